From an optimization exercise on the open Yosys and OpenROAD flow, aimed at small area and a short achievable clock period; shortcuts taken in it are not production practice.
Only simulation tests tie the RTL to the original design; equivalence was not proved.
Order is by start time. A run may have started before the one above it ended, and the first run may already hold edits.
Not every run is shown, and edits may drop behaviour that the tests do not exercise.

==> flow/design.v <==
module pipeline_processor(
    input clk,
    input reset,
    input [31:0] instr,
    output [31:0] result
);
    reg [31:0] reg_file [0:31];
    reg [31:0] IF_instr, ID_instr, EX_instr, WB_instr;
    reg [31:0] IF_PC, ID_PC, EX_PC, WB_PC;
    reg [31:0] ALU_result, WB_data;
    always @(posedge clk or posedge reset) begin
        if (reset) begin
            IF_PC <= 0;
            IF_instr <= 32'b0;
        end else begin
            IF_instr <= instr;
            IF_PC <= IF_PC + 1;
        end
    end
    always @(posedge clk or posedge reset) begin
        if (reset) begin
            ID_instr <= 32'b0;
            ID_PC <= 0;
        end else begin
            ID_instr <= IF_instr;
            ID_PC <= IF_PC;
        end
    end
    always @(posedge clk or posedge reset) begin
        if (reset) begin
            EX_instr <= 32'b0;
            EX_PC <= 0;
            ALU_result <= 0;
        end else begin
            EX_instr <= ID_instr;
            EX_PC <= ID_PC;
            case (EX_instr[31:26])  
                6'b000000:  
                    case (EX_instr[5:0])
                        6'b100000: ALU_result <= reg_file[EX_instr[25:21]] + reg_file[EX_instr[20:16]];  
                        6'b100010: ALU_result <= reg_file[EX_instr[25:21]] - reg_file[EX_instr[20:16]];  
                        default: ALU_result <= 0;
                    endcase
                6'b100011:  
                    ALU_result <= reg_file[EX_instr[25:21]] + EX_instr[15:0];  
                default: ALU_result <= 0;
            endcase
        end
    end
    always @(posedge clk or posedge reset) begin
        if (reset) begin
            WB_instr <= 32'b0;
            WB_PC <= 0;
            WB_data <= 0;
        end else begin
            WB_instr <= EX_instr;
            WB_PC <= EX_PC;
            case (WB_instr[31:26])
                6'b000000: reg_file[WB_instr[15:11]] <= ALU_result;  
                6'b100011: reg_file[WB_instr[20:16]] <= ALU_result;  
                default: ;
            endcase
            WB_data <= ALU_result;
        end
    end
    assign result = WB_data;
endmodule
==> flow/run.sh <==
#!/bin/bash
# synth_recipe.tcl (not shown) runs the flow's synth.tcl, then flattens the netlist and writes it again
# the make line also repeats each setting of config.mk as NAME=value (left out here)
make -C /OpenROAD-flow-scripts/flow DESIGN_CONFIG=/design/flow/config.mk WORK_HOME=/design/flow/orfs CLKGATE_MAP_FILE= SYNTH_SCRIPT=/design/flow/synth_recipe.tcl finish
==> flow/config.mk <==
export PLATFORM = sky130hd
export DESIGN_NAME = pipeline_processor
export DESIGN_NICKNAME = pipeline_processor
export VERILOG_FILES = /design/flow/design.v
export SDC_FILE = /design/flow/constraint.sdc
export NUM_CORES = 4
export LEC_CHECK = 0
export CAP_MARGIN = 20
export CORE_MARGIN = 2
export CORE_UTILIZATION = 40
export SLEW_MARGIN = 20
==> flow/constraint.sdc <==
create_clock -name core_clock -period 8.0 [get_ports {clk}]
set_input_delay 1.6000 -clock core_clock [delete_from_list [all_inputs] [get_ports {clk}]]
set_output_delay 1.6000 -clock core_clock [all_outputs]
set_load 0.01 [all_outputs]
==> insert_results.sql, run 1 <==
INSERT INTO impl_metrics (metric_group, metric, value, unit) VALUES
('yosys', 'synth.ff_latch_count', '1200', ''),
('clock_network', 'cts.path.max_buffers', '3', ''),
('clock_network', 'cts-buffers-inserted', '131', ''),
('yosys', 'ys.warnings.count', '2', ''),
('yosys', 'synth_top_cell_by_area', 'sky130_fd_sc_hd__edfxtp_1', ''),
('worst_setup_path', 'crit_fanout', '19', ''),
('clock_network', 'cts_setup_buffers', '0', ''),
('route', 'postRouteAntennaNets', '0', ''),
('worst_setup_path', 'arrival_time_of_data_at_the_critical_path_endpoint', '8.01', 'ns'),
('yosys', 'synth.lib_cells_used.distinct', '81', ''),
('yosys', 'synthesis.area_per_instance', '12.9', 'um2'),
('worst_setup_path', 'critPathKind', 'reg -> reg', ''),
('yosys', 'ys_top_cells_by_area', 'sky130_fd_sc_hd__edfxtp_1 57%, sky130_fd_sc_hd__dfrtp_1 8.2%, sky130_fd_sc_hd__a22oi_1 6.8%, sky130_fd_sc_hd__and3_1 4.3%, sky130_fd_sc_hd__nand3_1 2.5%', ''),
('clock_network', 'cts-hold-fix-buffers', '0', ''),
('global_routing', 'combined_global_route_utilization_of_all_metal_layers', '0.396', ''),
('timing', 'fin_worst_skew', '0.0368', 'ns'),
('yosys', 'netlist_area', '0.0540', 'mm2'),
('global_routing', 'global_route_wire_length_before_repair', '370', 'mm'),
('route', 'via_count', '47602', ''),
('route', 'drt-total-wl', '279', 'mm'),
('layout', 'drive_gt1_frac', '0.135', ''),
('worst_setup_path', 'setup.worst_path.start_class', 'flip-flop', ''),
('global_routing', 'grt_antenna_before_repair', '19', ''),
('yosys', 'synthesized_netlist_net_count', '4285', ''),
('timing', 'final-setup-viol-count', '0', ''),
('placed_design', 'placement.io_buffers', '65', ''),
('route', 'drt-initial-drc-count', '12375', ''),
('timing', 'final_worst_path_period_share', '0.922', ''),
('yosys', 'synth.top_cell.area_share', '0.569', ''),
('global_routing', 'first_global_vias', '43561', ''),
('floorplan', 'rows', '134', ''),
('timing', 'worst_pin_slew', '1.36', 'ns'),
('floorplan', 'horiz_die_dim', '371', 'um'),
('clock_network', 'ctsHtreeMaxLevel', '4', ''),
('clock_network', 'number_of_gates_given_a_new_drive_strength_after_cts', '0', ''),
('yosys', 'synth_sequential_area_ratio', '0.651', ''),
('route', 'wl_per_cell', '44.8', 'um'),
('clock_network', 'clkTransAtPathRegs', '0.06', 'ns'),
('floorplan', 'die_y', '371', 'um'),
('floorplan', 'die_area', '0.138', 'mm2'),
('clock_network', 'clock-sinks', '1200', ''),
('layout', 'fin_nets', '4417', ''),
('yosys', 'synth.most_common_cell', 'sky130_fd_sc_hd__edfxtp_1', ''),
('yosys', 'ys_dominant_reg_cell', 'sky130_fd_sc_hd__edfxtp_1', ''),
('timing', 'max_freq', '136', 'MHz'),
('timing', 'timing.max_slew.rel_slack', '0.0881', ''),
('run_status', 'outcome', 'complete, no violations', ''),
('layout', 'syn2layout_area_growth', '15.4', '%'),
('clock_network', 'cts_tree', 'yes', ''),
('route', 'drcViolationCount', '0', ''),
('floorplan', 'initial_utilization', '0.404', ''),
('clock_network', 'root_buffer_cell', 'sky130_fd_sc_hd__clkbuf_16', ''),
('global_routing', 'grt_max_degree', '76', ''),
('flow_run', 'drv.max_cap_violation_count', '0', ''),
('floorplan', 'top_level_i_o_count', '66', ''),
('placed_design', 'gpl.final_weighted_congestion', '1.03', ''),
('yosys', 'number_of_synthesized_flops_with_an_enable_pin', '1024', ''),
('worst_setup_path', 'cp_data_required_time', '8.63', 'ns'),
('timing', 'final_period_minus_worst_setup_slack', '7.38', 'ns'),
('timing', 'setup_repair_after_global_routing_missed_its_margin', 'no', ''),
('yosys', 'ys_async_sr_fraction', '0.147', ''),
('route', 'via_per_inst', '7.64', ''),
('placed_design', 'dp_hpwl', '164', 'mm'),
('min_path', 'hold_path_class', 'reg -> reg', ''),
('yosys', 'synth_cells', '4201', ''),
('clock_network', 'insertion_delay', '0.82', 'ns'),
('timing', 'slew_viol_final', '0', ''),
('yosys', 'netlist_top_cells_count', '1024 x sky130_fd_sc_hd__edfxtp_1, 489 x sky130_fd_sc_hd__a22oi_1, 375 x sky130_fd_sc_hd__and3_1, 268 x sky130_fd_sc_hd__nand3_1, 242 x sky130_fd_sc_hd__clkbuf_1', ''),
('timing', 'total_count_of_hold_check_failures_in_the_final_report', '0', ''),
('floorplan', 'core_area', '0.134', 'mm2'),
('timing', 'timing.setup.tns', '0', 'ns'),
('global_routing', 'gr-total-overflow', '0', ''),
('worst_setup_path', 'worst_r2r_path_depth', '22', ''),
('worst_setup_path', 'type_of_destination_of_the_critical_path', 'flip-flop', ''),
('min_path', 'min_delay_path_depth', '0', ''),
('route', 'number_of_iterations_in_the_first_detailed_routing_pass', '9', '');
[worst paths after layout]
path	from	end	slack [ns]
setup / recovery	EX_instr[20]$_DFF_PP0_	ALU_result[30]$_DFF_PP0_	0.62
hold / removal	ID_instr[9]$_DFF_PP0_	EX_instr[9]$_DFF_PP0_	0.34
setup reg to reg	EX_instr[20]$_DFF_PP0_	ALU_result[30]$_DFF_PP0_	0.62
hold reg to reg	ID_instr[9]$_DFF_PP0_	EX_instr[9]$_DFF_PP0_	0.34
max in group asynchronous	reset	EX_instr[25]$_DFF_PP0_	5.15
min in group asynchronous	reset	IF_instr[12]$_DFF_PP0_	1.42
[cells in the final DEF (no fill, tap or decap), types with 36 or more instances in the layout]
| master | instances |
|---|---|
| sky130_fd_sc_hd__dfrtp_1 | 162 |
| sky130_fd_sc_hd__ha_1 | 48 |
| sky130_fd_sc_hd__nand3_1 | 268 |
| sky130_fd_sc_hd__a21oi_1 | 137 |
| sky130_fd_sc_hd__and3_1 | 374 |
| sky130_fd_sc_hd__o21ai_0 | 47 |
| sky130_fd_sc_hd__a2111oi_0 | 98 |
| sky130_fd_sc_hd__a221oi_1 | 38 |
| sky130_fd_sc_hd__nand2_1 | 206 |
| sky130_fd_sc_hd__nand4_1 | 123 |
| sky130_fd_sc_hd__xor2_1 | 45 |
| sky130_fd_sc_hd__edfxtp_1 | 1024 |
| sky130_fd_sc_hd__a22oi_1 | 489 |
| sky130_fd_sc_hd__clkdlybuf4s50_1 | 65 |
| sky130_fd_sc_hd__nor4_1 | 46 |
| sky130_fd_sc_hd__buf_4 | 235 |
| sky130_fd_sc_hd__clkbuf_16 | 135 |
| sky130_fd_sc_hd__nor2_1 | 101 |
| sky130_fd_sc_hd__xnor2_1 | 36 |
| sky130_fd_sc_hd__nor3_1 | 46 |
[registers in the layout (all words and copies together) (netlist names)]
signal	cells
ALU_result	32
reg_file	1024
IF_instr	32
ID_instr	32
WB_instr	16
WB_data	32
EX_instr	32
[worst max-delay path: stages (launching register included)]
cell and delay, ns:
sky130_fd_sc_hd__dfrtp_1 0.79, sky130_fd_sc_hd__nand2b_1 0.50, sky130_fd_sc_hd__nor2_2 1.12, sky130_fd_sc_hd__a22oi_1 0.14, sky130_fd_sc_hd__and4_1 0.25, sky130_fd_sc_hd__a41oi_1 0.64
sky130_fd_sc_hd__inv_1 0.11, sky130_fd_sc_hd__ha_1 0.26, sky130_fd_sc_hd__nor3b_1 0.18, sky130_fd_sc_hd__nand2_1 0.16, sky130_fd_sc_hd__o31ai_1 0.08, sky130_fd_sc_hd__xor2_1 0.19
sky130_fd_sc_hd__ha_1 0.38, sky130_fd_sc_hd__nand2_1 0.06, sky130_fd_sc_hd__o21ai_0 0.46, sky130_fd_sc_hd__a31oi_1 0.12, sky130_fd_sc_hd__o31ai_1 0.59, sky130_fd_sc_hd__a211o_1 0.27
sky130_fd_sc_hd__a41o_1 0.25, sky130_fd_sc_hd__nand3_1 0.13, sky130_fd_sc_hd__and4_1 0.21, sky130_fd_sc_hd__nor3_1 0.19, sky130_fd_sc_hd__o22ai_1 0.11
[metrics by stage]
step	area (um2)	util	worst slack, ns	hold WS, ns	std cells
2_1_floorplan	54000	-	1.24	0.331	4201
3_3_place_gp	58000	0.434	0.950	0.333	5966
3_5_place_dp	58000	0.434	0.875	0.335	5967
4_1_cts	62200	0.465	0.837	0.345	6208
5_1_grt	62300	0.466	0.363	0.353	6209
6_report	62400	0.466	0.621	0.343	6234
[logic make-up (layout without fill, tap and decap cells)]
| kind of cell | count (synthesis) | count (layout) | synth area share |
|---|---|---|---|
| fa+ha+maj | 50 | 50 | 0.0119 |
| mux | 14 | 14 | 0.00273 |
| flops | 1200 | 1200 | 0.651 |
| compound gates | 1072 | 1072 | 0.149 |
| other cells | 0 | 25 | 0 |
| buf+inv | 332 | 572 | 0.0251 |
| xor+xnor | 81 | 81 | 0.0131 |
| simple gates | 1452 | 1452 | 0.148 |
[area by class of cell]
cell class                 count  area, um2
antenna                       25       62.6
clock buffer                 174       3620
clock inverter                67        589
fill                       11905      71400
inverter                      27        105
multi-input combinational   2669      18100
sequential                  1200      35200
tap                         1768       2210
timing repair buffer         304       2480
[metal layers]
layer	vias to the layer above	wire length (um)	global-route usage
li1	17298	-	-
met1	23012	93700	0.502
met2	5759	109000	0.539
met3	1511	50700	0.175
met4	22	25200	0.271
met5	-	142	0
Power of run 1 is not shown: the default activity estimate is doubtful for this run.
==> run 2: changes to the inputs <==
==> flow/design.v (replaced) <==
module pipeline_processor(
    input clk,
    input reset,
    input [31:0] instr,
    output [31:0] result
);
    reg [31:0] reg_file [0:31];
    reg [31:0] s0_instr;
    reg        s0_valid;
    always @(posedge clk)
        s0_instr <= instr;
    always @(posedge clk or posedge reset)
        if (reset) s0_valid <= 1'b0;
        else       s0_valid <= 1'b1;
    wire [5:0] op    = s0_instr[31:26];
    wire [5:0] funct = s0_instr[5:0];
    wire is_r    = (op == 6'h00);
    wire is_load = (op == 6'h23);
    wire is_add  = is_r & (funct == 6'h20);
    wire is_sub  = is_r & (funct == 6'h22);
    reg [4:0]  s1_rs, s1_rt, s2_rs, s2_rt;
    reg [15:0] s1_imm, s2_imm;
    reg        s1_use_a, s1_use_b, s1_load, s1_sub, s1_wen;
    reg [4:0]  s1_wd;
    reg        s2_use_a, s2_use_b, s2_load, s2_sub, s2_wen;
    reg [4:0]  s2_wd;
    always @(posedge clk) begin
        s1_rs  <= s0_instr[25:21];
        s1_rt  <= s0_instr[20:16];
        s1_imm <= s0_instr[15:0];
        s2_rs  <= s1_rs;
        s2_rt  <= s1_rt;
        s2_imm <= s1_imm;
    end
    always @(posedge clk or posedge reset) begin
        if (reset) begin
            s1_use_a <= 1'b0; s1_use_b <= 1'b0; s1_load <= 1'b0; s1_sub <= 1'b0;
            s1_wen <= 1'b1; s1_wd <= 5'd0;
            s2_use_a <= 1'b0; s2_use_b <= 1'b0; s2_load <= 1'b0; s2_sub <= 1'b0;
            s2_wen <= 1'b1; s2_wd <= 5'd0;
        end else begin
            s1_use_a <= s0_valid & (is_add | is_sub | is_load);
            s1_use_b <= s0_valid & (is_add | is_sub);
            s1_load  <= s0_valid & is_load;
            s1_sub   <= s0_valid & is_sub;
            s1_wen   <= ~s0_valid | is_r | is_load;
            s1_wd    <= ~s0_valid ? 5'd0 : is_r ? s0_instr[15:11] : s0_instr[20:16];
            s2_use_a <= s1_use_a; s2_use_b <= s1_use_b; s2_load <= s1_load;
            s2_sub <= s1_sub; s2_wen <= s1_wen; s2_wd <= s1_wd;
        end
    end
    wire [31:0] sel_a = {31'd0, s2_use_a} << s2_rs;
    wire [31:0] sel_b = {31'd0, s2_use_b} << s2_rt;
    reg  [31:0] rd_a, rd_b;
    integer k;
    always @* begin
        rd_a = 32'd0;
        rd_b = {16'd0, s2_imm & {16{s2_load}}};
        for (k = 0; k < 32; k = k + 1) begin
            rd_a = rd_a | (reg_file[k] & {32{sel_a[k]}});
            rd_b = rd_b | (reg_file[k] & {32{sel_b[k]}});
        end
    end
    reg [31:0] s3_a, s3_b;
    reg        s3_sub, s3_wen;
    reg [4:0]  s3_wd;
    always @(posedge clk or posedge reset) begin
        if (reset) begin
            s3_a <= 32'd0; s3_b <= 32'd0; s3_sub <= 1'b0;
            s3_wen <= 1'b1; s3_wd <= 5'd0;
        end else begin
            s3_a <= rd_a; s3_b <= rd_b; s3_sub <= s2_sub;
            s3_wen <= s2_wen; s3_wd <= s2_wd;
        end
    end
    wire [31:0] sum = s3_a + (s3_b ^ {32{s3_sub}}) + {31'd0, s3_sub};
    reg [31:0] res;
    always @(posedge clk or posedge reset)
        if (reset) res <= 32'd0;
        else       res <= sum;
    always @(posedge clk)
        if (s3_wen) reg_file[s3_wd] <= sum;
    assign result = res;
endmodule
==> insert_results.sql, run 2 <==
INSERT INTO impl_metrics (metric_group, metric, value, unit) VALUES
('yosys', 'netlist_area', '0.0489', 'mm2'),
('layout', 'drive_gt1_frac', '0.143', ''),
('yosys', 'ys_async_sr_fraction', '0.101', ''),
('yosys', 'ys_top_cells_by_area', 'sky130_fd_sc_hd__edfxtp_1 63%, sky130_fd_sc_hd__a22oi_1 9.7%, sky130_fd_sc_hd__dfrtp_1 6.2%, sky130_fd_sc_hd__dfxtp_1 3.4%, sky130_fd_sc_hd__a221oi_1 3.2%', ''),
('yosys', 'synthesized_netlist_net_count', '3245', ''),
('timing', 'fin_worst_skew', '0.0352', 'ns'),
('worst_setup_path', 'critical_path.slowest_cell', 'sky130_fd_sc_hd__dfrtp_2', ''),
('clock_network', 'clkTransAtPathRegs', '0.06', 'ns'),
('layout', 'design_area', '0.0574', 'mm2'),
('yosys', 'synth_top_cell_by_area', 'sky130_fd_sc_hd__edfxtp_1', ''),
('layout', 'n_fill_cell', '10262', ''),
('timing', 'timing.setup.tns', '0', 'ns'),
('clock_network', 'insertion_delay', '0.77', 'ns'),
('clock_network', 'cts.path.max_buffers', '3', ''),
('timing', 'worst_pin_slew', '1.27', 'ns'),
('global_routing', 'grt_antenna_before_repair', '11', ''),
('worst_setup_path', 'cp_data_required_time', '8.44', 'ns'),
('floorplan', 'top_level_i_o_count', '66', ''),
('worst_setup_path', 'critical-path-top-delay-family', 'compound AO/OA/AOI/OAI gates', ''),
('worst_setup_path', 'reg2reg_setup_slack', '2.97', 'ns'),
('floorplan', 'rows', '128', ''),
('run_status', 'outcome', 'complete, no violations', ''),
('clock_network', 'cts-buffers-inserted', '130', ''),
('yosys', 'synth.lib_cells_used.distinct', '57', ''),
('placed_design', 'dp_hpwl', '105', 'mm'),
('timing', 'final-setup-viol-count', '0', ''),
('route', 'drcViolationCount', '0', ''),
('route', 'number_of_iterations_in_the_first_detailed_routing_pass', '14', ''),
('route', 'drt-initial-drc-count', '10499', ''),
('worst_setup_path', 'cp_cell_sequence', 'xor2_1 -> ha_1 -> nand2_1 -> or4_1 -> o31ai_1 -> a41o_1 -> a21bo_2 -> a211oi_1 -> o21bai_1 -> xor2_4', ''),
('route', 'via_count', '38748', ''),
('yosys', 'netlist_top_cells_count', '1024 x sky130_fd_sc_hd__edfxtp_1, 633 x sky130_fd_sc_hd__a22oi_1, 180 x sky130_fd_sc_hd__a221oi_1, 175 x sky130_fd_sc_hd__a22o_1, 173 x sky130_fd_sc_hd__clkbuf_1', ''),
('timing', 'setup_repair_after_global_routing_missed_its_margin', 'no', ''),
('clock_network', 'number_of_gates_given_a_new_drive_strength_after_cts', '0', ''),
('clock_network', 'root_buffer_cell', 'sky130_fd_sc_hd__clkbuf_16', ''),
('floorplan', 'horiz_die_dim', '353', 'um'),
('global_routing', 'combined_global_route_utilization_of_all_metal_layers', '0.350', ''),
('clock_network', 'cts_tree', 'yes', ''),
('layout', 'syn2layout_area_growth', '17.4', '%'),
('worst_setup_path', 'slowest_stage_delay_cp', '1.04', 'ns'),
('floorplan', 'die_area', '0.125', 'mm2'),
('worst_setup_path', 'setup.worst_path.start_class', 'flip-flop', ''),
('layout', 'largest_reg_flops', '1024', ''),
('route', 'wl_per_cell', '44.6', 'um'),
('floorplan', 'die_y', '353', 'um'),
('clock_network', 'cts_setup_buffers', '0', ''),
('yosys', 'number_of_synthesized_flops_with_an_enable_pin', '1024', ''),
('route', 'postRouteAntennaNets', '0', ''),
('placed_design', 'placed_cells', '4794', ''),
('yosys', 'synthesis.area_per_instance', '15.4', 'um2'),
('yosys', 'synth_sequential_area_ratio', '0.727', ''),
('route', 'via_per_inst', '7.68', ''),
('global_routing', 'first_global_vias', '36112', ''),
('yosys', 'ys.warnings.count', '1', ''),
('global_routing', 'gr-total-overflow', '0', ''),
('min_path', 'hold_path_class', 'reg -> reg', ''),
('yosys', 'synth.ff_latch_count', '1232', ''),
('yosys', 'synth.most_common_cell', 'sky130_fd_sc_hd__edfxtp_1', ''),
('layout', 'leading_cell_type_in_the_layout_fill_and_taps_excluded', 'sky130_fd_sc_hd__edfxtp_1', ''),
('placed_design', 'gpl.final_weighted_congestion', '0.914', ''),
('worst_setup_path', 'crit_fanout', '33', ''),
('route', 'drt-total-wl', '225', 'mm'),
('floorplan', 'initial_utilization', '0.402', ''),
('clock_network', 'cts-hold-fix-buffers', '0', ''),
('worst_setup_path', 'arrival_time_of_data_at_the_critical_path_endpoint', '5.47', 'ns'),
('clock_network', 'ctsHtreeMaxLevel', '4', ''),
('global_routing', 'grt_max_degree', '67', ''),
('timing', 'timing.max_slew.rel_slack', '0.153', ''),
('timing', 'max_freq', '199', 'MHz'),
('layout', 'mostFrequentLayoutCells', '1024 x sky130_fd_sc_hd__edfxtp_1, 633 x sky130_fd_sc_hd__a22oi_1, 180 x sky130_fd_sc_hd__a221oi_1', ''),
('global_routing', 'global_route_wire_length_before_repair', '299', 'mm'),
('placed_design', 'placement.io_buffers', '65', ''),
('timing', 'final_worst_path_period_share', '0.629', ''),
('layout', 'fin_nets', '3366', ''),
('yosys', 'synth.top_cell.area_share', '0.629', ''),
('worst_setup_path', 'critPathKind', 'reg -> reg', ''),
('timing', 'slew_viol_final', '0', ''),
('layout', 'final-instance-count-excl-fill', '5045', ''),
('clock_network', 'clock-sinks', '1232', ''),
('yosys', 'synth_cells', '3180', ''),
('worst_setup_path', 'critPathBufInv', '0', ''),
('timing', 'final_period_minus_worst_setup_slack', '5.03', 'ns'),
('worst_setup_path', 'type_of_destination_of_the_critical_path', 'flip-flop', ''),
('floorplan', 'core_area', '0.122', 'mm2'),
('placed_design', 'post_dp_cell_area', '0.0527', 'mm2'),
('yosys', 'ys_dominant_reg_cell', 'sky130_fd_sc_hd__edfxtp_1', ''),
('timing', 'total_count_of_hold_check_failures_in_the_final_report', '0', ''),
('flow_run', 'drv.max_cap_violation_count', '0', '');
run 2: cell count changes after synthesis, sizes merged, moves of 41 or more:
cell,change
dfxtp,+84
a22o,+141
nand2,-156
a221oi,+142
a21oi,-113
nor2,-62
a22oi,+144
nor4,-41
clkbuf,-68
dfrtp,-55
and3,-371
a2111oi,-99
nand3,-173
run 2: final timing paths:
| check | startpoint | to | depth (start not counted) |
|---|---|---|---|
| worst max-delay path | s3_sub$_DFF_PP0_ | reg_file[9][30]$_DFFE_PP_ | 10 |
| worst min-delay path | s0_instr[24]$_DFF_P_ | s1_rs[3]$_DFF_P_ | 0 |
| worst max register to register | s3_sub$_DFF_PP0_ | reg_file[9][30]$_DFFE_PP_ | 10 |
| worst min register to register | s0_instr[24]$_DFF_P_ | s1_rs[3]$_DFF_P_ | 0 |
| max in group asynchronous | reset | s3_sub$_DFF_PP0_ | 3 |
| min in group asynchronous | reset | res[0]$_DFF_PP0_ | 2 |
run 2: cell families (layout without fill, tap and decap cells):
kind of cell	count (synthesis)	count (layout)	synth area share
xor+xnor	63	63	0.0113
fa+ha+maj	31	31	0.00809
compound gates	1100	1100	0.178
simple gates	530	530	0.0569
flops	1232	1232	0.727
mux	7	7	0.00146
buf+inv	216	443	0.0169
other cells	1	14	0.0000768
run 2: metrics by stage:
step	util	worst slack, ns	hold slack [ns]
after global placement	0.433	2.98	0.311
after CTS	0.471	2.84	0.323
after floorplan	-	3.11	0.310
after global routing	0.472	2.87	0.332
final	0.472	2.97	0.325
after detailed placement	0.434	2.85	0.312
run 2: area by class of cell:
| cell class | instances | area (um2) | area share |
|---|---|---|---|
| Clock buffer | 171 | 3630 | 0.0633 |
| Clock inverter | 67 | 946 | 0.0165 |
| Timing Repair Buffer | 196 | 1630 | 0.0285 |
| Antenna cell | 13 | 32.5 | 0.000567 |
| Inverter | 9 | 41.3 | 0.000720 |
| Sequential cell | 1232 | 35500 | 0.619 |
| Tap cell | 1625 | 2030 | 0.0354 |
| Multi-Input combinational cell | 1732 | 13500 | 0.236 |
run 2: layer usage:
metal	part of all wire	wire length, um	up-vias	global-route usage
li1	-	-	13739	-
met1	0.33	73200	18568	0.439
met2	0.39	88600	5070	0.476
met3	0.20	44700	1355	0.185
met4	0.081	18200	16	0.206
met5	0.00085	192	-	0.00566
Power of run 2 is not shown: the default activity estimate is doubtful for this run.
==> run 3: changes to the inputs <==
--- a/flow/design.v
+++ b/flow/design.v
@@ -69,11 +69,12 @@
             s3_a <= 32'd0; s3_b <= 32'd0; s3_sub <= 1'b0;
             s3_wen <= 1'b1; s3_wd <= 5'd0;
         end else begin
-            s3_a <= rd_a; s3_b <= rd_b; s3_sub <= s2_sub;
+            s3_a <= rd_a; s3_b <= rd_b ^ {32{s2_sub}}; s3_sub <= s2_sub;
             s3_wen <= s2_wen; s3_wd <= s2_wd;
         end
     end
-    wire [31:0] sum = s3_a + (s3_b ^ {32{s3_sub}}) + {31'd0, s3_sub};
+    wire [32:0] sum_x = {s3_a, 1'b1} + {s3_b, s3_sub};
+    wire [31:0] sum = sum_x[32:1];
     reg [31:0] res;
     always @(posedge clk or posedge reset)
         if (reset) res <= 32'd0;
--- a/flow/config.mk
+++ b/flow/config.mk
@@ -8,4 +8,5 @@
 export CAP_MARGIN = 20
 export CORE_MARGIN = 2
 export CORE_UTILIZATION = 40
+export SETUP_SLACK_MARGIN = 4.5
 export SLEW_MARGIN = 20
==> insert_results.sql, run 3 <==
INSERT INTO impl_metrics (metric_group, metric, value, unit) VALUES
('worst_setup_path', 'reg2reg_setup_slack', '4.51', 'ns'),
('placed_design', 'placement.io_buffers', '65', ''),
('worst_setup_path', 'crit_fanout', '17', ''),
('min_path', 'hold_path_class', 'reg -> reg', ''),
('worst_setup_path', 'cp_data_required_time', '8.66', 'ns'),
('global_routing', 'combined_global_route_utilization_of_all_metal_layers', '0.354', ''),
('floorplan', 'horiz_die_dim', '356', 'um'),
('worst_setup_path', 'cp_cell_sequence', 'nand2b_1 -> nor2_4 -> buf_4 -> a22oi_1 -> nand2_1 -> nor4_1 -> nand3_1 -> xor2_1', ''),
('min_path', 'worstHoldEndpoint', 's2_imm[4]$_DFF_P_', ''),
('yosys', 'synthesized_netlist_net_count', '3354', ''),
('placed_design', 'gpl.final_weighted_congestion', '0.903', ''),
('clock_network', 'cts_tree', 'yes', ''),
('timing', 'worst_pin_slew', '1.24', 'ns'),
('timing', 'total_count_of_hold_check_failures_in_the_final_report', '0', ''),
('route', 'drcViolationCount', '0', ''),
('clock_network', 'insertion_delay', '0.77', 'ns'),
('timing', 'max_freq', '287', 'MHz'),
('layout', 'largest_reg_flops', '1024', ''),
('worst_setup_path', 'critPathKind', 'reg -> reg', ''),
('yosys', 'ys_top_cells_by_area', 'sky130_fd_sc_hd__edfxtp_1 62%, sky130_fd_sc_hd__a22oi_1 14%, sky130_fd_sc_hd__dfrtp_1 6.1%, sky130_fd_sc_hd__dfxtp_1 3.4%, sky130_fd_sc_hd__nand4_1 2.4%', ''),
('global_routing', 'grt_antenna_before_repair', '7', ''),
('yosys', 'synth_sequential_area_ratio', '0.719', ''),
('timing', 'slew_viol_final', '0', ''),
('worst_setup_path', 'critPathBufInv', '1', ''),
('clock_network', 'ctsHtreeMaxLevel', '4', ''),
('floorplan', 'initial_utilization', '0.405', ''),
('yosys', 'netlist_area', '0.0494', 'mm2'),
('yosys', 'ys.warnings.count', '1', ''),
('floorplan', 'core_area', '0.122', 'mm2'),
('layout', 'fin_nets', '3455', ''),
('clock_network', 'clkTransAtPathRegs', '0.06', 'ns'),
('global_routing', 'grt_max_degree', '125', ''),
('timing', 'final_worst_path_period_share', '0.436', ''),
('yosys', 'synth_cells', '3288', ''),
('yosys', 'synthesis.area_per_instance', '15.0', 'um2'),
('floorplan', 'rows', '128', ''),
('timing', 'fin_worst_skew', '0.0404', 'ns'),
('floorplan', 'top_level_i_o_count', '66', ''),
('global_routing', 'global_route_wire_length_before_repair', '306', 'mm'),
('layout', 'final-instance-count-excl-fill', '5127', ''),
('yosys', 'synth_top_cell_by_area', 'sky130_fd_sc_hd__edfxtp_1', ''),
('worst_setup_path', 'slowest_stage_delay_cp', '0.92', 'ns'),
('global_routing', 'first_global_vias', '36772', ''),
('worst_setup_path', 'critical_path.slowest_cell', 'sky130_fd_sc_hd__nor2_4', ''),
('route', 'drt-initial-drc-count', '10830', ''),
('yosys', 'ys_dominant_reg_cell', 'sky130_fd_sc_hd__edfxtp_1', ''),
('route', 'via_per_inst', '7.78', ''),
('min_path', 'hold_path.startpoint', 's1_imm[4]$_DFF_P_', ''),
('run_status', 'outcome', 'complete, no violations', ''),
('timing', 'final-setup-viol-count', '0', ''),
('route', 'number_of_iterations_in_the_first_detailed_routing_pass', '10', ''),
('yosys', 'netlist_top_cells_count', '1024 x sky130_fd_sc_hd__edfxtp_1, 927 x sky130_fd_sc_hd__a22oi_1, 192 x sky130_fd_sc_hd__nand4_1, 166 x sky130_fd_sc_hd__clkbuf_1, 121 x sky130_fd_sc_hd__dfrtp_1', ''),
('yosys', 'synth.lib_cells_used.distinct', '76', ''),
('yosys', 'synth.ff_latch_count', '1232', ''),
('timing', 'setup_repair_after_global_routing_missed_its_margin', 'yes', ''),
('floorplan', 'die_area', '0.126', 'mm2'),
('placed_design', 'dp_hpwl', '106', 'mm'),
('worst_setup_path', 'worstReg2RegStart', 's2_rt[4]$_DFF_P_', ''),
('worst_setup_path', 'arrival_time_of_data_at_the_critical_path_endpoint', '4.15', 'ns'),
('flow_run', 'drv.max_cap_violation_count', '0', ''),
('clock_network', 'root_buffer_cell', 'sky130_fd_sc_hd__clkbuf_16', ''),
('timing', 'setup_ws', '4.51', 'ns'),
('timing', 'timing.setup.tns', '0', 'ns'),
('layout', 'mostFrequentLayoutCells', '1024 x sky130_fd_sc_hd__edfxtp_1, 927 x sky130_fd_sc_hd__a22oi_1, 192 x sky130_fd_sc_hd__nand4_1', ''),
('yosys', 'ys_async_sr_fraction', '0.101', ''),
('yosys', 'synth.most_common_cell', 'sky130_fd_sc_hd__edfxtp_1', ''),
('yosys', 'number_of_synthesized_flops_with_an_enable_pin', '1024', ''),
('layout', 'drive_gt1_frac', '0.142', ''),
('worst_setup_path', 'worst_r2r_path_depth', '8', ''),
('clock_network', 'clock-sinks', '1232', ''),
('timing', 'timing.max_slew.rel_slack', '0.174', ''),
('route', 'via_count', '39908', ''),
('worst_setup_path', 'setup.worst_path.start_class', 'flip-flop', ''),
('worst_setup_path', 'worstReg2RegEnd', 's3_b[6]$_DFF_PP0_', ''),
('yosys', 'synth.top_cell.area_share', '0.622', ''),
('route', 'wl_per_cell', '44.9', 'um'),
('worst_setup_path', 'type_of_destination_of_the_critical_path', 'flip-flop', ''),
('placed_design', 'preCtsSetupSlack', '4.04', 'ns'),
('layout', 'syn2layout_area_growth', '16.6', '%'),
('global_routing', 'gr-total-overflow', '0', ''),
('clock_network', 'cts-hold-fix-buffers', '0', ''),
('route', 'drt-total-wl', '230', 'mm'),
('timing', 'final_period_minus_worst_setup_slack', '3.49', 'ns'),
('placed_design', 'placed_cells', '4872', ''),
('worst_setup_path', 'critical-path-top-delay-family', 'simple AND/OR/NAND/NOR gates', ''),
('layout', 'leading_cell_type_in_the_layout_fill_and_taps_excluded', 'sky130_fd_sc_hd__edfxtp_1', ''),
('floorplan', 'die_y', '356', 'um'),
('min_path', 'min_delay_path_depth', '0', ''),
('layout', 'n_fill_cell', '10358', ''),
('timing', 'holdWs', '0.313', 'ns'),
('route', 'postRouteAntennaNets', '0', ''),
('clock_network', 'cts.path.max_buffers', '3', ''),
('clock_network', 'cts-buffers-inserted', '130', '');
run 3: changes by cell type after synthesis, sizes merged, moves of 21 or more:
cell	before	now
xor2	43	21
a22o	175	40
or4	12	33
nor3	49	14
buf	33	67
a22oi	633	927
nand4	156	192
a221oi	180	42
run 3: worst max-delay path by stage:
stage | from | to | cells past startpoint | slack, ns
after detailed placement | s3_a[0]$_DFF_PP0_ | reg_file[26][21]$_DFFE_PP_ | 9 | 4.04
after CTS | s3_a[9]$_DFF_PP0_ | reg_file[4][30]$_DFFE_PP_ | 8 | 4.27
after global placement | s3_a[0]$_DFF_PP0_ | reg_file[4][21]$_DFFE_PP_ | 9 | 4.15
after global routing | s3_a[9]$_DFF_PP0_ | reg_file[12][28]$_DFFE_PP_ | 9 | 4.43
after floorplan | s3_a[19]$_DFF_PP0_ | reg_file[0][30]$_DFFE_PP_ | 8 | 4.09
final | s2_rt[4]$_DFF_P_ | s3_b[6]$_DFF_PP0_ | 8 | 4.51
run 3: final cells by class:
type / instances / area [um2] / area share
tap: 1625 / 2030 / 0.0353
sequential: 1232 / 35500 / 0.617
inverter: 10 / 41.3 / 0.000716
clock inverter: 57 / 704 / 0.0122
multi-input combinational: 1815 / 13800 / 0.240
antenna: 9 / 22.5 / 0.000391
clock buffer: 179 / 3720 / 0.0645
timing repair buffer: 200 / 1740 / 0.0302
run 3: metrics by stage:
step | area [um2] | utilization
floorplan | 49400 | -
global placement | 52900 | 0.433
detailed placement | 53000 | 0.433
CTS | 57400 | 0.470
global route | 57600 | 0.471
finish | 57600 | 0.472
run 3: cells by family (layout without fill, tap and decap cells):
group	Yosys count	in the layout	share of synthesized area
AO/OA/AOI/OAI	1138	1139	0.175
multiplexers	4	4	0.000835
buffers and inverters	243	446	0.0206
adder cells (fa/ha/maj)	32	32	0.00825
AND/OR/NAND/NOR	586	586	0.0671
flip-flops	1232	1232	0.719
other	1	10	0.0000759
XOR/XNOR	52	53	0.00921
run 3: worst register-to-register path, cell delays in order, from the launching register on:
cell	delay, ns
sky130_fd_sc_hd__dfxtp_1	0.70
sky130_fd_sc_hd__nand2b_1	0.34
sky130_fd_sc_hd__nor2_4	0.92
sky130_fd_sc_hd__buf_4	0.59
sky130_fd_sc_hd__a22oi_1	0.21
sky130_fd_sc_hd__nand2_1	0.10
sky130_fd_sc_hd__nor4_1	0.05
sky130_fd_sc_hd__nand3_1	0.28
sky130_fd_sc_hd__xor2_1	0.21
run 3: timing repair:
item                                    4_1_cts  5_1_grt
setup buffers                                 0        5
gates resized for setup                       8        7
endpoints found under the setup margin      294      220
gates cloned                                  0        2
pin swaps                                     1        2
run 3: metal layers:
metal | track usage | vias to the layer above | part of all wire | wire, um
li1 | - | 14001 | - | -
met1 | 0.445 | 19283 | 0.33 | 75100
met2 | 0.491 | 5109 | 0.40 | 91500
met3 | 0.155 | 1503 | 0.18 | 42200
met4 | 0.236 | 12 | 0.092 | 21100
met5 | 0.0143 | - | 0.0014 | 329
Power of run 3 is not shown: the default activity estimate is doubtful for this run.
==> run 4: changes to the inputs <==
--- a/flow/config.mk
+++ b/flow/config.mk
@@ -7,6 +7,6 @@
 export LEC_CHECK = 0
 export CAP_MARGIN = 20
 export CORE_MARGIN = 2
-export CORE_UTILIZATION = 40
+export CORE_UTILIZATION = 55
 export SETUP_SLACK_MARGIN = 4.5
 export SLEW_MARGIN = 20
==> insert_results.sql, run 4 <==
INSERT INTO impl_metrics (metric_group, metric, value, unit) VALUES
('floorplan', 'horiz_die_dim', '304', 'um'),
('yosys', 'synth.top_cell.area_share', '0.622', ''),
('yosys', 'ys_dominant_reg_cell', 'sky130_fd_sc_hd__edfxtp_1', ''),
('yosys', 'netlist_top_cells_count', '1024 x sky130_fd_sc_hd__edfxtp_1, 927 x sky130_fd_sc_hd__a22oi_1, 192 x sky130_fd_sc_hd__nand4_1, 166 x sky130_fd_sc_hd__clkbuf_1, 121 x sky130_fd_sc_hd__dfrtp_1', ''),
('timing', 'timing.setup.tns', '0', 'ns'),
('global_routing', 'combined_global_route_utilization_of_all_metal_layers', '0.505', ''),
('floorplan', 'core_area', '0.0888', 'mm2'),
('layout', 'design_area', '0.0571', 'mm2'),
('worst_setup_path', 'type_of_destination_of_the_critical_path', 'flip-flop', ''),
('yosys', 'synth.lib_cells_used.distinct', '76', ''),
('global_routing', 'grt_max_degree', '125', ''),
('flow_run', 'drv.max_cap_violation_count', '0', ''),
('clock_network', 'ctsHtreeMaxLevel', '3', ''),
('layout', 'largest_reg_flops', '1024', ''),
('clock_network', 'clkTransAtPathRegs', '0.07', 'ns'),
('timing', 'total_count_of_hold_check_failures_in_the_final_report', '0', ''),
('yosys', 'number_of_synthesized_flops_with_an_enable_pin', '1024', ''),
('clock_network', 'cts_tree', 'yes', ''),
('timing', 'max_freq', '266', 'MHz'),
('global_routing', 'first_global_vias', '37462', ''),
('route', 'drt-initial-drc-count', '10733', ''),
('global_routing', 'gr-total-overflow', '0', ''),
('run_status', 'outcome', 'complete, no violations', ''),
('worst_setup_path', 'setup.worst_path.start_class', 'flip-flop', ''),
('route', 'drcViolationCount', '0', ''),
('route', 'postRouteAntennaNets', '0', ''),
('layout', 'fin_util', '0.644', ''),
('timing', 'holdWs', '0.324', 'ns'),
('layout', 'drive_gt1_frac', '0.147', ''),
('clock_network', 'clock-sinks', '1232', ''),
('layout', 'leading_cell_type_in_the_layout_fill_and_taps_excluded', 'sky130_fd_sc_hd__edfxtp_1', ''),
('timing', 'worst_pin_slew', '1.32', 'ns'),
('placed_design', 'gpl.final_weighted_congestion', '0.969', ''),
('floorplan', 'initial_utilization', '0.557', ''),
('timing', 'timing.max_slew.rel_slack', '0.119', ''),
('clock_network', 'insertion_delay', '0.73', 'ns'),
('layout', 'syn2layout_area_growth', '15.6', '%'),
('route', 'number_of_iterations_in_the_first_detailed_routing_pass', '12', ''),
('yosys', 'synth.ff_latch_count', '1232', ''),
('floorplan', 'die_area', '0.0923', 'mm2'),
('min_path', 'hold_path_class', 'reg -> reg', ''),
('worst_setup_path', 'critPathKind', 'reg -> reg', ''),
('placed_design', 'placement.io_buffers', '65', ''),
('clock_network', 'cts-buffers-inserted', '120', ''),
('route', 'via_per_inst', '8.59', ''),
('layout', 'mostFrequentLayoutCells', '1024 x sky130_fd_sc_hd__edfxtp_1, 927 x sky130_fd_sc_hd__a22oi_1, 192 x sky130_fd_sc_hd__nand4_1', ''),
('yosys', 'synth.most_common_cell', 'sky130_fd_sc_hd__edfxtp_1', ''),
('yosys', 'synthesized_netlist_net_count', '3354', ''),
('worst_setup_path', 'critPathBufInv', '1', ''),
('yosys', 'synth_cells', '3288', ''),
('placed_design', 'dp_hpwl', '119', 'mm'),
('global_routing', 'global_route_wire_length_before_repair', '316', 'mm'),
('timing', 'fin_worst_skew', '0.0273', 'ns'),
('worst_setup_path', 'cp_cell_sequence', 'nand3_1 -> nor2_4 -> buf_4 -> a22oi_1 -> nand4_1 -> or4_1', ''),
('worst_setup_path', 'arrival_time_of_data_at_the_critical_path_endpoint', '4.38', 'ns'),
('clock_network', 'cts-hold-fix-buffers', '0', ''),
('floorplan', 'die_y', '304', 'um'),
('route', 'drt-total-wl', '237', 'mm'),
('yosys', 'synth_top_cell_by_area', 'sky130_fd_sc_hd__edfxtp_1', ''),
('yosys', 'synthesis.area_per_instance', '15.0', 'um2'),
('clock_network', 'root_buffer_cell', 'sky130_fd_sc_hd__clkbuf_16', ''),
('yosys', 'ys_async_sr_fraction', '0.101', ''),
('timing', 'final_period_minus_worst_setup_slack', '3.75', 'ns'),
('timing', 'final-setup-viol-count', '0', ''),
('clock_network', 'cts.path.max_buffers', '3', ''),
('worst_setup_path', 'crit_fanout', '20', ''),
('timing', 'final_worst_path_period_share', '0.469', ''),
('route', 'wl_per_cell', '50.7', 'um'),
('worst_setup_path', 'slowest_stage_delay_cp', '1.13', 'ns'),
('timing', 'setup_repair_after_global_routing_missed_its_margin', 'no', ''),
('yosys', 'ys_top_cells_by_area', 'sky130_fd_sc_hd__edfxtp_1 62%, sky130_fd_sc_hd__a22oi_1 14%, sky130_fd_sc_hd__dfrtp_1 6.1%, sky130_fd_sc_hd__dfxtp_1 3.4%, sky130_fd_sc_hd__nand4_1 2.4%', ''),
('placed_design', 'post_dp_cell_area', '0.0525', 'mm2'),
('route', 'via_count', '40215', ''),
('worst_setup_path', 'cp_data_required_time', '8.63', 'ns'),
('layout', 'fin_nets', '3461', ''),
('yosys', 'ys.warnings.count', '1', ''),
('yosys', 'netlist_area', '0.0494', 'mm2'),
('yosys', 'synth_sequential_area_ratio', '0.719', ''),
('floorplan', 'top_level_i_o_count', '66', ''),
('global_routing', 'grt_antenna_before_repair', '14', ''),
('timing', 'slew_viol_final', '0', ''),
('floorplan', 'rows', '109', ''),
('worst_setup_path', 'critical_path.slowest_cell', 'sky130_fd_sc_hd__nor2_4', ''),
('worst_setup_path', 'critical-path-top-delay-family', 'simple AND/OR/NAND/NOR gates', '');
[run 4: cell counts after synthesis]
Identical to the previous run, type by type.
[run 4: worst paths after layout]
| check | from | endpoint | slack, ns | depth (start not counted) |
|---|---|---|---|---|
| setup reg to reg | s2_use_a$_DFF_PP0_ | s3_a[18]$_DFF_PP0_ | 4.25 | 6 |
| hold / removal | s1_rs[0]$_DFF_P_ | s2_rs[0]$_DFF_P_ | 0.32 | 0 |
| min in group asynchronous | reset | res[6]$_DFF_PP0_ | 1.44 | 3 |
| hold reg to reg | s1_rs[0]$_DFF_P_ | s2_rs[0]$_DFF_P_ | 0.32 | 0 |
| setup / recovery | s2_use_a$_DFF_PP0_ | s3_a[18]$_DFF_PP0_ | 4.25 | 6 |
| max in group asynchronous | reset | res[31]$_DFF_PP0_ | 5.74 | 3 |
[run 4: what timing repair did]
item,4_1_cts,5_1_grt
gates resized for setup,9,8
hold endpoints to repair,0,0
cloned,0,2
pin swaps,2,7
buffers inserted,4,14
endpoints found under the setup margin,297,268
[run 4: logic make-up after synthesis]
family          Yosys count  share of synthesized area
compound gates         1138                      0.175
flops                  1232                      0.719
mux                       4                   0.000835
other cells               1                  0.0000759
fa+ha+maj                32                    0.00825
simple gates            586                     0.0671
xor+xnor                 52                    0.00921
buf+inv                 243                     0.0206
[run 4: through the flow]
stage | setup slack [ns] | instances
2_1_floorplan | 4.09 | 3288
3_3_place_gp | 4.21 | 4408
3_5_place_dp | 4.12 | 4414
4_1_cts | 4.28 | 4645
5_1_grt | 4.50 | 4666
6_report | 4.25 | 4681
[run 4: metal layers]
layer  vias to the layer above  GRT usage  routed length [um]
met1                     19327      0.636               76200
met5                         -     0.0382                 541
met4                        29      0.339               22100
met3                      1626      0.262               46900
li1                      14032          -                   -
met2                      5201      0.672               91400
[run 4: area by class of cell]
class	count	area (um2)
inverter	10	41.3
antenna	16	40.0
fill	6274	31600
clock inverter	71	915
clock buffer	156	3260
multi-input combinational	1815	13900
timing repair buffer	216	1990
tap	1165	1460
sequential	1232	35500
[run 4: worst register-to-register path, cell delays in order (launching register included)]
cell	delay [ns]
sky130_fd_sc_hd__dfrtp_1	0.65
sky130_fd_sc_hd__nand3_1	0.46
sky130_fd_sc_hd__nor2_4	1.14
sky130_fd_sc_hd__buf_4	0.77
sky130_fd_sc_hd__a22oi_1	0.25
sky130_fd_sc_hd__nand4_1	0.14
sky130_fd_sc_hd__or4_1	0.25
Power of run 4 is not shown: the default activity estimate is doubtful for this run.
==> run 5: changes to the inputs <==
==> flow/design.v (replaced) <==
module pipeline_processor(
    input clk,
    input reset,
    input [31:0] instr,
    output [31:0] result
);
    reg [31:0] reg_file [0:31];
    reg [31:0] s0_instr;
    reg        s0_valid;
    always @(posedge clk)
        s0_instr <= instr;
    always @(posedge clk or posedge reset)
        if (reset) s0_valid <= 1'b0;
        else       s0_valid <= 1'b1;
    wire [5:0] op    = s0_instr[31:26];
    wire [5:0] funct = s0_instr[5:0];
    wire is_r    = (op == 6'h00);
    wire is_load = (op == 6'h23);
    wire is_add  = is_r & (funct == 6'h20);
    wire is_sub  = is_r & (funct == 6'h22);
    reg [4:0]  s1_rs, s1_rt;
    reg [15:0] s1_imm, s2_imm;
    reg        s1_use_a, s1_use_b, s1_load, s1_sub, s1_wen;
    reg [4:0]  s1_wd;
    reg        s2_load, s2_sub, s2_wen;
    reg [4:0]  s2_wd;
    reg        s3_sub, s3_wen;
    reg [4:0]  s3_wd;
    always @(posedge clk) begin
        s1_rs  <= s0_instr[25:21];
        s1_rt  <= s0_instr[20:16];
        s1_imm <= s0_instr[15:0];
        s2_imm <= s1_imm;
    end
    always @(posedge clk or posedge reset) begin
        if (reset) begin
            s1_use_a <= 1'b0; s1_use_b <= 1'b0; s1_load <= 1'b0; s1_sub <= 1'b0;
            s1_wen <= 1'b1; s1_wd <= 5'd0;
            s2_load <= 1'b0; s2_sub <= 1'b0; s2_wen <= 1'b1; s2_wd <= 5'd0;
        end else begin
            s1_use_a <= s0_valid & (is_add | is_sub | is_load);
            s1_use_b <= s0_valid & (is_add | is_sub);
            s1_load  <= s0_valid & is_load;
            s1_sub   <= s0_valid & is_sub;
            s1_wen   <= ~s0_valid | is_r | is_load;
            s1_wd    <= ~s0_valid ? 5'd0 : is_r ? s0_instr[15:11] : s0_instr[20:16];
            s2_load <= s1_load; s2_sub <= s1_sub; s2_wen <= s1_wen; s2_wd <= s1_wd;
        end
    end
    wire byp_a = s1_use_a & s3_wen & (s1_rs == s3_wd);
    wire byp_b = s1_use_b & s3_wen & (s1_rt == s3_wd);
    wire rf_a  = s1_use_a & ~byp_a;
    wire rf_b  = s1_use_b & ~byp_b;
    reg [3:0] s2_lo_a, s2_lo_b;
    reg [7:0] s2_hi_a, s2_hi_b;
    reg       s2_byp_a, s2_byp_b;
    always @(posedge clk) begin
        s2_lo_a <= 4'd1 << s1_rs[1:0];
        s2_lo_b <= 4'd1 << s1_rt[1:0];
    end
    always @(posedge clk or posedge reset) begin
        if (reset) begin
            s2_hi_a <= 8'd0; s2_hi_b <= 8'd0; s2_byp_a <= 1'b0; s2_byp_b <= 1'b0;
        end else begin
            s2_hi_a <= {7'd0, rf_a} << s1_rs[4:2];
            s2_hi_b <= {7'd0, rf_b} << s1_rt[4:2];
            s2_byp_a <= byp_a;
            s2_byp_b <= byp_b;
        end
    end
    reg  [31:0] wb_data;
    reg  [31:0] rd_a, rd_b;
    integer k;
    always @* begin
        rd_a = wb_data & {32{s2_byp_a}};
        rd_b = (wb_data & {32{s2_byp_b}}) | {16'd0, s2_imm & {16{s2_load}}};
        for (k = 0; k < 32; k = k + 1) begin
            rd_a = rd_a | (reg_file[k] & {32{s2_hi_a[k / 4] & s2_lo_a[k % 4]}});
            rd_b = rd_b | (reg_file[k] & {32{s2_hi_b[k / 4] & s2_lo_b[k % 4]}});
        end
    end
    reg [31:0] s3_a, s3_b;
    always @(posedge clk or posedge reset) begin
        if (reset) begin
            s3_a <= 32'd0; s3_b <= 32'd0; s3_sub <= 1'b0;
            s3_wen <= 1'b1; s3_wd <= 5'd0;
        end else begin
            s3_a <= rd_a; s3_b <= rd_b ^ {32{s2_sub}}; s3_sub <= s2_sub;
            s3_wen <= s2_wen; s3_wd <= s2_wd;
        end
    end
    wire [32:0] sum_x = {s3_a, 1'b1} + {s3_b, s3_sub};
    wire [31:0] sum = sum_x[32:1];
    reg [31:0] res;
    always @(posedge clk or posedge reset)
        if (reset) res <= 32'd0;
        else       res <= sum;
    reg       wb_wen;
    reg [4:0] wb_wd;
    always @(posedge clk) begin
        wb_data <= sum;
        wb_wen  <= s3_wen;
        wb_wd   <= s3_wd;
    end
    always @(posedge clk)
        if (wb_wen) reg_file[wb_wd] <= wb_data;
    assign result = res;
endmodule
==> flow/flow/run.sh (new file) <==
#!/bin/bash
# The standard layout (standard.sh, all steps through finish), except
# that the input and output ports are buffered with buf_4 cells instead of the
# slow delay buffer the port buffering picks by default.
set -euo pipefail
bash "$(dirname "$0")/../standard.sh" "BUFFER_PORTS_ARGS=-buffer_cell sky130_fd_sc_hd__buf_4" finish > flow_make.log 2>&1
==> flow/standard.sh (new file) <==
#!/bin/bash
# synth_recipe.tcl (not shown) runs the flow's synth.tcl, then flattens the netlist and writes it again
# the make line also repeats each setting of config.mk as NAME=value (left out here)
make -C /OpenROAD-flow-scripts/flow DESIGN_CONFIG=/design/flow/config.mk WORK_HOME=/design/flow/orfs CLKGATE_MAP_FILE= SYNTH_SCRIPT=/design/flow/synth_recipe.tcl "${@:-finish}"
--- a/flow/config.mk
+++ b/flow/config.mk
@@ -7,6 +7,8 @@
 export LEC_CHECK = 0
 export CAP_MARGIN = 20
 export CORE_MARGIN = 2
-export CORE_UTILIZATION = 55
-export SETUP_SLACK_MARGIN = 4.5
+export CORE_UTILIZATION = 40
+export CTS_CLUSTER_DIAMETER = 100
+export CTS_CLUSTER_SIZE = 30
+export SETUP_SLACK_MARGIN = 5
 export SLEW_MARGIN = 20
removed: flow/run.sh
==> insert_results.sql, run 5 <==
INSERT INTO impl_metrics (metric_group, metric, value, unit) VALUES
('route', 'wl_met2', '94.1', 'mm'),
('worst_setup_path', 'setup.worst_path.start_class', 'flip-flop', ''),
('floorplan', 'die_y', '361', 'um'),
('yosys', 'synth.top_cell.area_share', '0.604', ''),
('placed_design', 'placement.io_buffers', '65', ''),
('global_routing', 'global_route_wire_length_before_repair', '313', 'mm'),
('layout', 'n_fill_cell', '11152', ''),
('yosys', 'synth_sequential_area_ratio', '0.721', ''),
('yosys', 'synth_top_cell_by_area', 'sky130_fd_sc_hd__edfxtp_1', ''),
('global_routing', 'combined_global_route_utilization_of_all_metal_layers', '0.351', ''),
('worst_setup_path', 'slowest_stage_delay_cp', '0.51', 'ns'),
('yosys', 'synthesized_netlist_net_count', '3420', ''),
('layout', 'syn2layout_area_growth', '8.77', '%'),
('floorplan', 'core_area', '0.126', 'mm2'),
('placed_design', 'dp_hpwl', '113', 'mm'),
('floorplan', 'top_level_i_o_count', '66', ''),
('worst_setup_path', 'crit_fanout', '1', ''),
('timing', 'timing.max_slew.rel_slack', '0.216', ''),
('route', 'postRouteAntennaNets', '0', ''),
('yosys', 'synth.lib_cells_used.distinct', '57', ''),
('route', 'drcViolationCount', '0', ''),
('timing', 'slew_viol_final', '0', ''),
('route', 'wirelength_met1', '77.4', 'mm'),
('floorplan', 'rows', '130', ''),
('run_status', 'outcome', 'complete, no violations', ''),
('layout', 'leading_cell_type_in_the_layout_fill_and_taps_excluded', 'sky130_fd_sc_hd__edfxtp_1', ''),
('timing', 'holdWs', '0.323', 'ns'),
('timing', 'setup_repair_after_global_routing_missed_its_margin', 'no', ''),
('yosys', 'ys.warnings.count', '1', ''),
('clock_network', 'insertion_delay', '0.73', 'ns'),
('timing', 'max_freq', '333', 'MHz'),
('floorplan', 'initial_utilization', '0.404', ''),
('layout', 'mostFrequentLayoutCells', '1024 x sky130_fd_sc_hd__edfxtp_1, 444 x sky130_fd_sc_hd__a22oi_1, 251 x sky130_fd_sc_hd__a22o_1', ''),
('timing', 'total_count_of_hold_check_failures_in_the_final_report', '0', ''),
('worst_setup_path', 'critical_path.slowest_cell', 'sky130_fd_sc_hd__dfrtp_2', ''),
('timing', 'fin_worst_skew', '0.0482', 'ns'),
('route', 'route.top_layer_used', 'met5', ''),
('layout', 'fin_nets', '3394', ''),
('global_routing', 'grt_max_degree', '141', ''),
('yosys', 'synth.most_common_cell', 'sky130_fd_sc_hd__edfxtp_1', ''),
('worst_setup_path', 'cp_data_required_time', '6.40', 'ns'),
('flow_run', 'drv.max_cap_violation_count', '0', ''),
('worst_setup_path', 'critPathKind', 'reg -> out', ''),
('worst_setup_path', 'cp_cell_sequence', 'buf_4', ''),
('yosys', 'netlist_area', '0.0509', 'mm2'),
('route', 'number_of_iterations_in_the_first_detailed_routing_pass', '12', ''),
('yosys', 'number_of_synthesized_flops_with_an_enable_pin', '1024', ''),
('floorplan', 'horiz_die_dim', '361', 'um'),
('timing', 'timing.setup.tns', '0', 'ns'),
('global_routing', 'first_global_vias', '36406', ''),
('clock_network', 'root_buffer_cell', 'sky130_fd_sc_hd__clkbuf_16', ''),
('global_routing', 'grt_antenna_before_repair', '8', ''),
('yosys', 'ys_top_cells_by_area', 'sky130_fd_sc_hd__edfxtp_1 60%, sky130_fd_sc_hd__dfrtp_1 6.7%, sky130_fd_sc_hd__a22oi_1 6.6%, sky130_fd_sc_hd__dfxtp_1 4.7%, sky130_fd_sc_hd__a22o_1 4.3%', ''),
('route', 'drt-total-wl', '235', 'mm'),
('yosys', 'ys_async_sr_fraction', '0.109', ''),
('floorplan', 'die_area', '0.130', 'mm2'),
('yosys', 'netlist_top_cells_count', '1024 x sky130_fd_sc_hd__edfxtp_1, 444 x sky130_fd_sc_hd__a22oi_1, 251 x sky130_fd_sc_hd__a22o_1, 250 x sky130_fd_sc_hd__a221oi_1, 235 x sky130_fd_sc_hd__clkbuf_1', ''),
('route', 'routed-wl-met3', '42.9', 'mm'),
('clock_network', 'ctsHtreeMaxLevel', '2', ''),
('yosys', 'synth_cells', '3354', ''),
('clock_network', 'cts_tree', 'yes', ''),
('yosys', 'synthesis.area_per_instance', '15.2', 'um2'),
('worst_setup_path', 'critPathBufInv', '1', ''),
('timing', 'worst_pin_slew', '1.18', 'ns'),
('worst_setup_path', 'critical-path-top-delay-family', 'flip-flops', ''),
('placed_design', 'gpl.final_weighted_congestion', '0.927', ''),
('worst_setup_path', 'type_of_destination_of_the_critical_path', 'output port', ''),
('yosys', 'synth.ff_latch_count', '1284', ''),
('min_path', 'hold_path_class', 'reg -> reg', ''),
('clock_network', 'cts.path.max_buffers', '3', ''),
('clock_network', 'clock-sinks', '1284', ''),
('route', 'wl_per_cell', '46.8', 'um'),
('timing', 'final_period_minus_worst_setup_slack', '3.00', 'ns'),
('yosys', 'ys_dominant_reg_cell', 'sky130_fd_sc_hd__edfxtp_1', ''),
('timing', 'final_worst_path_period_share', '0.375', ''),
('worst_setup_path', 'arrival_time_of_data_at_the_critical_path_endpoint', '1.40', 'ns'),
('clock_network', 'cts-buffers-inserted', '50', ''),
('clock_network', 'clkTransAtPathRegs', '0.12', 'ns'),
('route', 'via_count', '39505', ''),
('route', 'drt-initial-drc-count', '11566', ''),
('layout', 'drive_gt1_frac', '0.115', ''),
('timing', 'final-setup-viol-count', '0', ''),
('layout', 'largest_reg_flops', '1024', ''),
('global_routing', 'gr-total-overflow', '0', ''),
('route', 'via_per_inst', '7.86', '');
[run 5: cell count changes in the layout (fill, tap and decap cells not counted), sizes merged, moves of 36 or more]
cell and delta:
a22oi -483, a22o +211, a221oi +208, nand4 -102
clkbuf -71, a222oi +65, clkdlybuf4s50 -65, nand3 +65
and2 +51, buf +42, clkinv -39, nor2 -37
dfxtp +36
[run 5: area by class of cell]
class	count	area, um2	area share
Clock buffer	85	1410	0.0256
Inverter	13	52.6	0.000950
Antenna cell	10	25.0	0.000452
Clock inverter	8	101	0.00183
Timing Repair Buffer	193	1470	0.0265
Tap cell	1650	2060	0.0373
Multi-Input combinational cell	1786	13500	0.245
Sequential cell	1284	36700	0.663
[run 5: cells by family (layout without fill, tap and decap cells)]
group           Yosys count  count (layout)  synth area share
xor+xnor                 67              67            0.0115
flops                  1284            1284             0.721
compound gates         1117            1117             0.180
simple gates            568             568            0.0587
fa+ha+maj                32              32           0.00802
mux                       1               1          0.000197
buf+inv                 284             299            0.0211
other cells               1              11         0.0000737
[run 5: what timing repair did]
item                                    4_1_cts  5_1_grt
pin swaps                                     1        2
endpoints found under the setup margin       13       17
hold buffers                                  0        0
resized for setup                            12        8
setup buffers                                 0        1
[run 5: final timing paths]
path / start / end / slack, ns / depth (start not counted)
max: res[9]$_DFF_PP0_ / result[9] / 5.00 / 1
min in group asynchronous: reset / s2_hi_a[6]$_DFF_PP0_ / 1.11 / 3
max reg2reg: s2_lo_b[0]$_SDFF_PP0_ / s3_b[6]$_DFF_PP0_ / 5.06 / 6
min: s1_imm[1]$_DFF_P_ / s2_imm[1]$_DFF_P_ / 0.32 / 0
min reg2reg: s1_imm[1]$_DFF_P_ / s2_imm[1]$_DFF_P_ / 0.32 / 0
max in group asynchronous: reset / res[6]$_DFF_PP0_ / 6.11 / 3
[run 5: metal layers]
metal,global-route usage,up-vias
li1,-,13939
met1,0.439,19131
met2,0.490,4979
met3,0.163,1441
met4,0.217,15
met5,0.0115,-
[run 5: through the flow]
step                      cell area, um2  instances  setup slack [ns]  utilization
after floorplan                    50900       3354              4.65            -
after global placement             53700       4925              4.85        0.427
after detailed placement           53700       4925              4.90        0.427
after CTS                          55200       5018              5.00        0.439
after global routing               55300       5020              5.00        0.439
final                              55300       5029              5.00        0.439
Power of run 5 is not shown: the default activity estimate is doubtful for this run.
==> run 6: changes to the inputs <==
--- a/flow/config.mk
+++ b/flow/config.mk
@@ -8,7 +8,7 @@
 export CAP_MARGIN = 20
 export CORE_MARGIN = 2
 export CORE_UTILIZATION = 40
-export CTS_CLUSTER_DIAMETER = 100
-export CTS_CLUSTER_SIZE = 30
+export CTS_CLUSTER_DIAMETER = 80
+export CTS_CLUSTER_SIZE = 24
 export SETUP_SLACK_MARGIN = 5
 export SLEW_MARGIN = 20
==> insert_results.sql, run 6 <==
INSERT INTO impl_metrics (metric_group, metric, value, unit) VALUES
('run_status', 'outcome', 'complete, no violations', ''),
('clock_network', 'ctsHtreeMaxLevel', '3', ''),
('worst_setup_path', 'slowest_stage_delay_cp', '0.51', 'ns'),
('yosys', 'synth.ff_latch_count', '1284', ''),
('floorplan', 'initial_utilization', '0.404', ''),
('yosys', 'ys_top_cells_by_area', 'sky130_fd_sc_hd__edfxtp_1 60%, sky130_fd_sc_hd__dfrtp_1 6.7%, sky130_fd_sc_hd__a22oi_1 6.6%, sky130_fd_sc_hd__dfxtp_1 4.7%, sky130_fd_sc_hd__a22o_1 4.3%', ''),
('worst_setup_path', 'critical-path-top-delay-family', 'flip-flops', ''),
('global_routing', 'first_global_vias', '36633', ''),
('worst_setup_path', 'critical_path.slowest_cell', 'sky130_fd_sc_hd__dfrtp_1', ''),
('yosys', 'synth.top_cell.area_share', '0.604', ''),
('timing', 'slew_viol_final', '0', ''),
('clock_network', 'cts.path.max_buffers', '3', ''),
('layout', 'fin_nets', '3411', ''),
('placed_design', 'placed_cells', '4925', ''),
('yosys', 'netlist_area', '0.0509', 'mm2'),
('timing', 'timing.setup.tns', '0', 'ns'),
('worst_setup_path', 'setup.worst_path.start_class', 'flip-flop', ''),
('timing', 'timing.max_slew.rel_slack', '0.201', ''),
('worst_setup_path', 'critPathKind', 'reg -> out', ''),
('route', 'number_of_iterations_in_the_first_detailed_routing_pass', '14', ''),
('clock_network', 'cts_tree', 'yes', ''),
('timing', 'setup_repair_after_global_routing_missed_its_margin', 'no', ''),
('placed_design', 'preCtsSetupSlack', '4.90', 'ns'),
('placed_design', 'placement.io_buffers', '65', ''),
('yosys', 'synth.lib_cells_used.distinct', '57', ''),
('clock_network', 'insertion_delay', '0.69', 'ns'),
('timing', 'fin_worst_skew', '0.0503', 'ns'),
('route', 'wl_per_cell', '46.7', 'um'),
('global_routing', 'grt_max_degree', '141', ''),
('yosys', 'synth_top_cell_by_area', 'sky130_fd_sc_hd__edfxtp_1', ''),
('min_path', 'min_delay_path_depth', '0', ''),
('worst_setup_path', 'cp_cell_sequence', 'buf_4', ''),
('global_routing', 'global_route_wire_length_before_repair', '313', 'mm'),
('worst_setup_path', 'cp_data_required_time', '6.40', 'ns'),
('timing', 'total_count_of_hold_check_failures_in_the_final_report', '0', ''),
('timing', 'setup_ws', '5.00', 'ns'),
('yosys', 'ys.warnings.count', '1', ''),
('timing', 'final_worst_path_period_share', '0.375', ''),
('global_routing', 'gr-usage-met2', '0.490', ''),
('route', 'drcViolationCount', '0', ''),
('min_path', 'hold_path_class', 'reg -> reg', ''),
('timing', 'final_period_minus_worst_setup_slack', '3.00', 'ns'),
('layout', 'mostFrequentLayoutCells', '1024 x sky130_fd_sc_hd__edfxtp_1, 444 x sky130_fd_sc_hd__a22oi_1, 251 x sky130_fd_sc_hd__a22o_1', ''),
('clock_network', 'root_buffer_cell', 'sky130_fd_sc_hd__clkbuf_16', ''),
('layout', 'largest_reg_flops', '1024', ''),
('layout', 'final-instance-count-excl-fill', '5050', ''),
('global_routing', 'gr-total-overflow', '0', ''),
('yosys', 'synth.most_common_cell', 'sky130_fd_sc_hd__edfxtp_1', ''),
('floorplan', 'core_area', '0.126', 'mm2'),
('worst_setup_path', 'worst-path-stages', '1', ''),
('route', 'via_per_inst', '7.76', ''),
('layout', 'syn2layout_area_growth', '9.94', '%'),
('clock_network', 'clkTransAtPathRegs', '0.09', 'ns'),
('global_routing', 'grt_util_met1', '0.437', ''),
('yosys', 'netlist_top_cells_count', '1024 x sky130_fd_sc_hd__edfxtp_1, 444 x sky130_fd_sc_hd__a22oi_1, 251 x sky130_fd_sc_hd__a22o_1, 250 x sky130_fd_sc_hd__a221oi_1, 235 x sky130_fd_sc_hd__clkbuf_1', ''),
('floorplan', 'die_area', '0.130', 'mm2'),
('placed_design', 'gpl.final_weighted_congestion', '0.927', ''),
('global_routing', 'combined_global_route_utilization_of_all_metal_layers', '0.352', ''),
('route', 'via_count', '39208', ''),
('yosys', 'synth_cells', '3354', ''),
('yosys', 'ys_dominant_reg_cell', 'sky130_fd_sc_hd__edfxtp_1', ''),
('placed_design', 'dp_hpwl', '113', 'mm'),
('global_routing', 'use_met3', '0.169', ''),
('floorplan', 'rows', '130', ''),
('worst_setup_path', 'type_of_destination_of_the_critical_path', 'output port', ''),
('clock_network', 'cts-hold-fix-buffers', '0', ''),
('route', 'postRouteAntennaNets', '0', ''),
('floorplan', 'die_y', '361', 'um'),
('route', 'drt-total-wl', '236', 'mm'),
('floorplan', 'top_level_i_o_count', '66', ''),
('worst_setup_path', 'worst_r2r_path_depth', '6', ''),
('timing', 'worst_pin_slew', '1.20', 'ns'),
('clock_network', 'cts-buffers-inserted', '67', ''),
('yosys', 'synthesized_netlist_net_count', '3420', ''),
('global_routing', 'grt_antenna_before_repair', '5', ''),
('global_routing', 'gr-max-usage-layer', 'met2', ''),
('layout', 'n_fill_cell', '11074', ''),
('flow_run', 'drv.max_cap_violation_count', '0', ''),
('worst_setup_path', 'critPathBufInv', '1', ''),
('layout', 'leading_cell_type_in_the_layout_fill_and_taps_excluded', 'sky130_fd_sc_hd__edfxtp_1', ''),
('worst_setup_path', 'arrival_time_of_data_at_the_critical_path_endpoint', '1.40', 'ns'),
('worst_setup_path', 'crit_fanout', '1', ''),
('route', 'drt-initial-drc-count', '11775', ''),
('yosys', 'synthesis.area_per_instance', '15.2', 'um2'),
('layout', 'fin_util', '0.444', ''),
('yosys', 'synth_sequential_area_ratio', '0.721', ''),
('yosys', 'number_of_synthesized_flops_with_an_enable_pin', '1024', ''),
('yosys', 'ys_async_sr_fraction', '0.109', ''),
('timing', 'final-setup-viol-count', '0', ''),
('floorplan', 'horiz_die_dim', '361', 'um'),
('layout', 'drive_gt1_frac', '0.121', ''),
('timing', 'max_freq', '334', 'MHz'),
('clock_network', 'clock-sinks', '1284', '');
## run 6: final timing paths
path                                        from              endpoint  slack (ns)
max                            res[11]$_DFF_PP0_            result[11]        5.00
min                            s1_imm[4]$_DFF_P_     s2_imm[4]$_DFF_P_        0.32
max reg2reg                s2_lo_b[0]$_SDFF_PP0_     s3_b[6]$_DFF_PP0_        5.01
min reg2reg                    s1_imm[4]$_DFF_P_     s2_imm[4]$_DFF_P_        0.32
max in group asynchronous                  reset      res[9]$_DFF_PP0_        6.12
min in group asynchronous                  reset  s2_hi_a[2]$_DFF_PP0_        1.16
## run 6: through the flow
step	instance area, um2	hold WS, ns
after floorplan	50900	0.310
after detailed placement	53700	0.312
after global placement	53700	0.311
after CTS	55900	0.329
final	55900	0.320
after global routing	55900	0.330
## run 6: layout make-up
type | count | area [um2] | area share
Antenna cell | 2 | 5.00 | 0.0000895
Clock buffer | 108 | 1950 | 0.0348
Clock inverter | 14 | 186 | 0.00333
Inverter | 13 | 52.6 | 0.000940
Multi-Input combinational cell | 1786 | 13500 | 0.242
Sequential cell | 1284 | 36700 | 0.656
Tap cell | 1650 | 2060 | 0.0369
Timing Repair Buffer | 193 | 1460 | 0.0261
## run 6: kinds of logic after synthesis
logic type                 Yosys count  share of synthesized area
AOI/OAI and AO/OA                 1117                      0.180
xor gates and xnor gates            67                     0.0115
adders and majority gates           32                    0.00802
buffers and inverters              284                     0.0211
DFF                               1284                      0.721
muxes                                1                   0.000197
other                                1                  0.0000737
and+or+nand+nor                    568                     0.0587
## run 6: timing repair
action / 4_1_cts / 5_1_grt
endpoints found under the setup margin: 10 / 17
setup buffers: 0 / 1
resized for setup: 8 / 11
pin swaps: 1 / 2
## run 6: worst register-to-register path: stages, from the launching register on
cell	delay, ns
sky130_fd_sc_hd__dfxtp_1	0.48
sky130_fd_sc_hd__and2_2	0.93
sky130_fd_sc_hd__buf_4	0.60
sky130_fd_sc_hd__a22oi_1	0.16
sky130_fd_sc_hd__nand3_1	0.19
sky130_fd_sc_hd__nor3_1	0.10
sky130_fd_sc_hd__xnor2_1	0.38
## run 6: layer usage
layer	vias up	wire (um)
met5	-	217
met4	12	21200
met3	1448	43300
met2	4821	93500
met1	18952	77700
li1	13975	-
Power of run 6 is not shown: the default activity estimate is doubtful for this run.
==> run 7: changes to the inputs <==
==> flow/flow/run.sh (replaced) <==
#!/bin/bash
set -euo pipefail
bash "$(dirname "$0")/../standard.sh" \
  "BUFFER_PORTS_ARGS=-buffer_cell sky130_fd_sc_hd__buf_4" \
  SETUP_SLACK_MARGIN=5.3 \
  finish > flow_make.log 2>&1
--- a/flow/config.mk
+++ b/flow/config.mk
@@ -7,8 +7,9 @@
 export LEC_CHECK = 0
 export CAP_MARGIN = 20
 export CORE_MARGIN = 2
-export CORE_UTILIZATION = 40
+export CORE_UTILIZATION = 55
 export CTS_CLUSTER_DIAMETER = 80
 export CTS_CLUSTER_SIZE = 24
+export PLACE_DENSITY = 0.65
 export SETUP_SLACK_MARGIN = 5
 export SLEW_MARGIN = 20
==> insert_results.sql, run 7 <==
INSERT INTO impl_metrics (metric_group, metric, value, unit) VALUES
('run_status', 'outcome', 'complete, no violations', ''),
('global_routing', 'combined_global_route_utilization_of_all_metal_layers', '0.481', ''),
('yosys', 'netlist_area', '0.0509', 'mm2'),
('worst_setup_path', 'slowest_stage_delay_cp', '0.54', 'ns'),
('clock_network', 'ctsHtreeMaxLevel', '2', ''),
('clock_network', 'root_buffer_cell', 'sky130_fd_sc_hd__clkbuf_16', ''),
('global_routing', 'grt_max_degree', '74', ''),
('global_routing', 'first_global_vias', '37019', ''),
('timing', 'timing.max_slew.rel_slack', '0.194', ''),
('timing', 'fin_worst_skew', '0.0333', 'ns'),
('worst_setup_path', 'critPathBufInv', '1', ''),
('floorplan', 'core_area', '0.0917', 'mm2'),
('layout', 'largest_reg_flops', '1024', ''),
('global_routing', 'grt_antenna_before_repair', '7', ''),
('floorplan', 'die_y', '308', 'um'),
('floorplan', 'die_area', '0.0949', 'mm2'),
('route', 'drcViolationCount', '0', ''),
('route', 'wl_per_cell', '50.5', 'um'),
('route', 'drt-initial-drc-count', '12148', ''),
('worst_setup_path', 'critical_path.slowest_cell', 'sky130_fd_sc_hd__dfrtp_2', ''),
('timing', 'total_count_of_hold_check_failures_in_the_final_report', '0', ''),
('worst_setup_path', 'reg2reg_setup_slack', '5.11', 'ns'),
('yosys', 'synth.top_cell.area_share', '0.604', ''),
('yosys', 'ys_dominant_reg_cell', 'sky130_fd_sc_hd__edfxtp_1', ''),
('layout', 'syn2layout_area_growth', '9.34', '%'),
('yosys', 'synth.most_common_cell', 'sky130_fd_sc_hd__edfxtp_1', ''),
('layout', 'n_fill_cell', '6839', ''),
('yosys', 'ys_top_cells_by_area', 'sky130_fd_sc_hd__edfxtp_1 60%, sky130_fd_sc_hd__dfrtp_1 6.7%, sky130_fd_sc_hd__a22oi_1 6.6%, sky130_fd_sc_hd__dfxtp_1 4.7%, sky130_fd_sc_hd__a22o_1 4.3%', ''),
('timing', 'worst_pin_slew', '1.21', 'ns'),
('timing', 'final_worst_path_period_share', '0.380', ''),
('timing', 'slew_viol_final', '0', ''),
('layout', 'multi_input_area', '0.0139', 'mm2'),
('yosys', 'number_of_synthesized_flops_with_an_enable_pin', '1024', ''),
('yosys', 'synthesized_netlist_net_count', '3420', ''),
('yosys', 'synth_sequential_area_ratio', '0.721', ''),
('route', 'drt-total-wl', '232', 'mm'),
('placed_design', 'placement.io_buffers', '65', ''),
('worst_setup_path', 'setup.worst_path.start_class', 'flip-flop', ''),
('floorplan', 'initial_utilization', '0.555', ''),
('yosys', 'synth.lib_cells_used.distinct', '57', ''),
('layout', 'mostFrequentLayoutCells', '1024 x sky130_fd_sc_hd__edfxtp_1, 444 x sky130_fd_sc_hd__a22oi_1, 251 x sky130_fd_sc_hd__a22o_1', ''),
('timing', 'max_freq', '329', 'MHz'),
('worst_setup_path', 'critical-path-top-delay-family', 'flip-flops', ''),
('worst_setup_path', 'arrival_time_of_data_at_the_critical_path_endpoint', '1.44', 'ns'),
('placed_design', 'gpl.final_weighted_congestion', '0.956', ''),
('placed_design', 'dp_hpwl', '108', 'mm'),
('yosys', 'ys_async_sr_fraction', '0.109', ''),
('clock_network', 'cts_tree', 'yes', ''),
('route', 'postRouteAntennaNets', '0', ''),
('clock_network', 'insertion_delay', '0.73', 'ns'),
('timing', 'setup_repair_after_global_routing_missed_its_margin', 'yes', ''),
('route', 'via_per_inst', '8.78', ''),
('route', 'via_count', '40231', ''),
('yosys', 'synth_top_cell_by_area', 'sky130_fd_sc_hd__edfxtp_1', ''),
('clock_network', 'cts-hold-fix-buffers', '0', ''),
('clock_network', 'cts.path.max_buffers', '3', ''),
('timing', 'final-setup-viol-count', '0', ''),
('yosys', 'ys.warnings.count', '1', ''),
('yosys', 'synth_cells', '3354', ''),
('floorplan', 'rows', '111', ''),
('yosys', 'synthesis.area_per_instance', '15.2', 'um2'),
('layout', 'regArea', '0.0367', 'mm2'),
('flow_run', 'drv.max_cap_violation_count', '0', ''),
('global_routing', 'global_route_wire_length_before_repair', '307', 'mm'),
('min_path', 'hold_path_class', 'reg -> reg', ''),
('worst_setup_path', 'cp_cell_sequence', 'buf_6', ''),
('layout', 'drive_gt1_frac', '0.126', ''),
('worst_setup_path', 'critPathKind', 'reg -> out', ''),
('worst_setup_path', 'cp_data_required_time', '6.40', 'ns'),
('timing', 'holdWs', '0.314', 'ns'),
('worst_setup_path', 'crit_fanout', '1', ''),
('clock_network', 'clkTransAtPathRegs', '0.10', 'ns'),
('layout', 'fin_nets', '3391', ''),
('timing', 'timing.setup.tns', '0', 'ns'),
('route', 'number_of_iterations_in_the_first_detailed_routing_pass', '14', ''),
('clock_network', 'cts-buffers-inserted', '61', ''),
('layout', 'leading_cell_type_in_the_layout_fill_and_taps_excluded', 'sky130_fd_sc_hd__edfxtp_1', ''),
('global_routing', 'gr-total-overflow', '0', ''),
('floorplan', 'top_level_i_o_count', '66', ''),
('worst_setup_path', 'type_of_destination_of_the_critical_path', 'output port', ''),
('clock_network', 'clock-sinks', '1284', ''),
('floorplan', 'horiz_die_dim', '308', 'um'),
('timing', 'final_period_minus_worst_setup_slack', '3.04', 'ns'),
('yosys', 'netlist_top_cells_count', '1024 x sky130_fd_sc_hd__edfxtp_1, 444 x sky130_fd_sc_hd__a22oi_1, 251 x sky130_fd_sc_hd__a22o_1, 250 x sky130_fd_sc_hd__a221oi_1, 235 x sky130_fd_sc_hd__clkbuf_1', ''),
('yosys', 'synth.ff_latch_count', '1284', '');
==> run 7: cell counts after synthesis <==
No cell type changed its count.
==> run 7: worst reg2reg max path: cells and delay by family, from the launching register on <==
kind / cells / cell delay [ns]
compound gates: 2 / 0.31
buf+inv: 1 / 0.61
flops: 1 / 0.49
xor+xnor: 1 / 0.41
simple gates: 4 / 0.91
==> run 7: stage by stage <==
| step | setup slack, ns | instance area (um2) | utilization | std cells |
|---|---|---|---|---|
| global placement | 4.56 | 52800 | 0.576 | 4410 |
| detailed placement | 4.57 | 52800 | 0.576 | 4410 |
| floorplan | 4.65 | 50900 | - | 3354 |
| CTS | 4.96 | 55300 | 0.603 | 4552 |
| global route | 4.95 | 55600 | 0.606 | 4566 |
| finish | 4.96 | 55600 | 0.607 | 4583 |
==> run 7: worst paths after layout <==
kind,depth (start not counted),startpoint,end
setup / recovery,1,res[13]$_DFF_PP0_,result[13]
hold / removal,0,s1_imm[10]$_DFF_P_,s2_imm[10]$_DFF_P_
setup reg to reg,8,s2_lo_b[3]$_SDFF_PN0_,s3_b[15]$_DFF_PP0_
hold reg to reg,0,s1_imm[10]$_DFF_P_,s2_imm[10]$_DFF_P_
max in group asynchronous,4,reset,s3_wen$_DFF_PP1_
min in group asynchronous,3,reset,res[27]$_DFF_PP0_
==> run 7: logic make-up after synthesis <==
family	share of synthesized area
AO/OA/AOI/OAI	0.180
flip-flops	0.721
AND/OR/NAND/NOR	0.0587
multiplexers	0.000197
other	0.0000737
adder cells (fa/ha/maj)	0.00802
XOR/XNOR	0.0115
buffers and inverters	0.0211
==> run 7: metal layers <==
| metal | share of wire | up-vias | global-route usage |
|---|---|---|---|
| met5 | 0.00082 | - | 0.0155 |
| met4 | 0.083 | 12 | 0.294 |
| met3 | 0.21 | 1510 | 0.275 |
| met2 | 0.39 | 5405 | 0.636 |
| met1 | 0.32 | 19337 | 0.605 |
| li1 | - | 13967 | - |
==> run 7: timing repair <==
action                                  4_1_cts  5_1_grt
endpoints found under the setup margin      304      126
setup buffers                                26        9
resized for setup                            76       33
pin swaps                                    30       16
==> run 7: area by class of cell <==
class,count,area share
clock buffers,105,0.0314
diodes,19,0.000855
repair buffers,179,0.0281
flip-flops and latches,1284,0.659
inverters,13,0.000945
clock inverters,11,0.00263
multi-input cells,1786,0.250
well taps,1186,0.0267
Power of run 7 is not shown: the default activity estimate is doubtful for this run.
==> run 8: changes to the inputs <==
==> flow/flow/run.sh (replaced) <==
#!/bin/bash
set -euo pipefail
bash "$(dirname "$0")/../standard.sh" \
  "BUFFER_PORTS_ARGS=-buffer_cell sky130_fd_sc_hd__buf_4" \
  SETUP_SLACK_MARGIN=5.5 \
  finish > flow_make.log 2>&1
--- a/flow/config.mk
+++ b/flow/config.mk
@@ -8,8 +8,8 @@
 export CAP_MARGIN = 20
 export CORE_MARGIN = 2
 export CORE_UTILIZATION = 55
-export CTS_CLUSTER_DIAMETER = 80
-export CTS_CLUSTER_SIZE = 24
+export CTS_CLUSTER_DIAMETER = 100
+export CTS_CLUSTER_SIZE = 30
 export PLACE_DENSITY = 0.65
 export SETUP_SLACK_MARGIN = 5
 export SLEW_MARGIN = 20
==> insert_results.sql, run 8 <==
INSERT INTO impl_metrics (metric_group, metric, value, unit) VALUES
('floorplan', 'die_area', '0.0949', 'mm2'),
('route', 'wl_per_cell', '50.7', 'um'),
('floorplan', 'core_area', '0.0917', 'mm2'),
('route', 'via_count', '39985', ''),
('timing', 'final_worst_path_period_share', '0.374', ''),
('worst_setup_path', 'worstReg2RegEnd', 'res[28]$_DFF_PP0_', ''),
('timing', 'slew_viol_final', '0', ''),
('yosys', 'synth.ff_latch_count', '1284', ''),
('min_path', 'hold_path_class', 'reg -> reg', ''),
('layout', 'drive_gt1_frac', '0.130', ''),
('layout', 'largest_reg_flops', '1024', ''),
('layout', 'fin_nets', '3409', ''),
('worst_setup_path', 'critPathBufInv', '1', ''),
('global_routing', 'global_route_wire_length_before_repair', '306', 'mm'),
('yosys', 'netlist_top_cells_count', '1024 x sky130_fd_sc_hd__edfxtp_1, 444 x sky130_fd_sc_hd__a22oi_1, 251 x sky130_fd_sc_hd__a22o_1, 250 x sky130_fd_sc_hd__a221oi_1, 235 x sky130_fd_sc_hd__clkbuf_1', ''),
('yosys', 'synth_sequential_area_ratio', '0.721', ''),
('floorplan', 'die_y', '308', 'um'),
('worst_setup_path', 'type_of_destination_of_the_critical_path', 'output port', ''),
('route', 'postRouteAntennaNets', '0', ''),
('clock_network', 'cts-buffers-inserted', '50', ''),
('flow_run', 'drv.max_cap_violation_count', '0', ''),
('yosys', 'synth.top_cell.area_share', '0.604', ''),
('layout', 'syn2layout_area_growth', '9.45', '%'),
('placed_design', 'placement.io_buffers', '65', ''),
('yosys', 'ys_async_sr_fraction', '0.109', ''),
('worst_setup_path', 'arrival_time_of_data_at_the_critical_path_endpoint', '1.39', 'ns'),
('yosys', 'netlist_area', '0.0509', 'mm2'),
('yosys', 'number_of_synthesized_flops_with_an_enable_pin', '1024', ''),
('global_routing', 'gr-total-overflow', '0', ''),
('worst_setup_path', 'crit_fanout', '1', ''),
('yosys', 'synthesis.area_per_instance', '15.2', 'um2'),
('worst_setup_path', 'critical_path.slowest_cell', 'sky130_fd_sc_hd__dfrtp_2', ''),
('worst_setup_path', 'critical-path-top-delay-family', 'flip-flops', ''),
('global_routing', 'combined_global_route_utilization_of_all_metal_layers', '0.480', ''),
('floorplan', 'rows', '111', ''),
('layout', 'mostFrequentLayoutCells', '1024 x sky130_fd_sc_hd__edfxtp_1, 444 x sky130_fd_sc_hd__a22oi_1, 251 x sky130_fd_sc_hd__a22o_1', ''),
('worst_setup_path', 'critPathKind', 'reg -> out', ''),
('worst_setup_path', 'slowest_stage_delay_cp', '0.52', 'ns'),
('yosys', 'ys_dominant_reg_cell', 'sky130_fd_sc_hd__edfxtp_1', ''),
('timing', 'setup_repair_after_global_routing_missed_its_margin', 'yes', ''),
('floorplan', 'horiz_die_dim', '308', 'um'),
('timing', 'worst_pin_slew', '1.22', 'ns'),
('layout', 'leading_cell_type_in_the_layout_fill_and_taps_excluded', 'sky130_fd_sc_hd__edfxtp_1', ''),
('route', 'drt-initial-drc-count', '11877', ''),
('timing', 'timing.setup.tns', '0', 'ns'),
('timing', 'total_count_of_hold_check_failures_in_the_final_report', '0', ''),
('clock_network', 'clkTransAtPathRegs', '0.12', 'ns'),
('clock_network', 'insertion_delay', '0.72', 'ns'),
('min_path', 'min_delay_path_depth', '0', ''),
('timing', 'final-setup-viol-count', '0', ''),
('worst_setup_path', 'cp_data_required_time', '6.40', 'ns'),
('route', 'via_per_inst', '8.73', ''),
('global_routing', 'first_global_vias', '37180', ''),
('clock_network', 'cts.path.max_buffers', '3', ''),
('yosys', 'synth.most_common_cell', 'sky130_fd_sc_hd__edfxtp_1', ''),
('min_path', 'hold_path.startpoint', 's0_instr[9]$_DFF_P_', ''),
('route', 'number_of_iterations_in_the_first_detailed_routing_pass', '14', ''),
('yosys', 'synth_cells', '3354', ''),
('placed_design', 'dp_hpwl', '110', 'mm'),
('floorplan', 'initial_utilization', '0.555', ''),
('route', 'drcViolationCount', '0', ''),
('clock_network', 'cts_tree', 'yes', ''),
('run_status', 'outcome', 'complete, no violations', ''),
('yosys', 'synth_top_cell_by_area', 'sky130_fd_sc_hd__edfxtp_1', ''),
('yosys', 'synthesized_netlist_net_count', '3420', ''),
('worst_setup_path', 'worst_r2r_path_depth', '12', ''),
('route', 'drt-total-wl', '232', 'mm'),
('timing', 'timing.max_slew.rel_slack', '0.185', ''),
('global_routing', 'grt_antenna_before_repair', '7', ''),
('layout', 'fin_util', '0.607', ''),
('yosys', 'synth.lib_cells_used.distinct', '57', ''),
('layout', 'n_fill_cell', '6898', ''),
('min_path', 'worstHoldEndpoint', 's1_imm[9]$_DFF_P_', ''),
('clock_network', 'clock-sinks', '1284', ''),
('worst_setup_path', 'reg2reg_setup_slack', '5.19', 'ns'),
('worst_setup_path', 'setup.worst_path.start_class', 'flip-flop', ''),
('timing', 'fin_worst_skew', '0.0328', 'ns'),
('worst_setup_path', 'cp_cell_sequence', 'buf_6', ''),
('yosys', 'ys.warnings.count', '1', ''),
('floorplan', 'top_level_i_o_count', '66', ''),
('placed_design', 'gpl.final_weighted_congestion', '0.976', ''),
('timing', 'max_freq', '335', 'MHz'),
('clock_network', 'root_buffer_cell', 'sky130_fd_sc_hd__clkbuf_16', ''),
('clock_network', 'ctsHtreeMaxLevel', '2', ''),
('worst_setup_path', 'worstReg2RegStart', 's3_b[9]$_DFF_PP0_', ''),
('yosys', 'ys_top_cells_by_area', 'sky130_fd_sc_hd__edfxtp_1 60%, sky130_fd_sc_hd__dfrtp_1 6.7%, sky130_fd_sc_hd__a22oi_1 6.6%, sky130_fd_sc_hd__dfxtp_1 4.7%, sky130_fd_sc_hd__a22o_1 4.3%', ''),
('timing', 'final_period_minus_worst_setup_slack', '2.99', 'ns'),
('global_routing', 'grt_max_degree', '55', '');
## run 8: cell counts after synthesis
No cell type changed its count.
## run 8: metal layers
layer / vias to the layer above / GRT usage / part of all wire / routed length, um
met5: - / 0.00517 / 0.00061 / 142
met4: 12 / 0.280 / 0.092 / 21400
met3: 1664 / 0.270 / 0.21 / 48200
met2: 5397 / 0.642 / 0.38 / 88800
met1: 18963 / 0.608 / 0.32 / 73500
li1: 13949 / - / - / -
## run 8: per-stage QoR
| step | area [um2] | hold slack (ns) | worst slack (ns) | instances |
|---|---|---|---|---|
| floorplan | 50900 | 0.310 | 4.65 | 3354 |
| global placement | 53000 | 0.312 | 4.76 | 4435 |
| detailed placement | 53000 | 0.312 | 4.68 | 4435 |
| CTS | 55100 | 0.335 | 5.04 | 4549 |
| global route | 55700 | 0.344 | 5.00 | 4571 |
| finish | 55700 | 0.332 | 5.01 | 4580 |
## run 8: repair_timing
| action | CTS | global route |
|---|---|---|
| endpoints found under the setup margin | 450 | 362 |
| buffers inserted | 21 | 20 |
| hold buffers | 0 | 0 |
| gates resized for setup | 103 | 86 |
| pin swaps | 25 | 21 |
## run 8: worst max-delay path by stage
stage,startpoint,to,cells past startpoint
after detailed placement,reset,s2_byp_a$_DFF_PP0_,3
after global placement,s3_sub$_DFF_PP0_,res[29]$_DFF_PP0_,11
after CTS,res[15]$_DFF_PP0_,result[15],1
final,res[15]$_DFF_PP0_,result[15],1
after floorplan,reset,res[0]$_DFF_PP0_,1
after global routing,res[15]$_DFF_PP0_,result[15],1
## run 8: cells by family (layout without fill, tap and decap cells)
logic type | count (synthesis) | after routing | share of synthesized area
simple gates | 568 | 568 | 0.0587
fa+ha+maj | 32 | 32 | 0.00802
other cells | 1 | 11 | 0.0000737
mux | 1 | 1 | 0.000197
xor+xnor | 67 | 67 | 0.0115
compound gates | 1117 | 1117 | 0.180
buf+inv | 284 | 314 | 0.0211
flops | 1284 | 1284 | 0.721
## run 8: cell type report
| type | instances | area (um2) | share of cell area |
|---|---|---|---|
| diodes | 10 | 25.0 | 0.000449 |
| clock buffers | 87 | 1430 | 0.0257 |
| clock inverters | 6 | 87.6 | 0.00157 |
| inverters | 13 | 52.6 | 0.000944 |
| multi-input cells | 1786 | 14000 | 0.251 |
| flip-flops and latches | 1284 | 36700 | 0.659 |
| well taps | 1186 | 1480 | 0.0267 |
| repair buffers | 208 | 1960 | 0.0351 |
Power of run 8 is not shown: the default activity estimate is doubtful for this run.

[separate check: timing with driven ports]
The results above use ideal ports. As a check the final layouts listed here were re-extracted and re-timed, cells and wires unchanged. Step 1: set_driving_cell puts a clkbuf_16 on clk and a buf_2 on each other input, an assumption about the parent block. Step 2 times the ports against the registers' clock, not the clock port: input delays grow and output delays shrink by t, the midpoint of the rising clock arrivals with the driver on. a / b / c = ideal ports / drivers / drivers and shift; a / b = the first two.
| run | shift t [ns] | setup WS [ns] | latest minus earliest clock arrival (ns) | cell pins on the clock port's net |
|---|---|---|---|---|
| run 1 | 0.872 | 0.621 / 0.621 / 0.621 | 0.040 / 0.040 | 1 |
| run 2 | 0.819 | 2.970 / 2.970 / 2.970 | 0.040 / 0.040 | 1 |
| run 3 | 0.827 | 4.510 / 4.482 / 4.510 | 0.045 / 0.045 | 1 |
| run 4 | 0.795 | 4.246 / 4.246 / 4.246 | 0.029 / 0.028 | 1 |
| run 5 | 0.777 | 4.996 / 4.920 / 5.062 | 0.056 / 0.056 | 1 |
| run 6 | 0.749 | 5.003 / 4.924 / 5.010 | 0.056 / 0.056 | 1 |
| run 7 | 0.788 | 4.956 / 4.884 / 5.111 | 0.040 / 0.041 | 1 |
| run 8 | 0.781 | 5.011 / 4.938 / 5.189 | 0.040 / 0.040 | 1 |
After both steps every run listed still meets setup and hold.
